Source: an optimization exercise on an open RTL-to-GDS flow (aim: small area, a short achievable clock period and few clock cycles). Production flows keep margins and buffers that such runs may drop. At most, simulation tests tie the RTL to the original design; equivalence was not proved. The runs stand in the order in which they began. Some may have run side by side, so a run need not build on the results above it, and the first need not be the original design. The series may have gaps, and a smaller design here may also do less where the tests do not look. Only the layout flow was run in runs 1 and 4; the RTL was not checked for function there. Power and IR drop assume default switching activity.

[flow/design.v]
`timescale 1ns / 1ps
module Pipeline_CPU(
    input aclk,
    input reset,
    output [3 :0] if_ben,
    output [31:0] if_wdata,
    output [31:0] if_addr,
    input         if_addr_ok,
    input         if_data_ok,
    input  [31:0] if_rdata,
    output [3 :0] mem_ben,
    output [31:0] mem_wdata,
    output        mem_wr,
    output [31:0] mem_addr,
    input         mem_addr_ok,
    input         mem_data_ok,
    input  [31:0] mem_rdata
    );
    parameter KM = 4;    
    parameter KD = 2;    
    reg rst;
    always @(posedge aclk) rst <= reset;
    reg  [29:0] pc_f;             
    reg  [29:0] pc_f2;            
    reg         v_f2;             
    reg  [31:0] ir;               
    reg  [29:0] pc_d;
    reg         v_d;
    reg  [31:0] sb;               
    reg  [29:0] pc_sb;
    reg         v_sb;
    reg         v_e;              
    reg  [4 :0] e_dst;
    reg  [31:0] e_a, e_b, e_imm;
    reg         e_fa_em, e_fa_w2, e_fb_em, e_fb_w2;
    reg         e_useimm, e_sub;
    reg         e_sel_add, e_sel_slt, e_sel_sltu, e_sel_and, e_sel_or,
                e_sel_xor, e_sel_nor, e_sel_sh, e_sel_link, e_sel_hi, e_sel_lo;
    reg         e_shl, e_sha, e_shimm, e_shbig;
    reg         e_load, e_store, e_lsign;
    reg  [1 :0] e_size;
    reg         e_mthi, e_mtlo, e_md, e_mddiv, e_mdu;
    reg  [29:0] e_pc8;
    reg  [4 :0] m_dst;            
    reg  [31:0] m_res;
    reg         m_load, m_lsign, m_pend, m_wr;
    reg  [1 :0] m_size;
    reg  [3 :0] m_ben;
    reg  [31:0] m_wdata;
    reg  [4 :0] w_dst;            
    reg  [31:0] w_res;
    reg         w_load, w_lsign;
    reg  [1 :0] w_size, w_a;
    reg  [4 :0] w2_dst;           
    reg  [31:0] w2_val;
    reg         w2_load, w2_lsign;
    reg  [1 :0] w2_size, w2_a;
    reg  [31:0] rf [1:31];
    reg  [31:0] hi, lo;
    assign if_ben    = 4'b1111;
    assign if_wdata  = 32'b0;
    assign if_addr   = {3'b000, pc_f[26:0], 2'b00};
    assign mem_ben   = m_ben;
    assign mem_wr    = m_wr;
    assign mem_wdata = m_wdata;
    assign mem_addr  = {3'b000, m_res[28:0]};
    wire hold = m_pend & ~mem_addr_ok;       
    wire [7 :0] l_byte = (w2_a == 2'd0) ? w2_val[7:0]   :
                         (w2_a == 2'd1) ? w2_val[15:8]  :
                         (w2_a == 2'd2) ? w2_val[23:16] : w2_val[31:24];
    wire [15:0] l_half = w2_a[1] ? w2_val[31:16] : w2_val[15:0];
    wire [31:0] w2_wb  = (!w2_load || w2_size == 2'd2) ? w2_val :
                         (w2_size == 2'd1) ? {{16{w2_lsign & l_half[15]}}, l_half} :
                                             {{24{w2_lsign & l_byte[7]}},  l_byte};
    always @(posedge aclk)
        if (w2_dst != 5'd0)
            rf[w2_dst] <= w2_wb;
    wire [5:0] op = ir[31:26];
    wire [4:0] rs = ir[25:21];
    wire [4:0] rt = ir[20:16];
    wire [4:0] rd = ir[15:11];
    wire [5:0] fn = ir[5:0];
    wire op_r    = (op == 6'h00);
    wire op_ri   = (op == 6'h01);
    wire i_j     = (op == 6'h02);
    wire i_jal   = (op == 6'h03);
    wire i_beq   = (op == 6'h04);
    wire i_bne   = (op == 6'h05);
    wire i_blez  = (op == 6'h06);
    wire i_bgtz  = (op == 6'h07);
    wire i_alui  = (op[5:3] == 3'b001);
    wire i_load  = (op[5:3] == 3'b100);
    wire i_store = (op[5:3] == 3'b101);
    wire i_lui   = (op == 6'h0F);
    wire i_logi  = i_alui & op[2] & ~(op[1] & op[0]);    
    wire i_jr    = op_r & (fn == 6'h08);
    wire i_jalr  = op_r & (fn == 6'h09);
    wire i_mfhi  = op_r & (fn == 6'h10);
    wire i_mthi  = op_r & (fn == 6'h11);
    wire i_mflo  = op_r & (fn == 6'h12);
    wire i_mtlo  = op_r & (fn == 6'h13);
    wire i_md    = op_r & (fn[5:2] == 4'b0110);
    wire i_shift = op_r & (fn[5:3] == 3'b000);
    wire i_arith = op_r & (fn[5:2] == 4'b1000);          
    wire i_logr  = op_r & (fn[5:2] == 4'b1001);          
    wire i_sltr  = op_r & (fn[5:1] == 5'b10101);
    wire is_br   = i_beq | i_bne | i_blez | i_bgtz | op_ri;
    wire is_jmp  = i_j | i_jal | i_jr | i_jalr;
    wire is_cti  = is_br | is_jmp;
    wire i_link  = i_jal | i_jalr | (op_ri & rt[4]);
    wire [4:0] d_dst = op_r ? rd :
                       (i_alui | i_load) ? rt :
                       (i_jal | (op_ri & rt[4])) ? 5'd31 : 5'd0;
    wire use_rs  = ~(i_j | i_jal);
    wire use_rt  = op_r | i_beq | i_bne | i_store;
    wire d_rs    = is_br | i_jr | i_jalr;                
    wire d_rt    = i_beq | i_bne;                        
    wire [31:0] d_imm = i_lui  ? {ir[15:0], 16'b0} :
                        i_logi ? {16'b0, ir[15:0]} :
                                 {{16{ir[15]}}, ir[15:0]};
    wire rs_nz = (rs != 5'd0);
    wire rt_nz = (rt != 5'd0);
    wire hE_s  = rs_nz & (e_dst  == rs);
    wire hM_s  = rs_nz & (m_dst  == rs);
    wire hW_s  = rs_nz & (w_dst  == rs);
    wire hW2_s = rs_nz & (w2_dst == rs);
    wire hE_t  = rt_nz & (e_dst  == rt);
    wire hM_t  = rt_nz & (m_dst  == rt);
    wire hW_t  = rt_nz & (w_dst  == rt);
    wire hW2_t = rt_nz & (w2_dst == rt);
    wire [31:0] rf_s = rs_nz ? rf[rs] : 32'd0;
    wire [31:0] rf_t = rt_nz ? rf[rt] : 32'd0;
    wire [31:0] d_a = hM_s ? m_res : hW_s ? w_res : hW2_s ? w2_wb : rf_s;
    wire [31:0] d_b = hM_t ? m_res : hW_t ? w_res : hW2_t ? w2_wb : rf_t;
    wire sE_s = (hE_s & e_load) | (~hE_s & hM_s & m_load);
    wire sE_t = (hE_t & e_load) | (~hE_t & hM_t & m_load);
    wire sD_s = hE_s | (hM_s & m_load) | (~hM_s & hW_s & w_load);
    wire sD_t = hE_t | (hM_t & m_load) | (~hM_t & hW_t & w_load);
    wire md_wait;
    wire hilo_use = i_mfhi | i_mflo | i_mthi | i_mtlo | i_md;
    wire haz = (use_rs & (d_rs ? sD_s : sE_s)) |
               (use_rt & (d_rt ? sD_t : sE_t)) |
               (hilo_use & (md_wait | (v_e & e_md))) |
               (is_cti & ~v_sb & ~v_f2);
    wire d_adv  = v_d & ~haz & ~hold;
    wire d_free = ~v_d | d_adv;
    wire        a_eq  = (d_a == d_b);
    wire        a_z   = (d_a == 32'd0);
    wire        a_n   = d_a[31];
    wire        taken = is_jmp |
                        (i_beq  &  a_eq) |
                        (i_bne  & ~a_eq) |
                        (i_blez & (a_n | a_z)) |
                        (i_bgtz & ~a_n & ~a_z) |
                        (op_ri  & (rt[0] ^ a_n));
    wire [29:0] pc_d1   = pc_d + 30'd1;
    wire [29:0] br_tgt  = pc_d1 + {{14{ir[15]}}, ir[15:0]};
    wire [29:0] target  = (i_jr | i_jalr) ? d_a[31:2] :
                          (i_j  | i_jal)  ? {pc_d1[29:26], ir[25:0]} : br_tgt;
    wire redirect = d_adv & is_cti & taken;
    wire drop     = v_d & ~d_adv & v_sb & v_f2;      
    always @(posedge aclk)
    begin
        if (rst)
            pc_f <= 30'h2FF00000;                
        else if (redirect)
            pc_f <= target;
        else if (drop)
            pc_f <= pc_f2;
        else
            pc_f <= pc_f + 30'd1;
        pc_f2 <= pc_f;
        v_f2  <= ~rst & ~redirect & ~drop;
        if (d_free)
        begin
            if (v_sb)
            begin
                ir    <= sb;
                pc_d  <= pc_sb;
                sb    <= if_rdata;
                pc_sb <= pc_f2;
            end
            else
            begin
                ir    <= if_rdata;
                pc_d  <= pc_f2;
            end
        end
        else if (~v_sb)
        begin
            sb    <= if_rdata;
            pc_sb <= pc_f2;
        end
        if (rst)
        begin
            v_d  <= 1'b0;
            v_sb <= 1'b0;
        end
        else if (d_free)
        begin
            v_d  <= v_sb | v_f2;
            v_sb <= v_sb & v_f2 & ~redirect;
        end
        else if (~v_sb)
            v_sb <= v_f2;
    end
    wire [31:0] fa, fb;       
    always @(posedge aclk)
    begin
        if (hold)
        begin
            e_a     <= fa;
            e_b     <= fb;
            e_fa_em <= 1'b0;
            e_fa_w2 <= 1'b0;
            e_fb_em <= 1'b0;
            e_fb_w2 <= 1'b0;
        end
        else
        begin
            e_a     <= d_a;
            e_b     <= d_b;
            e_fa_em <= hE_s;
            e_fa_w2 <= ~hE_s & ~hM_s & hW_s & w_load;
            e_fb_em <= hE_t;
            e_fb_w2 <= ~hE_t & ~hM_t & hW_t & w_load;
            e_imm      <= d_imm;
            e_useimm   <= i_alui | i_load | i_store;
            e_sub      <= i_sltr | (op == 6'h0A) | (op == 6'h0B) | (i_arith & fn[1]);
            e_sel_add  <= i_arith | (op == 6'h08) | (op == 6'h09);
            e_sel_slt  <= (i_sltr & ~fn[0]) | (op == 6'h0A);
            e_sel_sltu <= (i_sltr &  fn[0]) | (op == 6'h0B);
            e_sel_and  <= (i_logr & fn[1:0] == 2'd0) | (op == 6'h0C);
            e_sel_or   <= (i_logr & fn[1:0] == 2'd1) | (op == 6'h0D) | i_lui;
            e_sel_xor  <= (i_logr & fn[1:0] == 2'd2) | (op == 6'h0E);
            e_sel_nor  <= (i_logr & fn[1:0] == 2'd3);
            e_sel_sh   <= i_shift;
            e_shl      <= ~fn[1];
            e_sha      <= fn[0];
            e_shimm    <= ~fn[2];
            e_shbig    <= fn[2] & ~fn[0];
            e_sel_link <= i_link;
            e_sel_hi   <= i_mfhi;
            e_sel_lo   <= i_mflo;
            e_size     <= (op[1:0] == 2'b11) ? 2'd2 : {1'b0, op[0]};
            e_lsign    <= ~op[2];
            e_mddiv    <= fn[1];
            e_mdu      <= fn[0];
            e_pc8      <= pc_d + 30'd2;
        end
        if (rst)
        begin
            v_e     <= 1'b0;
            e_dst   <= 5'd0;
            e_load  <= 1'b0;
            e_store <= 1'b0;
            e_mthi  <= 1'b0;
            e_mtlo  <= 1'b0;
            e_md    <= 1'b0;
        end
        else if (~hold)
        begin
            v_e     <= d_adv;
            e_dst   <= d_adv ? d_dst : 5'd0;
            e_load  <= d_adv & i_load;
            e_store <= d_adv & i_store;
            e_mthi  <= d_adv & i_mthi;
            e_mtlo  <= d_adv & i_mtlo;
            e_md    <= d_adv & i_md;
        end
    end
    assign fa = e_fa_em ? m_res : e_fa_w2 ? w2_wb : e_a;
    assign fb = e_fb_em ? m_res : e_fb_w2 ? w2_wb : e_b;
    wire [31:0] alu_b = e_useimm ? e_imm : fb;
    wire [32:0] sum   = {1'b0, fa} + {1'b0, alu_b ^ {32{e_sub}}} + {32'd0, e_sub};
    wire        slt   = (fa[31] ^ alu_b[31]) ? fa[31] : sum[31];
    wire        sltu  = ~sum[32];
    wire [4 :0] sh_amt = e_shimm ? e_imm[10:6] : fa[4:0];
    wire        sh_zero = e_shbig & (fa[31:5] != 27'd0);
    wire [31:0] sh_in;
    wire [31:0] sh_rev;
    genvar gi;
    generate for (gi = 0; gi < 32; gi = gi + 1) begin : rev
        assign sh_in[gi]  = e_shl ? fb[31-gi] : fb[gi];
    end endgenerate
    wire [32:0] sh_x   = {e_sha & fb[31], sh_in};
    wire [32:0] sh_r   = $signed(sh_x) >>> sh_amt;
    generate for (gi = 0; gi < 32; gi = gi + 1) begin : rev2
        assign sh_rev[gi] = e_shl ? sh_r[31-gi] : sh_r[gi];
    end endgenerate
    wire [31:0] e_res = ({32{e_sel_add}}  & sum[31:0]) |
                        ({32{e_sel_slt}}  & {31'd0, slt}) |
                        ({32{e_sel_sltu}} & {31'd0, sltu}) |
                        ({32{e_sel_and}}  & (fa & alu_b)) |
                        ({32{e_sel_or}}   & (fa | alu_b)) |
                        ({32{e_sel_xor}}  & (fa ^ alu_b)) |
                        ({32{e_sel_nor}}  & ~(fa | alu_b)) |
                        ({32{e_sel_sh & ~sh_zero}} & sh_rev) |
                        ({32{e_sel_link}} & {e_pc8, 2'b00}) |
                        ({32{e_sel_hi}}   & hi) |
                        ({32{e_sel_lo}}   & lo);
    wire        e_mem   = e_load | e_store;
    wire [3 :0] e_ben   = ~e_store ? 4'b1111 :
                          (e_size == 2'd2) ? 4'b1111 :
                          (e_size == 2'd1) ? (sum[1] ? 4'b1100 : 4'b0011) :
                          (4'b0001 << sum[1:0]);
    wire [31:0] e_wdata = (e_size == 2'd0) ? {4{fb[7:0]}} :
                          (e_size == 2'd1) ? {2{fb[15:0]}} : fb;
    always @(posedge aclk)
    begin
        if (rst)
        begin
            m_dst  <= 5'd0;
            m_load <= 1'b0;
            m_pend <= 1'b0;
            m_ben  <= 4'b0000;
        end
        else if (~hold)
        begin
            m_dst   <= e_dst;
            m_res   <= e_mem ? sum[31:0] : e_res;
            m_load  <= e_load;
            m_pend  <= e_mem;
            m_ben   <= e_mem ? e_ben : 4'b0000;
            m_wr    <= e_store;
            m_wdata <= e_wdata;
            m_size  <= e_size;
            m_lsign <= e_lsign;
        end
        if (rst | hold)
        begin
            w_dst  <= 5'd0;
            w_load <= 1'b0;
        end
        else
        begin
            w_dst  <= m_dst;
            w_load <= m_load;
        end
        w_res   <= m_res;
        w_size  <= m_size;
        w_lsign <= m_lsign;
        w_a     <= m_res[1:0];
        if (rst)
        begin
            w2_dst  <= 5'd0;
            w2_load <= 1'b0;
        end
        else
        begin
            w2_dst  <= w_dst;
            w2_load <= w_load;
        end
        w2_val   <= w_load ? mem_rdata : w_res;
        w2_size  <= w_size;
        w2_lsign <= w_lsign;
        w2_a     <= w_a;
    end
    wire e_fire = v_e & ~hold;
    reg         md_busy, md_fix, md_div, md_sgn, md_negq, md_negr;
    reg  [4 :0] md_cnt;
    reg  [31:0] md_m;
    localparam NM = 32 / KM;
    localparam ND = 32 / KD;
    wire md_fixnext = md_div & (md_negq | md_negr);
    wire md_endit   = md_div ? (md_cnt == ND - 1) : (md_cnt == NM - 1);
    wire md_last    = md_busy & (md_fix | (md_endit & ~md_fixnext));
    assign md_wait  = md_busy & ~md_last;
    reg  [31:0] it_h, it_l;
    reg  [32:0] it_t, it_add, it_s;
    integer k;
    always @*
    begin
        it_h = hi;
        it_l = lo;
        if (md_div)
        begin
            for (k = 0; k < KD; k = k + 1)
            begin
                it_t = {it_h, it_l[31]} - {1'b0, md_m};
                if (!it_t[32])
                    it_h = it_t[31:0];
                else
                    it_h = {it_h[30:0], it_l[31]};
                it_l = {it_l[30:0], ~it_t[32]};
            end
        end
        else
        begin
            for (k = 0; k < KM; k = k + 1)
            begin
                it_add = it_l[0] ? {md_sgn & md_m[31], md_m} : 33'd0;
                if (md_sgn && (md_cnt * KM + k == 31))
                    it_s = {md_sgn & it_h[31], it_h} - it_add;
                else
                    it_s = {md_sgn & it_h[31], it_h} + it_add;
                it_h = it_s[32:1];
                it_l = {it_s[0], it_l[31:1]};
            end
        end
    end
    wire        st_an = ~e_mdu & fa[31];
    wire        st_bn = ~e_mdu & fb[31];
    wire [31:0] neg_a = st_an ? -fa : fa;
    wire [31:0] neg_b = st_bn ? -fb : fb;
    always @(posedge aclk)
    begin
        if (rst)
        begin
            md_busy <= 1'b0;
            md_fix  <= 1'b0;
        end
        else if (e_fire & e_md)
        begin
            md_busy <= 1'b1;
            md_fix  <= 1'b0;
            md_cnt  <= 5'd0;
            md_div  <= e_mddiv;
            md_sgn  <= ~e_mdu;
            md_negq <= st_an ^ st_bn;
            md_negr <= st_an;
            md_m    <= e_mddiv ? neg_b : fa;
            hi      <= 32'd0;
            lo      <= e_mddiv ? neg_a : fb;
        end
        else if (md_busy)
        begin
            if (md_fix)
            begin
                hi      <= md_negr ? -hi : hi;
                lo      <= md_negq ? -lo : lo;
                md_busy <= 1'b0;
            end
            else
            begin
                hi     <= it_h;
                lo     <= it_l;
                md_cnt <= md_cnt + 5'd1;
                if (md_endit)
                begin
                    if (md_fixnext)
                        md_fix  <= 1'b1;
                    else
                        md_busy <= 1'b0;
                end
            end
        end
        else if (e_fire)
        begin
            if (e_mthi) hi <= fa;
            if (e_mtlo) lo <= fa;
        end
    end
endmodule
[flow/config.mk]
export PLATFORM = sky130hd
export DESIGN_NAME = Pipeline_CPU
export DESIGN_NICKNAME = Pipeline_CPU
export VERILOG_FILES = /design/flow/design.v
export SDC_FILE = /design/flow/constraint.sdc
export NUM_CORES = 4
export LEC_CHECK = 0
export CAP_MARGIN = 20
export CORE_MARGIN = 2
export CORE_UTILIZATION = 30
export PLACE_DENSITY = 0.55
export SLEW_MARGIN = 20
[flow/run.sh]
#!/bin/bash
# synth_recipe.tcl (not shown) runs the flow's synth.tcl, then flattens the netlist and writes it again
# the make line also repeats each setting of config.mk as NAME=value (left out here)
make -C /OpenROAD-flow-scripts/flow DESIGN_CONFIG=/design/flow/config.mk WORK_HOME=/design/flow/orfs CLKGATE_MAP_FILE= SYNTH_SCRIPT=/design/flow/synth_recipe.tcl finish
[flow/constraint.sdc]
create_clock -name core_clock -period 22.0 [get_ports {aclk}]
set_input_delay 4.4000 -clock core_clock [delete_from_list [all_inputs] [get_ports {aclk}]]
set_output_delay 4.4000 -clock core_clock [all_outputs]
set_load 0.01 [all_outputs]
==> impl_metrics.yaml, run 1 <==
cts:
  clock_tree_from_tritoncts: "yes"
  worstSkewPairLatency_ns: 0.94
  clock_buffer_count_from_cts: 184
  numClockSinks: 1622
  clock_tree_buf_depth: 4
  cts_max_level: 4
  cts_post_setup_buffers_inserted: 0
  cell_at_the_root_of_the_clock_tree: "sky130_fd_sc_hd__clkbuf_16"
  post_cts_resized: 0
  cts_hold_repair.buffers: 0
  clkSlewWorstSetupHoldPaths_ns: 0.07
route:
  route.detailed.drc: 0
  routed_via_density: 6.00
  drt_wl_total_um: 455000
  first_pass_iters: 7
  drt_iter0_markers: 10900
  drtAntennaViolNets: 0
  detail_route.wl_per_cell_um: 32.8
  vias: 83300
synthesis:
  syn_area_per_cell_um2: 11.2
  cell_count_after_synthesis: 9178
  async_reset_ff_frac: 0
  synth_area_mm2: 0.102
  edff_count_synth: 1372
  dominantRegCellSynth: "sky130_fd_sc_hd__edfxtp_1"
  post_synth_num_cell_types: 133
  synth.ff_latch_count: 1622
  synth_seq_area_share: 0.451
  yosysWarningCount: 1
worst_hold_path:
  worstHoldStart: "w_size[1]$_DFF_P_"
  timing.hold.worst.class: "reg -> reg"
sta:
  final.hold.worst_slack_ns: 0.326
  tightestPinTransition_ns: 1.21
  timing.final.max_slew_violations: 0
  timing.final.hold_violations: 0
  relSlewSlack: 0.172
  timing.final.setup_violations: 0
  period_minus_slack_ns: 10.44
  final_critical_path_share_of_the_clock_period: 0.475
  setup_repair_after_global_routing_missed_its_margin: "false"
  max_freq_ghz: 0.0958
  tns_ns: 0
  fin_skew_ns: 0.134
floorplan:
  chipHeight_um: 588
  core_region_area_mm2: 0.340
  pin_count: 207
  rows: 214
  floorplan.die.width_um: 588
  initial_utilization: 0.301
  die_area_mm2: 0.346
cells_and_area:
  final_net_count: 9582
  drive_gt1_frac: 0.146
  layout-area-overhead-vs-synth_pct: 12.3
  top_library_cells_by_usage_in_the_layout_fill_and_taps_aside: "1372 x sky130_fd_sc_hd__edfxtp_1, 670 x sky130_fd_sc_hd__nor2_1, 569 x sky130_fd_sc_hd__a21oi_1, 560 x sky130_fd_sc_hd__nand2_1, 457 x sky130_fd_sc_hd__o21ai_0"
  fillCellCount: 33800
  layout.cell_area.non_filler_mm2: 0.115
  layout_commonest_cell: "sky130_fd_sc_hd__edfxtp_1"
grt:
  grt_first_pass_wirelength_um: 627000
  grt_antenna_before_repair: 49
  grt_start_max_net_pins: 132
  groute.usage.overall: 0.253
  first_global_vias: 79400
  grt_overflow: 0
power:
  power_frac_comb: 0.393
  clock_power_share: 0.266
  power.density_mw_per_mm2: 101
  power.share.sequential: 0.341
  sw_share: 0.405
  power.static_leakage_nw: 40.5
  power_switching_w: 0.00468
  internal_power_w: 0.00689
  irDropWorstVdd_mv: 0.0735
worst_setup_path:
  setup.worst_path.end_class: "flip-flop"
  worst_path_dominant_cell_family: "compound AO/OA/AOI/OAI gates"
  crit_buf_inv: 2
  crit_path_frequent_cell: "sky130_fd_sc_hd__nor2_1"
  reg2reg_from: "lo[0]$_DFFE_PP_"
  cp-startpoint: "lo[0]$_DFFE_PP_"
  timing.critical_path.slowest_cell_delay_ns: 0.75
  critPathMaxFanout: 31
  start_kind: "flip-flop"
  timing.setup.critical_path_class: "reg -> reg"
  critPathSlowestCell: "sky130_fd_sc_hd__o31ai_1"
  critPathRequiredTime_ns: 22.59
  worst-endpoint-arrival_ns: 11.03
run_status:
  outcome: "finished clean"
run:
  max-cap-violations: 0
placed_design:
  placement.io_buffers: 159
  dp_hpwl_um: 325000
  routabilityCongestion: 0.973
  post_dp_cell_area_mm2: 0.109
[path summary, 6_finish.rpt]
path	endpoint	slack, ns	depth (start not counted)
setup reg to reg	hi[31]$_SDFFCE_PP0P_	11.56	39
setup / recovery	hi[31]$_SDFFCE_PP0P_	11.56	39
hold / removal	w2_size[1]$_DFF_P_	0.33	0
hold reg to reg	w2_size[1]$_DFF_P_	0.33	0
[layout make-up]
type | instances | area [um2] | area share
Clock buffer | 244 | 5100 | 0.0443
Timing Repair Buffer | 473 | 3990 | 0.0346
Multi-Input combinational cell | 6632 | 52200 | 0.454
Sequential cell | 1622 | 46200 | 0.402
Inverter | 266 | 1000 | 0.00872
Antenna cell | 22 | 55.1 | 0.000479
Tap cell | 4536 | 5680 | 0.0493
Clock inverter | 86 | 749 | 0.00651
[worst register-to-register path: cells and delay by family (launching register included)]
| kind | cells | cell delay, ns |
|---|---|---|
| AO/OA/AOI/OAI | 17 | 4.80 |
| AND/OR/NAND/NOR | 13 | 2.67 |
| adder cells (fa/ha/maj) | 4 | 1.31 |
| flip-flops | 1 | 0.49 |
| buffers and inverters | 2 | 0.46 |
| XOR/XNOR | 3 | 0.46 |
[synth_stat cells, drive strengths merged (64+ instances only)]
| cell | number | area (um2) |
|---|---|---|
| and3 | 66 | 418 |
| and2 | 84 | 526 |
| xnor2 | 367 | 3210 |
| mux2 | 177 | 2020 |
| a31oi | 139 | 906 |
| nor3 | 143 | 721 |
| o22ai | 112 | 701 |
| dfxtp | 250 | 5000 |
| ha | 325 | 4070 |
| o211ai | 112 | 876 |
| nor2b | 80 | 500 |
| clkbuf | 360 | 1430 |
| edfxtp | 1372 | 41200 |
| a21oi | 574 | 2880 |
| a21o | 112 | 841 |
| nand2b | 75 | 469 |
| nand2 | 565 | 2130 |
| o21ai | 482 | 2420 |
| nand4 | 75 | 469 |
| xor2 | 164 | 1440 |
| a22oi | 172 | 1330 |
| nand3 | 175 | 888 |
| mux4 | 387 | 8750 |
| inv | 260 | 976 |
| mux2i | 441 | 4410 |
| buf | 339 | 2180 |
| nor2 | 717 | 2720 |
| a211oi | 199 | 1500 |
| o21a | 64 | 480 |
[cell families (layout without fill, tap and decap cells)]
logic type,count (synthesis),in the layout,synth area share
buffers and inverters,966,1069,0.0452
multiplexers,1005,1005,0.148
AND/OR/NAND/NOR,2204,2204,0.103
other,2,66,0.0000733
adder cells (fa/ha/maj),333,333,0.0413
AO/OA/AOI/OAI,2514,2514,0.166
XOR/XNOR,532,532,0.0456
flip-flops,1622,1622,0.451
[state kept, by name, indices dropped and copies added, names as in the netlist, 4 cells and up, named ones only]
name and count:
sb 32, pc_d 30, w_dst 5, ir 32, md_cnt 5, hi 32
e_b 32, w2_val 32, m_wdata 32, pc_f 30, lo 32, m_res 32
w2_dst 5, w_res 31, e_imm 32, rf 992, pc_f2 30, e_pc8 30
md_m 32, m_ben 4, e_dst 5, e_a 32, pc_sb 30, m_dst 5
[metrics by stage]
step	total power, W	cells	util	setup WS [ns]
floorplan	0.00638	9220	-	12.96
global placement	0.00835	13500	0.321	11.58
detailed placement	0.00837	13500	0.321	11.57
CTS	0.0114	13900	0.338	11.53
global route	0.0119	13900	0.338	10.73
finish	0.0116	13900	0.339	11.56
[power groups by stage]
stage | logic, W | registers, W | clock network, W
2_1_floorplan | 0.00256 | 0.00382 | 0
3_3_place_gp | 0.00435 | 0.00400 | 0
3_5_place_dp | 0.00437 | 0.00400 | 0
4_1_cts | 0.00439 | 0.00394 | 0.00311
5_1_grt | 0.00469 | 0.00395 | 0.00323
6_report | 0.00454 | 0.00395 | 0.00308
[per-layer routing]
layer  vias up  wire length (um)  global-route usage
li1      35400                 -                   -
met3       998             42900              0.0541
met2      4664            203000               0.393
met4        38             28200               0.138
met1     42200            181000               0.328
met5         -               247                   0
==> run 2, diff against run 1 <==
--- a/flow/design.v
+++ b/flow/design.v
@@ -19,3 +19,2 @@
     parameter KM = 4;    
-    parameter KD = 2;    
     reg rst;
@@ -359,13 +358,14 @@
     wire e_fire = v_e & ~hold;
-    reg         md_busy, md_fix, md_div, md_sgn, md_negq, md_negr;
-    reg  [4 :0] md_cnt;
-    reg  [31:0] md_m;
     localparam NM = 32 / KM;
-    localparam ND = 32 / KD;
-    wire md_fixnext = md_div & (md_negq | md_negr);
-    wire md_endit   = md_div ? (md_cnt == ND - 1) : (md_cnt == NM - 1);
-    wire md_last    = md_busy & (md_fix | (md_endit & ~md_fixnext));
-    assign md_wait  = md_busy & ~md_last;
-    reg  [31:0] it_h, it_l;
-    reg  [32:0] it_t, it_add, it_s;
+    localparam W  = 32 + KM;
+    reg         md_mi, md_mf, md_dp, md_di, md_df;    
+    reg  [4 :0] md_cnt;
+    reg  [31:0] md_m;             
+    reg  [31:0] md_c;             
+    reg         md_cy;            
+    reg         md_n1;            
+    reg         md_n2;            
+    wire md_busy = md_mi | md_mf | md_dp | md_di | md_df;
+    reg  [W-1:0] cs_s, cs_c, cs_p, cs_t;
+    reg  [KM :0] cs_low;
     integer k;
@@ -373,34 +373,46 @@
     begin
-        it_h = hi;
-        it_l = lo;
-        if (md_div)
-        begin
-            for (k = 0; k < KD; k = k + 1)
-            begin
-                it_t = {it_h, it_l[31]} - {1'b0, md_m};
-                if (!it_t[32])
-                    it_h = it_t[31:0];
-                else
-                    it_h = {it_h[30:0], it_l[31]};
-                it_l = {it_l[30:0], ~it_t[32]};
-            end
-        end
-        else
-        begin
-            for (k = 0; k < KM; k = k + 1)
-            begin
-                it_add = it_l[0] ? {md_sgn & md_m[31], md_m} : 33'd0;
-                if (md_sgn && (md_cnt * KM + k == 31))
-                    it_s = {md_sgn & it_h[31], it_h} - it_add;
-                else
-                    it_s = {md_sgn & it_h[31], it_h} + it_add;
-                it_h = it_s[32:1];
-                it_l = {it_s[0], it_l[31:1]};
-            end
+        cs_s = {{KM{1'b0}}, hi};
+        cs_c = {{KM{1'b0}}, md_c};
+        for (k = 0; k < KM; k = k + 1)
+        begin
+            cs_p = lo[k] ? ({{KM{1'b0}}, md_m} << k) : {W{1'b0}};
+            cs_t = cs_s ^ cs_c ^ cs_p;
+            cs_c = ((cs_s & cs_c) | (cs_s & cs_p) | (cs_c & cs_p)) << 1;
+            cs_s = cs_t;
         end
+        cs_low = {1'b0, cs_s[KM-1:0]} + {1'b0, cs_c[KM-1:0]} + {{KM{1'b0}}, md_cy};
     end
+    wire        lo_z   = (lo == 32'd0);
+    wire        ad_xi  = (md_mf & md_n1) | (md_df & md_n1);
+    wire [31:0] ad_x   = hi ^ {32{ad_xi}};
+    wire [31:0] ad_y   = md_mf ? (md_c ^ {32{md_n1}}) :
+                         md_di ? ~md_m : 32'd0;
+    wire [1 :0] ad_ci  = md_mf ? (md_n1 ? ({1'b0, ~md_cy} + {1'b0, lo_z}) : {1'b0, md_cy}) :
+                         md_di ? 2'd1 : {1'b0, md_n1};
+    wire [32:0] ad_sum = {1'b0, ad_x} + {1'b0, ad_y} + {31'd0, ad_ci};
+    wire [31:0] lo_neg = ~lo + 32'd1;
+    function [5:0] clz32(input [31:0] x);
+        integer j;
+        begin
+            clz32 = 6'd32;
+            for (j = 0; j < 32; j = j + 1)
+                if (x[j]) clz32 = 6'd31 - j;
+        end
+    endfunction
+    wire [5 :0] za    = clz32(hi);
+    wire [5 :0] zb    = clz32(md_m);
+    wire        dv_z  = (md_m == 32'd0);
+    wire        dv_lt = (zb < za);
+    wire [4 :0] dv_d  = zb[4:0] - za[4:0];
+    wire        dp_end = dv_z | dv_lt;
+    wire        md_neg = md_n1 | md_n2;
+    wire        md_last = md_mf | md_df |
+                          (md_dp & dp_end & ~md_neg) |
+                          (md_di & (md_cnt == 5'd0) & ~md_neg);
+    assign md_wait = md_busy & ~md_last;
     wire        st_an = ~e_mdu & fa[31];
     wire        st_bn = ~e_mdu & fb[31];
-    wire [31:0] neg_a = st_an ? -fa : fa;
-    wire [31:0] neg_b = st_bn ? -fb : fb;
+    wire [31:0] abs_a = st_an ? (~fa + 32'd1) : fa;
+    wire [31:0] abs_b = st_bn ? (~fb + 32'd1) : fb;
+    wire        st_z  = (fa == 32'd0) | (fb == 32'd0);
     always @(posedge aclk)
@@ -409,4 +421,7 @@
         begin
-            md_busy <= 1'b0;
-            md_fix  <= 1'b0;
+            md_mi <= 1'b0;
+            md_mf <= 1'b0;
+            md_dp <= 1'b0;
+            md_di <= 1'b0;
+            md_df <= 1'b0;
         end
@@ -414,20 +429,55 @@
         begin
-            md_busy <= 1'b1;
-            md_fix  <= 1'b0;
-            md_cnt  <= 5'd0;
-            md_div  <= e_mddiv;
-            md_sgn  <= ~e_mdu;
-            md_negq <= st_an ^ st_bn;
-            md_negr <= st_an;
-            md_m    <= e_mddiv ? neg_b : fa;
-            hi      <= 32'd0;
-            lo      <= e_mddiv ? neg_a : fb;
+            md_cnt <= 5'd0;
+            md_c   <= 32'd0;
+            md_cy  <= 1'b0;
+            if (e_mddiv)
+            begin
+                md_dp <= 1'b1;
+                hi    <= abs_a;
+                lo    <= 32'd0;
+                md_m  <= abs_b;
+                md_n1 <= st_an;
+                md_n2 <= st_an ^ st_bn;
+            end
+            else if (st_z)
+            begin
+                hi    <= 32'd0;
+                lo    <= 32'd0;
+            end
+            else
+            begin
+                md_mi <= 1'b1;
+                hi    <= 32'd0;
+                lo    <= abs_b;
+                md_m  <= abs_a;
+                md_n1 <= st_an ^ st_bn;
+                md_n2 <= 1'b0;
+            end
+        end
+        else if (md_mi)
+        begin
+            hi     <= cs_s[W-1:KM];
+            md_c   <= cs_c[W-1:KM];
+            md_cy  <= cs_low[KM];
+            lo     <= {cs_low[KM-1:0], lo[31:KM]};
+            md_cnt <= md_cnt + 5'd1;
+            if (md_cnt == NM - 1)
+            begin
+                md_mi <= 1'b0;
+                md_mf <= 1'b1;
+            end
+        end
+        else if (md_mf)
+        begin
+            hi    <= ad_sum[31:0];
+            if (md_n1) lo <= lo_neg;
+            md_mf <= 1'b0;
         end
-        else if (md_busy)
+        else if (md_dp)
         begin
-            if (md_fix)
+            md_dp <= 1'b0;
+            if (dp_end)
             begin
-                hi      <= md_negr ? -hi : hi;
-                lo      <= md_negq ? -lo : lo;
-                md_busy <= 1'b0;
+                if (dv_z) lo <= 32'hFFFFFFFF;
+                md_df <= md_neg;
             end
@@ -435,14 +485,25 @@
             begin
-                hi     <= it_h;
-                lo     <= it_l;
-                md_cnt <= md_cnt + 5'd1;
-                if (md_endit)
-                begin
-                    if (md_fixnext)
-                        md_fix  <= 1'b1;
-                    else
-                        md_busy <= 1'b0;
-                end
+                md_m   <= md_m << dv_d;
+                md_cnt <= dv_d;
+                md_di  <= 1'b1;
             end
         end
+        else if (md_di)
+        begin
+            if (ad_sum[32]) hi <= ad_sum[31:0];
+            lo     <= {lo[30:0], ad_sum[32]};
+            md_m   <= md_m >> 1;
+            md_cnt <= md_cnt - 5'd1;
+            if (md_cnt == 5'd0)
+            begin
+                md_di <= 1'b0;
+                md_df <= md_neg;
+            end
+        end
+        else if (md_df)
+        begin
+            hi    <= ad_sum[31:0];
+            if (md_n2) lo <= lo_neg;
+            md_df <= 1'b0;
+        end
         else if (e_fire)
==> run 2 against run 1 <==
  * Register-to-register slack improved by 0.94 ns
  * Sequential power fell by 2%
  * Critical path depth fell by 11
  * Clock skew fell by 0.014 ns
  * Hold slack improved by 0.0050 ns
  * Clock power rose by 6%
  * Count of clock-buffer cells in the layout fell by 13
  * Final area fell by 1.5%
  * Worst setup slack improved by 0.94 ns
  * First-iteration DRC count fell by 2.7%
  * Sequential share of layout area rose by 1.5 points
  * Critical path type unchanged
  * Critical endpoint is now hi[6]$_DFFE_PP_
  * Largest cell class unchanged
  * Highest routed layer unchanged
==> impl_metrics.yaml, run 2 <==
run:
  max-cap-violations: 0
sta:
  tns_ns: 0
  final.hold.worst_slack_ns: 0.331
  timing.final.hold_violations: 0
  setup_repair_after_global_routing_missed_its_margin: "false"
  relSlewSlack: 0.0674
  timing.final.setup_violations: 0
  final_critical_path_share_of_the_clock_period: 0.432
  timing.final.max_slew_violations: 0
  period_minus_slack_ns: 9.51
  max_freq_ghz: 0.105
  fin_skew_ns: 0.120
  tightestPinTransition_ns: 1.40
power:
  power.density_mw_per_mm2: 96.1
  power.static_leakage_nw: 39.7
  totalPowerFinal_w: 0.0109
  irDropWorstVdd_mv: 0.0753
synthesis:
  post_synth_num_cell_types: 110
  syn_area_per_cell_um2: 11.6
  cell_types_with_the_highest_counts_after_synthesis: "1403 x sky130_fd_sc_hd__edfxtp_1, 792 x sky130_fd_sc_hd__nand2_1, 568 x sky130_fd_sc_hd__nor2_1"
  async_reset_ff_frac: 0
  synth_seq_area_share: 0.471
  synth.ff_latch_count: 1656
  yosys.area.top_type: "sky130_fd_sc_hd__edfxtp_1"
  post-synth-top-area-fraction: 0.420
  synth_area_mm2: 0.100
  yosysWarningCount: 1
  synth_most_common_cell: "sky130_fd_sc_hd__edfxtp_1"
  dominantRegCellSynth: "sky130_fd_sc_hd__edfxtp_1"
  cell_count_after_synthesis: 8659
  edff_count_synth: 1403
  ys_top_cells_by_area: "sky130_fd_sc_hd__edfxtp_1 42%, sky130_fd_sc_hd__mux4_2 11%, sky130_fd_sc_hd__dfxtp_1 5.1%, sky130_fd_sc_hd__mux2i_1 3.0%, sky130_fd_sc_hd__nand2_1 3.0%"
cts:
  cts_hold_repair.buffers: 0
  numClockSinks: 1656
  post_cts_resized: 0
  clock_tree_buf_depth: 4
  cts_max_level: 4
  cell_at_the_root_of_the_clock_tree: "sky130_fd_sc_hd__clkbuf_16"
  clock_tree_from_tritoncts: "yes"
  cts_post_setup_buffers_inserted: 0
  clock_buffer_count_from_cts: 190
  worstSkewPairLatency_ns: 0.94
  clkSlewWorstSetupHoldPaths_ns: 0.06
route:
  routed_via_density: 6.00
  drtAntennaViolNets: 0
  detail_route.wl_per_cell_um: 33.1
  first_pass_iters: 8
  vias: 79100
  route.detailed.drc: 0
  drt_iter0_markers: 10600
  drt_wl_total_um: 437000
worst_setup_path:
  worst-endpoint-arrival_ns: 9.99
  critPathMaxFanout: 32
  crit_buf_inv: 3
  setup.worst_path.end_class: "flip-flop"
  worst_path_dominant_cell_family: "compound AO/OA/AOI/OAI gates"
  critPathRequiredTime_ns: 22.49
  start_kind: "flip-flop"
  timing.critical_path.slowest_cell_delay_ns: 0.73
  critPathSlowestCell: "sky130_fd_sc_hd__nor4_1"
  timing.setup.critical_path_class: "reg -> reg"
floorplan:
  initial_utilization: 0.301
  core_region_area_mm2: 0.333
  pin_count: 207
  chipHeight_um: 582
  rows: 212
  floorplan.die.width_um: 582
  die_area_mm2: 0.339
cells_and_area:
  layout_commonest_cell: "sky130_fd_sc_hd__edfxtp_1"
  largest_reg_flops: 992
  final_net_count: 9036
  drive_gt1_frac: 0.157
  top_library_cells_by_usage_in_the_layout_fill_and_taps_aside: "1403 x sky130_fd_sc_hd__edfxtp_1, 792 x sky130_fd_sc_hd__nand2_1, 521 x sky130_fd_sc_hd__nor2_1, 485 x sky130_fd_sc_hd__mux4_2, 420 x sky130_fd_sc_hd__a21oi_1"
  layout-area-overhead-vs-synth_pct: 13.0
  max_flop_register: "rf"
run_status:
  outcome: "finished clean"
grt:
  grt_overflow: 0
  grt_start_max_net_pins: 92
  grt_antenna_before_repair: 46
  groute.usage.overall: 0.249
  grt_first_pass_wirelength_um: 603000
  first_global_vias: 76200
placed_design:
  dp_hpwl_um: 305000
  routabilityCongestion: 0.997
  placement.io_buffers: 159
worst_hold_path:
  timing.hold.worst.class: "reg -> reg"
[run 2: routing by layer]
layer  GRT usage  vias up  routed length [um]
met5           0        -                 236
met4       0.168       36               34500
li1            -    32900                   -
met3      0.0597     1112               43300
met2       0.384     4750              194000
met1       0.309    40300              165000
[run 2: final timing paths]
kind | to | startpoint | cells after the start | slack [ns]
min | w2_size[0]$_DFF_P_ | w_size[0]$_DFF_P_ | 0 | 0.33
max | hi[6]$_DFFE_PP_ | lo[0]$_DFFE_PP_ | 28 | 12.49
max reg2reg | hi[6]$_DFFE_PP_ | lo[0]$_DFFE_PP_ | 28 | 12.49
min reg2reg | w2_size[0]$_DFF_P_ | w_size[0]$_DFF_P_ | 0 | 0.33
[run 2: power by group]
| part | internal, W | switching [W] |
|---|---|---|
| Combinational | 0.00125 | 0.00250 |
| Clock | 0.00186 | 0.00140 |
| Sequential | 0.00369 | 0.000205 |
[run 2: logic make-up (layout without fill, tap and decap cells)]
family | count (synthesis) | count (layout) | synth area share
AND/OR/NAND/NOR | 2237 | 2237 | 0.104
AO/OA/AOI/OAI | 2063 | 2063 | 0.140
flip-flops | 1656 | 1656 | 0.471
buffers and inverters | 1068 | 1151 | 0.0478
multiplexers | 882 | 882 | 0.150
XOR/XNOR | 415 | 415 | 0.0362
adder cells (fa/ha/maj) | 336 | 336 | 0.0517
other | 2 | 62 | 0.0000749
[run 2: area by class of cell]
cell class              count  area [um2]
clock inverters           115        1150
clock buffers             231        5070
fillers                 33000      220000
diodes                     18        45.0
repair buffers            477        4110
inverters                 328        1240
well taps                4387        5490
multi-input cells        5977       49000
flip-flops and latches   1656       47200
[run 2: worst reg2reg max path, delay by kind of cell, from the launching register on]
kind | cells | cell delay (ns)
AOI/OAI and AO/OA | 12 | 3.07
and+or+nand+nor | 7 | 2.62
adders and majority gates | 4 | 1.45
buffers and inverters | 3 | 1.24
DFF | 1 | 0.37
xor gates and xnor gates | 1 | 0.25
muxes | 1 | 0.13
[run 2: through the flow]
stage          utilization  worst slack, ns  std cells  area, um2
2_1_floorplan            -            13.18       8701     100000
3_3_place_gp         0.321            12.09      12800     107000
3_5_place_dp         0.321            12.04      12800     107000
4_1_cts              0.340            12.62      13200     113000
5_1_grt              0.340            12.28      13200     113000
6_report             0.340            12.49      13200     113000
Testbench counts for the RTL of run 2, summed over its fixed seeds: cycles 46,752.
==> run 3, diff against run 2 <==
==> flow/flow/run.sh (new file) <==
#!/bin/bash
set -euo pipefail
MARGIN=$(cat flow/margin.txt)
bash standard.sh SETUP_SLACK_MARGIN=$MARGIN finish > flow_make.log 2>&1
==> flow/flow/margin.txt (new file) <==
15
==> flow/standard.sh (new file) <==
#!/bin/bash
# synth_recipe.tcl (not shown) runs the flow's synth.tcl, then flattens the netlist and writes it again
# the make line also repeats each setting of config.mk as NAME=value (left out here)
make -C /OpenROAD-flow-scripts/flow DESIGN_CONFIG=/design/flow/config.mk WORK_HOME=/design/flow/orfs CLKGATE_MAP_FILE= SYNTH_SCRIPT=/design/flow/synth_recipe.tcl "${@:-finish}"
removed: flow/run.sh
==> run 3 against run 2 <==
  * Count of clock-buffer cells in the layout increased by 25
  * Global-route usage rose by 0.22 points
  * Fmax is 37% higher
  * Hold slack better by 0.00089 ns
  * Largest power group unchanged
  * Critical path type is now reg -> out
  * Highest routed layer unchanged
  * Still clean on timing, DRC and antenna
  * Critical path depth down 27
  * Total power is 0.46% higher
  * Largest cell class unchanged
  * Sequential share of layout area shrank 0.40 points
==> impl_metrics.yaml, run 3 <==
cts:
  numClockSinks: 1656
  cell_at_the_root_of_the_clock_tree: "sky130_fd_sc_hd__clkbuf_16"
  worstSkewPairLatency_ns: 0.94
  clkSlewWorstSetupHoldPaths_ns: 0.06
  clock_tree_from_tritoncts: "yes"
  clock_buffer_count_from_cts: 194
  clock_tree_buf_depth: 4
  cts_max_level: 4
floorplan:
  die_area_mm2: 0.339
  rows: 212
  core_region_area_mm2: 0.333
  pin_count: 207
  floorplan.die.width_um: 582
  initial_utilization: 0.301
  chipHeight_um: 582
route:
  detail_route.wl_per_cell_um: 33.3
  route.detailed.drc: 0
  drtAntennaViolNets: 0
  first_pass_iters: 7
  drt_iter0_markers: 10500
  vias: 79100
  drt_wl_total_um: 441000
  routed_via_density: 5.97
worst_setup_path:
  timing.setup.critical_path_class: "reg -> out"
  worst_r2r_path_depth: 14
  crit_buf_inv: 1
  crit_path_cell_trace: "clkdlybuf4s50_1"
  critPathMaxFanout: 7
  critPathRequiredTime_ns: 17.60
  setup.worst_path.end_class: "primary output"
  timing.critical_path.depth: 1
  critPathSlowestCell: "sky130_fd_sc_hd__clkdlybuf4s50_1"
  worst-endpoint-arrival_ns: 2.56
  start_kind: "flip-flop"
  timing.critical_path.slowest_cell_delay_ns: 0.96
  worst_path_dominant_cell_family: "buffers and inverters"
synthesis:
  synth_seq_area_share: 0.471
  async_reset_ff_frac: 0
  synth_area_mm2: 0.100
  dominantRegCellSynth: "sky130_fd_sc_hd__edfxtp_1"
  synth.ff_latch_count: 1656
  post_synth_num_cell_types: 110
  yosys.area.top_type: "sky130_fd_sc_hd__edfxtp_1"
  edff_count_synth: 1403
  post-synth-top-area-fraction: 0.420
  yosysWarningCount: 1
  ys_top_cells_by_area: "sky130_fd_sc_hd__edfxtp_1 42%, sky130_fd_sc_hd__mux4_2 11%, sky130_fd_sc_hd__dfxtp_1 5.1%, sky130_fd_sc_hd__mux2i_1 3.0%, sky130_fd_sc_hd__nand2_1 3.0%"
  cell_count_after_synthesis: 8659
  syn_area_per_cell_um2: 11.6
  cell_types_with_the_highest_counts_after_synthesis: "1403 x sky130_fd_sc_hd__edfxtp_1, 792 x sky130_fd_sc_hd__nand2_1, 568 x sky130_fd_sc_hd__nor2_1"
  synth_most_common_cell: "sky130_fd_sc_hd__edfxtp_1"
grt:
  met2_capacity_usage_during_global_routing: 0.392
  grt_first_pass_wirelength_um: 606000
  grt_antenna_before_repair: 40
  first_global_vias: 75600
  grt.busiest_layer: "met2"
  groute.layer.met1.usage: 0.314
  grt_overflow: 0
  grt_start_max_net_pins: 97
  groute.usage.overall: 0.251
  globalRouteMet3Util: 0.0550
sta:
  max_freq_ghz: 0.144
  final_critical_path_setup_slack_ns: 15.04
  final.hold.worst_slack_ns: 0.332
  fin_skew_ns: 0.115
  timing.final.hold_violations: 0
  setup_repair_after_global_routing_missed_its_margin: "true"
  final_critical_path_share_of_the_clock_period: 0.316
  tns_ns: 0
  timing.final.setup_violations: 0
  tightestPinTransition_ns: 1.39
  relSlewSlack: 0.0704
  timing.final.max_slew_violations: 0
  period_minus_slack_ns: 6.96
placed_design:
  dp_hpwl_um: 309000
  placement.io_buffers: 159
  routabilityCongestion: 0.998
  dp.cells: 12800
  place_worst_setup_slack_ns: 12.94
cells_and_area:
  drive_gt1_frac: 0.167
  largest_reg_flops: 992
  post_layout_nonfiller_instances: 13200
  top_library_cells_by_usage_in_the_layout_fill_and_taps_aside: "1403 x sky130_fd_sc_hd__edfxtp_1, 792 x sky130_fd_sc_hd__nand2_1, 519 x sky130_fd_sc_hd__nor2_1, 485 x sky130_fd_sc_hd__mux4_2, 414 x sky130_fd_sc_hd__a21oi_1"
  final_core_utilization: 0.343
  layout-area-overhead-vs-synth_pct: 14.1
  layout_commonest_cell: "sky130_fd_sc_hd__edfxtp_1"
  max_flop_register: "rf"
  final_net_count: 9096
  fillCellCount: 32800
power:
  irDropWorstVdd_mv: 0.0650
  power.density_mw_per_mm2: 95.6
  power.static_leakage_nw: 40.1
run:
  max-cap-violations: 0
run_status:
  outcome: "finished clean"
worst_hold_path:
  timing.hold.worst.class: "reg -> reg"
  hold-path-cell-count: 0
run 3: worst paths after layout:
kind | startpoint | endpoint | slack, ns
worst max-delay path | m_res[18]$_DFFE_PP_ | mem_addr[18] | 15.04
worst min-delay path | w_size[0]$_DFF_P_ | w2_size[0]$_DFF_P_ | 0.33
worst max register to register | w2_a[1]$_DFF_P_ | m_res[25]$_DFFE_PP_ | 15.09
worst min register to register | w_size[0]$_DFF_P_ | w2_size[0]$_DFF_P_ | 0.33
run 3: cells by family (layout without fill, tap and decap cells):
logic type / Yosys count / in the layout / share of synthesized area
AND/OR/NAND/NOR: 2237 / 2239 / 0.104
AO/OA/AOI/OAI: 2063 / 2064 / 0.140
flip-flops: 1656 / 1656 / 0.471
buffers and inverters: 1068 / 1207 / 0.0478
multiplexers: 882 / 882 / 0.150
XOR/XNOR: 415 / 415 / 0.0362
adder cells (fa/ha/maj): 336 / 336 / 0.0517
other: 2 / 62 / 0.0000749
run 3: layout make-up:
| type | instances | area [um2] | share of cell area |
|---|---|---|---|
| multi-input combinational | 5980 | 49400 | 0.431 |
| sequential | 1656 | 47200 | 0.413 |
| tap | 4387 | 5490 | 0.0480 |
| clock buffer | 256 | 5410 | 0.0473 |
| timing repair buffer | 530 | 4740 | 0.0415 |
| inverter | 328 | 1250 | 0.0109 |
| clock inverter | 93 | 893 | 0.00781 |
| antenna | 18 | 45.0 | 0.000394 |
run 3: through the flow:
step | area [um2] | total power (W)
6_report | 114000 | 0.0109
4_1_cts | 114000 | 0.0108
2_1_floorplan | 100000 | 0.00597
3_3_place_gp | 107000 | 0.00753
5_1_grt | 114000 | 0.0112
3_5_place_dp | 107000 | 0.00755
run 3: metal layers:
| metal | share of wire | wire (um) |
|---|---|---|
| met1 | 0.37 | 165000 |
| met2 | 0.45 | 199000 |
| met3 | 0.098 | 43100 |
| met4 | 0.076 | 33700 |
| met5 | 0.00031 | 138 |
run 3: power by group:
group	switching (W)	total [W]	internal (W)
Combinational	0.00251	0.00377	0.00126
Clock	0.00140	0.00328	0.00188
Sequential	0.000206	0.00390	0.00369
Total	0.00411	0.0109	0.00684
run 3: repair_timing:
item                       4_1_cts  5_1_grt
gates cloned                     7        1
buffers inserted                23       23
gates resized for setup         79       44
setup endpoints to repair      408      216
pin swaps                       17       24
hold buffers                     0        0
==> run 4, diff against run 3 <==
--- a/flow/design.v
+++ b/flow/design.v
@@ -48,2 +48,9 @@
     reg  [31:0] m_wdata;
+    reg         v_m1;             
+    reg  [4 :0] m1_dst;
+    reg  [31:0] m1_res;
+    reg         m1_load, m1_lsign, m1_pend, m1_wr;
+    reg  [1 :0] m1_size;
+    reg  [3 :0] m1_ben;
+    reg  [31:0] m1_wdata;
     reg  [4 :0] w_dst;            
@@ -65,3 +72,3 @@
     assign mem_addr  = {3'b000, m_res[28:0]};
-    wire hold = m_pend & ~mem_addr_ok;       
+    wire hold = m_pend & ~mem_addr_ok;
     wire [7 :0] l_byte = (w2_a == 2'd0) ? w2_val[7:0]   :
@@ -143,3 +150,3 @@
                (is_cti & ~v_sb & ~v_f2);
-    wire d_adv  = v_d & ~haz & ~hold;
+    wire d_adv  = v_d & ~haz & ~v_m1;
     wire d_free = ~v_d | d_adv;
@@ -208,3 +215,3 @@
     begin
-        if (hold)
+        if (v_m1)
         begin
@@ -259,3 +266,3 @@
         end
-        else if (~hold)
+        else if (~v_m1)
         begin
@@ -270,4 +277,5 @@
     end
-    assign fa = e_fa_em ? m_res : e_fa_w2 ? w2_wb : e_a;
-    assign fb = e_fb_em ? m_res : e_fb_w2 ? w2_wb : e_b;
+    wire [31:0] m_fwd = v_m1 ? m1_res : m_res;    
+    assign fa = e_fa_em ? m_fwd : e_fa_w2 ? w2_wb : e_a;
+    assign fb = e_fb_em ? m_fwd : e_fb_w2 ? w2_wb : e_b;
     wire [31:0] alu_b = e_useimm ? e_imm : fb;
@@ -307,4 +315,22 @@
                           (e_size == 2'd1) ? {2{fb[15:0]}} : fb;
+    wire [31:0] e_mres = e_mem ? sum[31:0] : e_res;
+    wire [3 :0] e_mben = e_mem ? e_ben : 4'b0000;
     always @(posedge aclk)
     begin
+        if (~v_m1)
+        begin
+            m1_dst   <= e_dst;
+            m1_res   <= e_mres;
+            m1_load  <= e_load;
+            m1_pend  <= e_mem;
+            m1_ben   <= e_mben;
+            m1_wr    <= e_store;
+            m1_wdata <= e_wdata;
+            m1_size  <= e_size;
+            m1_lsign <= e_lsign;
+        end
+        if (rst)
+            v_m1 <= 1'b0;
+        else
+            v_m1 <= hold & (v_m1 | v_e);
         if (rst)
@@ -318,11 +344,26 @@
         begin
-            m_dst   <= e_dst;
-            m_res   <= e_mem ? sum[31:0] : e_res;
-            m_load  <= e_load;
-            m_pend  <= e_mem;
-            m_ben   <= e_mem ? e_ben : 4'b0000;
-            m_wr    <= e_store;
-            m_wdata <= e_wdata;
-            m_size  <= e_size;
-            m_lsign <= e_lsign;
+            if (v_m1)
+            begin
+                m_dst   <= m1_dst;
+                m_res   <= m1_res;
+                m_load  <= m1_load;
+                m_pend  <= m1_pend;
+                m_ben   <= m1_ben;
+                m_wr    <= m1_wr;
+                m_wdata <= m1_wdata;
+                m_size  <= m1_size;
+                m_lsign <= m1_lsign;
+            end
+            else
+            begin
+                m_dst   <= e_dst;
+                m_res   <= e_mres;
+                m_load  <= e_load;
+                m_pend  <= e_mem;
+                m_ben   <= e_mben;
+                m_wr    <= e_store;
+                m_wdata <= e_wdata;
+                m_size  <= e_size;
+                m_lsign <= e_lsign;
+            end
         end
@@ -357,3 +398,3 @@
     end
-    wire e_fire = v_e & ~hold;
+    wire e_fire = v_e & ~v_m1;
     localparam NM = 32 / KM;
@@ -384,11 +425,11 @@
     end
-    wire        lo_z   = (lo == 32'd0);
+    reg         md_lz;            
     wire        ad_xi  = (md_mf & md_n1) | (md_df & md_n1);
     wire [31:0] ad_x   = hi ^ {32{ad_xi}};
-    wire [31:0] ad_y   = md_mf ? (md_c ^ {32{md_n1}}) :
-                         md_di ? ~md_m : 32'd0;
-    wire [1 :0] ad_ci  = md_mf ? (md_n1 ? ({1'b0, ~md_cy} + {1'b0, lo_z}) : {1'b0, md_cy}) :
-                         md_di ? 2'd1 : {1'b0, md_n1};
+    wire [31:0] ad_y   = md_mf ? (md_c ^ {32{md_n1}}) : 32'd0;
+    wire [1 :0] ad_ci  = md_mf ? (md_n1 ? ({1'b0, ~md_cy} + {1'b0, md_lz}) : {1'b0, md_cy}) :
+                                 {1'b0, md_n1};
     wire [32:0] ad_sum = {1'b0, ad_x} + {1'b0, ad_y} + {31'd0, ad_ci};
     wire [31:0] lo_neg = ~lo + 32'd1;
+    wire [32:0] dv_t   = {1'b0, hi} + {1'b0, ~md_m} + 33'd1;     
     function [5:0] clz32(input [31:0] x);
@@ -432,2 +473,3 @@
             md_cy  <= 1'b0;
+            md_lz  <= 1'b1;
             if (e_mddiv)
@@ -461,2 +503,3 @@
             md_cy  <= cs_low[KM];
+            md_lz  <= md_lz & (cs_low[KM-1:0] == {KM{1'b0}});
             lo     <= {cs_low[KM-1:0], lo[31:KM]};
@@ -492,4 +535,4 @@
         begin
-            if (ad_sum[32]) hi <= ad_sum[31:0];
-            lo     <= {lo[30:0], ad_sum[32]};
+            if (dv_t[32]) hi <= dv_t[31:0];
+            lo     <= {lo[30:0], dv_t[32]};
             md_m   <= md_m >> 1;
==> flow/flow/margin.txt (replaced) <==
17
==> run 4 against run 3 <==
  * Synthesized area is 3.8% higher
  * Clock power hardly changed
  * Critical path depth is 18 higher
  * Still clean
  * Clock skew is 0.027 ns higher
  * Largest cell class unchanged
  * Via count is 9.6% higher
  * Total power is 14% higher
  * Synthesized cell count is 3.6% higher
  * Sequential power is 5% higher
==> impl_metrics.yaml, run 4 <==
cells_and_area:
  drive_gt1_frac: 0.268
  final-seq-area_mm2: 0.0490
  max_flop_register: "rf"
  top_library_cells_by_usage_in_the_layout_fill_and_taps_aside: "1404 x sky130_fd_sc_hd__edfxtp_1, 604 x sky130_fd_sc_hd__nand2_1, 566 x sky130_fd_sc_hd__nor2_1, 538 x sky130_fd_sc_hd__buf_4, 432 x sky130_fd_sc_hd__mux4_2"
  layout-area-overhead-vs-synth_pct: 22.8
  multi_input_comb_area_mm2: 0.0544
  final_net_count: 9925
  fillCellCount: 33300
  layout_commonest_cell: "sky130_fd_sc_hd__edfxtp_1"
  largest_reg_flops: 992
  post_layout_nonfiller_instances: 14200
sta:
  timing.final.setup_violations: 0
  setup_repair_after_global_routing_missed_its_margin: "true"
  period_minus_slack_ns: 6.13
  relSlewSlack: 0.119
  max_freq_ghz: 0.163
  final_critical_path_share_of_the_clock_period: 0.279
  tightestPinTransition_ns: 1.32
  tns_ns: 0
  timing.final.max_slew_violations: 0
  fin_skew_ns: 0.142
  timing.final.hold_violations: 0
worst_hold_path:
  whs_endpoint: "w2_size[1]$_DFF_P_"
  timing.hold.worst.class: "reg -> reg"
  worstHoldStart: "w_size[1]$_DFF_P_"
  hold-path-cell-count: 0
cts:
  cts_max_level: 4
  clock_tree_buf_depth: 4
  worstSkewPairLatency_ns: 0.94
  clkSlewWorstSetupHoldPaths_ns: 0.06
  clock_buffer_count_from_cts: 197
  numClockSinks: 1737
  clock_tree_from_tritoncts: "yes"
  cell_at_the_root_of_the_clock_tree: "sky130_fd_sc_hd__clkbuf_16"
  cts_hold_repair.buffers: 0
floorplan:
  chipHeight_um: 593
  core_region_area_mm2: 0.346
  pin_count: 207
  rows: 216
  initial_utilization: 0.301
  floorplan.die.width_um: 593
  die_area_mm2: 0.352
synthesis:
  yosysWarningCount: 1
  synth_seq_area_share: 0.469
  synth_area_mm2: 0.104
  post_synth_num_cell_types: 122
  synth.ff_latch_count: 1737
  ys_top_cells_by_area: "sky130_fd_sc_hd__edfxtp_1 41%, sky130_fd_sc_hd__mux4_2 9.3%, sky130_fd_sc_hd__dfxtp_1 6.4%, sky130_fd_sc_hd__mux2i_1 3.9%, sky130_fd_sc_hd__ha_1 2.8%"
  cell_types_with_the_highest_counts_after_synthesis: "1404 x sky130_fd_sc_hd__edfxtp_1, 644 x sky130_fd_sc_hd__nor2_1, 636 x sky130_fd_sc_hd__nand2_1"
  cell_count_after_synthesis: 8974
  edff_count_synth: 1404
  synth_most_common_cell: "sky130_fd_sc_hd__edfxtp_1"
  syn_area_per_cell_um2: 11.6
  dominantRegCellSynth: "sky130_fd_sc_hd__edfxtp_1"
  post-synth-top-area-fraction: 0.405
  async_reset_ff_frac: 0
  yosys.area.top_type: "sky130_fd_sc_hd__edfxtp_1"
worst_setup_path:
  critPathSlowestCell: "sky130_fd_sc_hd__a31oi_1"
  worst-endpoint-arrival_ns: 6.80
  critPathRequiredTime_ns: 22.67
  crit_path_frequent_cell: "sky130_fd_sc_hd__buf_4"
  crit_buf_inv: 5
  crit_path_cell_trace: "buf_4 > buf_6 > nand2_2 > nor2_2 > buf_4 > a22oi_1 > o21ai_0 > o21ai_0 > a31oi_1 > xor2_1 > nand4_1 > nor2_1 > nand4_1 > buf_4 > and4_4 > or3_4 > buf_12 > o211ai_1 > a21oi_1"
  worst_r2r_endpoint: "pc_f[3]$_SDFF_PP0_"
  worst_r2r_path_depth: 19
  critPathMaxFanout: 33
  worst_path_dominant_cell_family: "compound AO/OA/AOI/OAI gates"
  timing.setup.critical_path_class: "reg -> reg"
  timing.critical_path.slowest_cell_delay_ns: 0.98
  start_kind: "flip-flop"
  r2r_setup_slack_ns: 15.87
  setup.worst_path.end_class: "flip-flop"
run:
  max-cap-violations: 0
power:
  power.density_mw_per_mm2: 98.0
  irDropWorstVdd_mv: 0.0734
  power.static_leakage_nw: 46.3
grt:
  grt_overflow: 0
  grt_start_max_net_pins: 89
  grt_antenna_before_repair: 61
  first_global_vias: 82700
  groute.usage.overall: 0.273
  grt_first_pass_wirelength_um: 675000
route:
  drtAntennaViolNets: 0
  vias: 86700
  first_pass_iters: 9
  drt_wl_total_um: 497000
  route.detailed.drc: 0
  routed_via_density: 6.08
  drt_iter0_markers: 11600
  detail_route.wl_per_cell_um: 34.9
placed_design:
  dp_hpwl_um: 328000
  dp.cells: 13400
  placement.io_buffers: 159
  routabilityCongestion: 0.990
run_status:
  outcome: "finished clean"
[run 4: changes by cell type after synthesis, moves of 53 or more]
| cell | previous run | this run |
|---|---|---|
| sky130_fd_sc_hd__mux2i_1 | 304 | 407 |
| sky130_fd_sc_hd__nor2_1 | 568 | 644 |
| sky130_fd_sc_hd__and2_1 | 169 | 106 |
| sky130_fd_sc_hd__nand2_1 | 792 | 636 |
| sky130_fd_sc_hd__dfxtp_1 | 253 | 333 |
| sky130_fd_sc_hd__mux4_2 | 485 | 432 |
| sky130_fd_sc_hd__o21ai_0 | 367 | 426 |
| sky130_fd_sc_hd__mux2_2 | 91 | 214 |
[run 4: how the worst max path moves through the flow]
stage                                    end              start  cells past startpoint  slack [ns]
after floorplan            m_lsign$_DFFE_PP_        mem_addr_ok                      3       16.71
after global placement    pc_f[3]$_SDFF_PP0_          flip-flop                     18       13.78
after detailed placement  pc_f[3]$_SDFF_PP0_          flip-flop                     18       13.77
final                     pc_f[3]$_SDFF_PP0_          flip-flop                     19       15.87
after CTS                             mem_wr     m_wr$_DFFE_PP_                      1       15.90
after global routing      pc_f[7]$_SDFF_PP0_  md_m[3]$_DFFE_PP_                     34       15.78
[run 4: kinds of logic (layout without fill, tap and decap cells)]
family / Yosys count / count (layout) / share of synthesized area
buffers and inverters: 1102 / 1728 / 0.0493
and+or+nand+nor: 2068 / 2074 / 0.0918
DFF: 1737 / 1737 / 0.469
other: 2 / 63 / 0.0000721
AOI/OAI and AO/OA: 2194 / 2194 / 0.142
muxes: 1054 / 1054 / 0.156
xor gates and xnor gates: 450 / 450 / 0.0379
adders and majority gates: 367 / 367 / 0.0536
[run 4: power by group]
part / total (W) / switching, W / leakage (nW) / internal, W
clock: 0.00331 / 0.00145 / 3.05 / 0.00185
sequential: 0.00409 / 0.000229 / 15.8 / 0.00386
combinational: 0.00513 / 0.00324 / 27.4 / 0.00189
total: 0.0125 / 0.00492 / 46.3 / 0.00761
[run 4: final cells by class]
class / count / share of cell area
Sequential cell: 1737 / 0.383
Clock buffer: 252 / 0.0415
Tap cell: 4578 / 0.0448
Antenna cell: 19 / 0.000372
Multi-Input combinational cell: 6183 / 0.425
Inverter: 371 / 0.0119
Timing Repair Buffer: 992 / 0.0845
Timing Repair inverter: 6 / 0.000499
Clock inverter: 107 / 0.00764
[run 4: worst register-to-register path, delay by kind of cell, from the launching register on]
kind | cells | cell delay [ns]
AOI/OAI and AO/OA | 6 | 1.78
and+or+nand+nor | 7 | 1.74
buffers and inverters | 5 | 1.54
DFF | 1 | 0.67
xor gates and xnor gates | 1 | 0.21
[run 4: stage by stage]
stage                     utilization  hold slack (ns)  total power (W)  area, um2  setup slack, ns
after floorplan                     -            0.310          0.00642     104000            16.71
after global placement          0.321            0.316          0.00824     111000            13.78
after detailed placement        0.321            0.316          0.00827     111000            13.77
after CTS                       0.361            0.331           0.0121     125000            15.90
after global routing            0.370            0.333           0.0128     128000            15.78
final                           0.370            0.329           0.0125     128000            15.87
[run 4: metal layers]
metal	vias to the layer above	share of wire	global-route usage	wire length [um]
met5	-	0.00063	0.000541	315
met4	42	0.092	0.204	45800
met3	1623	0.11	0.0708	54400
met2	6011	0.43	0.414	215000
met1	43700	0.36	0.336	181000
li1	35200	-	-	-
[run 4: what timing repair did]
item	CTS	global route
buffers inserted	328	111
gates cloned	60	9
resized for setup	1317	396
endpoints found under the setup margin	647	581
pin swaps	191	158
==> run 5, diff against run 4 <==
--- a/flow/design.v
+++ b/flow/design.v
@@ -41,3 +41,2 @@
     reg         e_mthi, e_mtlo, e_md, e_mddiv, e_mdu;
-    reg  [29:0] e_pc8;
     reg  [4 :0] m_dst;            
@@ -226,6 +225,6 @@
         begin
-            e_a     <= d_a;
+            e_a     <= i_link ? {pc_d + 30'd2, 2'b00} : d_a;    
             e_b     <= d_b;
-            e_fa_em <= hE_s;
-            e_fa_w2 <= ~hE_s & ~hM_s & hW_s & w_load;
+            e_fa_em <= hE_s & ~i_link;
+            e_fa_w2 <= ~hE_s & ~hM_s & hW_s & w_load & ~i_link;
             e_fb_em <= hE_t;
@@ -254,3 +253,2 @@
             e_mdu      <= fn[0];
-            e_pc8      <= pc_d + 30'd2;
         end
@@ -305,3 +303,3 @@
                         ({32{e_sel_sh & ~sh_zero}} & sh_rev) |
-                        ({32{e_sel_link}} & {e_pc8, 2'b00}) |
+                        ({32{e_sel_link}} & fa) |
                         ({32{e_sel_hi}}   & hi) |
@@ -457,3 +455,4 @@
     wire [31:0] abs_b = st_bn ? (~fb + 32'd1) : fb;
-    wire        st_z  = (fa == 32'd0) | (fb == 32'd0);
+    wire        fa_z  = (fa == 32'd0);
+    wire        fb_z  = (fb == 32'd0);
     always @(posedge aclk)
@@ -474,3 +473,13 @@
             md_lz  <= 1'b1;
-            if (e_mddiv)
+            if (e_mddiv & fb_z)
+            begin
+                hi    <= fa;                 
+                lo    <= (~e_mdu & fa[31]) ? 32'd1 : 32'hFFFFFFFF;
+            end
+            else if (e_mddiv & fa_z)
+            begin
+                hi    <= 32'd0;
+                lo    <= 32'd0;
+            end
+            else if (e_mddiv)
             begin
@@ -483,3 +492,3 @@
             end
-            else if (st_z)
+            else if (fa_z | fb_z)
             begin
==> flow/flow/margin.txt (replaced) <==
16
==> run 5 against run 4 <==
  * Non-clock buffer count is 345 lower
  * Highest routed layer unchanged
  * Critical endpoint is now m_res[23]$_DFFE_PP_
  * Synthesized area rose by 1.4%
  * Still clean on timing, DRC and antenna
  * Register-to-register slack lost 0.17 ns
  * Sequential power fell by 3%
  * First-iteration DRC count grew 1.5%
  * Largest power group unchanged
  * Core utilization down 2.1 points
  * Clock power is 4% higher
  * Count of clock-buffer cells in the layout is 7 lower
==> impl_metrics.yaml, run 5 <==
route:
  vias: 86800
  drt_wl_total_um: 492000
  drt_iter0_markers: 11800
  route.detailed.drc: 0
  first_pass_iters: 6
  drtAntennaViolNets: 0
  routed_via_density: 6.13
  detail_route.wl_per_cell_um: 34.7
floorplan:
  rows: 217
  pin_count: 207
  core_region_area_mm2: 0.350
  die_area_mm2: 0.357
  initial_utilization: 0.302
  floorplan.die.width_um: 597
  chipHeight_um: 597
worst_setup_path:
  timing.critical_path.slowest_cell_delay_ns: 1.08
  critPathSlowestCell: "sky130_fd_sc_hd__a2111oi_1"
  r2r_setup_slack_ns: 15.70
  worst-endpoint-arrival_ns: 6.98
  worstSetupEndpoint: "m_res[23]$_DFFE_PP_"
  timing.critical_path.depth: 13
  timing.setup.critical_path_class: "reg -> reg"
  crit_path_cell_trace: "buf_12 > mux4_2 > and3_4 > a2111oi_1 > o31a_1 > buf_4 > nand4_1 > and4bb_2 > a31o_2 > nand2_1 > o21ai_0 > a32oi_1 > a41oi_1"
  worst_path_dominant_cell_family: "compound AO/OA/AOI/OAI gates"
  setup.worst_path.end_class: "flip-flop"
  cp-startpoint: "w2_a[1]$_DFF_P_"
  start_kind: "flip-flop"
  critPathMaxFanout: 17
  worst_r2r_path_depth: 13
  worst_r2r_endpoint: "m_res[23]$_DFFE_PP_"
  reg2reg_from: "w2_a[1]$_DFF_P_"
  crit_buf_inv: 2
  critPathRequiredTime_ns: 22.68
sta:
  fin_skew_ns: 0.105
  final_critical_path_share_of_the_clock_period: 0.286
  tns_ns: 0
  relSlewSlack: 0.186
  timing.final.max_slew_violations: 0
  max_freq_ghz: 0.159
  timing.final.setup_violations: 0
  tightestPinTransition_ns: 1.21
  timing.final.hold_violations: 0
  final.hold.worst_slack_ns: 0.329
  period_minus_slack_ns: 6.30
  setup_repair_after_global_routing_missed_its_margin: "true"
synthesis:
  async_reset_ff_frac: 0
  post-synth-top-area-fraction: 0.391
  cell_types_with_the_highest_counts_after_synthesis: "1374 x sky130_fd_sc_hd__edfxtp_1, 702 x sky130_fd_sc_hd__nor2_1, 628 x sky130_fd_sc_hd__nand2_1"
  dominantRegCellSynth: "sky130_fd_sc_hd__edfxtp_1"
  synth_most_common_cell: "sky130_fd_sc_hd__edfxtp_1"
  yosysWarningCount: 1
  synth_area_mm2: 0.106
  syn_area_per_cell_um2: 11.4
  cell_count_after_synthesis: 9272
  post_synth_num_cell_types: 112
  ys_top_cells_by_area: "sky130_fd_sc_hd__edfxtp_1 39%, sky130_fd_sc_hd__mux4_2 10%, sky130_fd_sc_hd__dfxtp_1 6.3%, sky130_fd_sc_hd__mux2i_1 3.4%, sky130_fd_sc_hd__ha_1 2.8%"
  synth_seq_area_share: 0.454
  yosys.area.top_type: "sky130_fd_sc_hd__edfxtp_1"
  synth.ff_latch_count: 1707
  edff_count_synth: 1374
cts:
  cts_max_level: 4
  clkSlewWorstSetupHoldPaths_ns: 0.06
  cell_at_the_root_of_the_clock_tree: "sky130_fd_sc_hd__clkbuf_16"
  clock_buffer_count_from_cts: 199
  numClockSinks: 1707
  clock_tree_buf_depth: 4
  clock_tree_from_tritoncts: "yes"
  worstSkewPairLatency_ns: 0.96
grt:
  grt_overflow: 0
  grt_antenna_before_repair: 39
  first_global_vias: 83700
  groute.usage.overall: 0.266
  grt_start_max_net_pins: 108
  grt_first_pass_wirelength_um: 672000
cells_and_area:
  max_flop_register: "rf"
  final_core_utilization: 0.349
  post_layout_nonfiller_instances: 14200
  largest_reg_flops: 992
  final_net_count: 9826
  layout_commonest_cell: "sky130_fd_sc_hd__edfxtp_1"
  layout-area-overhead-vs-synth_pct: 15.5
  drive_gt1_frac: 0.200
  top_library_cells_by_usage_in_the_layout_fill_and_taps_aside: "1374 x sky130_fd_sc_hd__edfxtp_1, 653 x sky130_fd_sc_hd__nor2_1, 618 x sky130_fd_sc_hd__nand2_1, 470 x sky130_fd_sc_hd__mux4_2, 462 x sky130_fd_sc_hd__a21oi_1"
placed_design:
  dp_hpwl_um: 333000
  routabilityCongestion: 1.01
  placement.io_buffers: 159
  dp.cells: 13600
power:
  power.static_leakage_nw: 43.2
  irDropWorstVdd_mv: 0.0747
  totalPowerFinal_w: 0.0120
  power.density_mw_per_mm2: 98.1
run_status:
  outcome: "finished clean"
worst_hold_path:
  timing.hold.worst.class: "reg -> reg"
run:
  max-cap-violations: 0
run 5: changes by cell type in the layout (fill, tap and decap cells not counted), moves of 61 or more:
cell,delta
sky130_fd_sc_hd__buf_6,-147
sky130_fd_sc_hd__buf_4,-119
sky130_fd_sc_hd__nor2_1,+87
sky130_fd_sc_hd__o21ai_0,+71
sky130_fd_sc_hd__mux2_2,+63
sky130_fd_sc_hd__a21oi_1,+61
run 5: worst register-to-register path: cells and delay by family, from the launching register on:
kind / cells / cell delay, ns
AOI/OAI and AO/OA: 6 / 3.09
muxes: 1 / 0.59
and+or+nand+nor: 4 / 1.62
buffers and inverters: 2 / 0.40
DFF: 1 / 0.40
run 5: kinds of logic (layout without fill, tap and decap cells):
group,Yosys count,in the layout,share of synthesized area
AOI/OAI and AO/OA,2314,2314,0.149
xor gates and xnor gates,436,436,0.0362
adders and majority gates,367,367,0.0529
buffers and inverters,1144,1378,0.0479
DFF,1707,1707,0.454
muxes,1058,1058,0.159
other,2,62,0.0000711
and+or+nand+nor,2244,2250,0.101
run 5: timing repair:
item,in CTS,in global routing
pin swaps,11,19
cloned,16,8
endpoints found under the setup margin,590,305
buffers inserted,92,44
hold buffers,0,0
resized for setup,578,78
run 5: area by class of cell:
type                       instances  area (um2)
fill                           34500      228000
multi-input combinational       6469       54100
sequential                      1707       48000
timing repair buffer             647        6060
tap                             4599        5750
clock buffer                     245        5310
inverter                         360        1390
clock inverter                   121        1210
antenna                           18        45.0
timing repair inverter             5        25.0
run 5: worst min-delay path by stage:
| stage | startpoint | to | slack, ns | cells past startpoint |
|---|---|---|---|---|
| floorplan | w_lsign$_DFF_P_ | w2_lsign$_DFF_P_ | 0.31 | 0 |
| global placement | w_lsign$_DFF_P_ | w2_lsign$_DFF_P_ | 0.32 | 0 |
| detailed placement | w_size[1]$_DFF_P_ | w2_size[1]$_DFF_P_ | 0.32 | 0 |
| CTS | w_size[0]$_DFF_P_ | w2_size[0]$_DFF_P_ | 0.33 | 0 |
| global route | w_size[1]$_DFF_P_ | w2_size[1]$_DFF_P_ | 0.34 | 0 |
| finish | w_size[1]$_DFF_P_ | w2_size[1]$_DFF_P_ | 0.33 | 0 |
run 5: layer usage:
layer  GRT usage  vias up  routed length [um]
met1       0.321    44000              178000
met3      0.0573     1362               48500
met2       0.418     5715              223000
met4       0.194       26               42800
met5           0        -                 175
li1            -    35700                   -
run 5: report_power, final:
group,switching [W],internal (W),leakage [nW]
Combinational,0.00305,0.00150,24.5
Clock,0.00150,0.00194,3.18
Sequential,0.000194,0.00378,15.5
Total,0.00474,0.00722,43.2
run 5: metrics by stage:
step                      instance area, um2  setup WS, ns
after floorplan                       106000         16.08
after global placement                113000         13.29
after detailed placement              113000         13.26
after CTS                             121000         15.86
after global routing                  122000         15.88
final                                 122000         15.70
Testbench counts for the RTL of run 5, summed over its fixed seeds: cycles 46,742.
==> run 6, diff against run 5 <==
--- a/flow/design.v
+++ b/flow/design.v
@@ -25,2 +25,3 @@
     reg  [31:0] ir;               
+    reg         ir_p;             
     reg  [29:0] pc_d;
@@ -28,2 +29,3 @@
     reg  [31:0] sb;               
+    reg         sb_p;
     reg  [29:0] pc_sb;
@@ -60,4 +62,2 @@
     reg  [31:0] w2_val;
-    reg         w2_load, w2_lsign;
-    reg  [1 :0] w2_size, w2_a;
     reg  [31:0] rf [1:31];
@@ -72,9 +72,10 @@
     wire hold = m_pend & ~mem_addr_ok;
-    wire [7 :0] l_byte = (w2_a == 2'd0) ? w2_val[7:0]   :
-                         (w2_a == 2'd1) ? w2_val[15:8]  :
-                         (w2_a == 2'd2) ? w2_val[23:16] : w2_val[31:24];
-    wire [15:0] l_half = w2_a[1] ? w2_val[31:16] : w2_val[15:0];
-    wire [31:0] w2_wb  = (!w2_load || w2_size == 2'd2) ? w2_val :
-                         (w2_size == 2'd1) ? {{16{w2_lsign & l_half[15]}}, l_half} :
-                                             {{24{w2_lsign & l_byte[7]}},  l_byte};
+    wire [7 :0] l_byte = (w_a == 2'd0) ? mem_rdata[7:0]   :
+                         (w_a == 2'd1) ? mem_rdata[15:8]  :
+                         (w_a == 2'd2) ? mem_rdata[23:16] : mem_rdata[31:24];
+    wire [15:0] l_half = w_a[1] ? mem_rdata[31:16] : mem_rdata[15:0];
+    wire [31:0] l_data = (w_size == 2'd2) ? mem_rdata :
+                         (w_size == 2'd1) ? {{16{w_lsign & l_half[15]}}, l_half} :
+                                            {{24{w_lsign & l_byte[7]}},  l_byte};
+    wire [31:0] w2_wb  = w2_val;
     always @(posedge aclk)
@@ -148,3 +149,3 @@
                (hilo_use & (md_wait | (v_e & e_md))) |
-               (is_cti & ~v_sb & ~v_f2);
+               (is_cti & ~ir_p & ~v_sb & ~v_f2);
     wire d_adv  = v_d & ~haz & ~v_m1;
@@ -164,4 +165,6 @@
                           (i_j  | i_jal)  ? {pc_d1[29:26], ir[25:0]} : br_tgt;
-    wire redirect = d_adv & is_cti & taken;
+    wire redirect = d_adv & is_cti & taken & ~ir_p;
     wire drop     = v_d & ~d_adv & v_sb & v_f2;      
+    wire        f_j    = v_f2 & (if_rdata[31:27] == 5'b00001);
+    wire        f_pred = f_j & ~redirect & ~drop;
     always @(posedge aclk)
@@ -174,2 +177,4 @@
             pc_f <= pc_f2;
+        else if (f_pred)
+            pc_f <= {pc_f[29:26], if_rdata[25:0]};
         else
@@ -183,4 +188,6 @@
                 ir    <= sb;
+                ir_p  <= sb_p;
                 pc_d  <= pc_sb;
                 sb    <= if_rdata;
+                sb_p  <= f_pred;
                 pc_sb <= pc_f2;
@@ -190,2 +197,3 @@
                 ir    <= if_rdata;
+                ir_p  <= f_pred;
                 pc_d  <= pc_f2;
@@ -196,4 +204,7 @@
             sb    <= if_rdata;
+            sb_p  <= f_pred;
             pc_sb <= pc_f2;
         end
+        else if (drop)
+            sb_p  <= 1'b0;       
         if (rst)
@@ -216,4 +227,4 @@
         begin
-            e_a     <= fa;
-            e_b     <= fb;
+            e_a     <= e_fa_em ? m1_res : fa;
+            e_b     <= e_fb_em ? m1_res : fb;
             e_fa_em <= 1'b0;
@@ -234,3 +245,3 @@
             e_sub      <= i_sltr | (op == 6'h0A) | (op == 6'h0B) | (i_arith & fn[1]);
-            e_sel_add  <= i_arith | (op == 6'h08) | (op == 6'h09);
+            e_sel_add  <= i_arith | (op == 6'h08) | (op == 6'h09) | i_load | i_store;
             e_sel_slt  <= (i_sltr & ~fn[0]) | (op == 6'h0A);
@@ -275,5 +286,4 @@
     end
-    wire [31:0] m_fwd = v_m1 ? m1_res : m_res;    
-    assign fa = e_fa_em ? m_fwd : e_fa_w2 ? w2_wb : e_a;
-    assign fb = e_fb_em ? m_fwd : e_fb_w2 ? w2_wb : e_b;
+    assign fa = e_fa_em ? m_res : e_fa_w2 ? w2_wb : e_a;
+    assign fb = e_fb_em ? m_res : e_fb_w2 ? w2_wb : e_b;
     wire [31:0] alu_b = e_useimm ? e_imm : fb;
@@ -313,3 +323,3 @@
                           (e_size == 2'd1) ? {2{fb[15:0]}} : fb;
-    wire [31:0] e_mres = e_mem ? sum[31:0] : e_res;
+    wire [31:0] e_mres = e_res;          
     wire [3 :0] e_mben = e_mem ? e_ben : 4'b0000;
@@ -382,15 +392,6 @@
         if (rst)
-        begin
-            w2_dst  <= 5'd0;
-            w2_load <= 1'b0;
-        end
+            w2_dst <= 5'd0;
         else
-        begin
-            w2_dst  <= w_dst;
-            w2_load <= w_load;
-        end
-        w2_val   <= w_load ? mem_rdata : w_res;
-        w2_size  <= w_size;
-        w2_lsign <= w_lsign;
-        w2_a     <= w_a;
+            w2_dst <= w_dst;
+        w2_val <= w_load ? l_data : w_res;
     end
@@ -448,3 +449,2 @@
     wire        md_last = md_mf | md_df |
-                          (md_dp & dp_end & ~md_neg) |
                           (md_di & (md_cnt == 5'd0) & ~md_neg);
--- a/flow/config.mk
+++ b/flow/config.mk
@@ -9,4 +9,4 @@
 export CORE_MARGIN = 2
-export CORE_UTILIZATION = 30
-export PLACE_DENSITY = 0.55
+export CORE_UTILIZATION = 45
+export PLACE_DENSITY = 0.65
 export SLEW_MARGIN = 20
==> run 6 against run 5 <==
  * Still clean
  * Core utilization rose by 16 points
  * Sequential share of layout area grew 1.6 points
  * First-iteration DRC count rose by 15%
  * Register-to-register slack improved by 0.21 ns
  * Critical endpoint is now mem_addr[10]
  * Largest cell class unchanged
==> impl_metrics.yaml, run 6 <==
run_status:
  outcome: "finished clean"
sta:
  final_critical_path_share_of_the_clock_period: 0.277
  max_freq_ghz: 0.164
  final_critical_path_setup_slack_ns: 15.90
  relSlewSlack: 0.169
  timing.final.max_slew_violations: 0
  tightestPinTransition_ns: 1.21
  fin_skew_ns: 0.118
  setup_repair_after_global_routing_missed_its_margin: "true"
  period_minus_slack_ns: 6.10
  timing.final.hold_violations: 0
  timing.final.setup_violations: 0
  tns_ns: 0
synthesis:
  synth_area_mm2: 0.104
  dominantRegCellSynth: "sky130_fd_sc_hd__edfxtp_1"
  ys_top_cells_by_area: "sky130_fd_sc_hd__edfxtp_1 40%, sky130_fd_sc_hd__mux4_2 11%, sky130_fd_sc_hd__dfxtp_1 6.3%, sky130_fd_sc_hd__a21oi_1 3.0%, sky130_fd_sc_hd__nand2_1 2.9%"
  edff_count_synth: 1376
  cell_types_with_the_highest_counts_after_synthesis: "1376 x sky130_fd_sc_hd__edfxtp_1, 798 x sky130_fd_sc_hd__nand2_1, 736 x sky130_fd_sc_hd__nor2_1"
  yosys.area.top_type: "sky130_fd_sc_hd__edfxtp_1"
  post_synth_num_cell_types: 101
  synth.ff_latch_count: 1703
  synth_seq_area_share: 0.461
  syn_area_per_cell_um2: 11.2
  synth_most_common_cell: "sky130_fd_sc_hd__edfxtp_1"
  post-synth-top-area-fraction: 0.398
  yosysWarningCount: 1
  async_reset_ff_frac: 0
  cell_count_after_synthesis: 9261
floorplan:
  pin_count: 207
  floorplan.die.width_um: 484
  initial_utilization: 0.452
  chipHeight_um: 484
  die_area_mm2: 0.234
  core_region_area_mm2: 0.230
  rows: 176
grt:
  grt_start_max_net_pins: 144
  groute.usage.overall: 0.371
  groute.layer.met1.usage: 0.468
  grt.busiest_layer: "met2"
  grt_first_pass_wirelength_um: 622000
  met2_capacity_usage_during_global_routing: 0.553
  globalRouteMet3Util: 0.0986
  grt_overflow: 0
  grt_antenna_before_repair: 36
  first_global_vias: 81000
route:
  first_pass_iters: 11
  drt_iter0_markers: 13600
  vias: 85500
  routed_via_density: 6.83
  detail_route.wl_per_cell_um: 35.8
  drt_wl_total_um: 448000
  drtAntennaViolNets: 0
  route.detailed.drc: 0
cells_and_area:
  layout-area-overhead-vs-synth_pct: 12.6
  largest_reg_flops: 992
  final_net_count: 9754
  layout.cell_area.non_filler_mm2: 0.117
  post_layout_nonfiller_instances: 12500
  drive_gt1_frac: 0.168
  layout_commonest_cell: "sky130_fd_sc_hd__edfxtp_1"
  max_flop_register: "rf"
  top_library_cells_by_usage_in_the_layout_fill_and_taps_aside: "1376 x sky130_fd_sc_hd__edfxtp_1, 795 x sky130_fd_sc_hd__nand2_1, 697 x sky130_fd_sc_hd__nor2_1, 618 x sky130_fd_sc_hd__a21oi_1, 493 x sky130_fd_sc_hd__mux4_2"
power:
  irDropWorstVdd_mv: 0.0947
  power.static_leakage_nw: 42.2
  totalPowerFinal_w: 0.0114
  power.density_mw_per_mm2: 97.2
placed_design:
  placement.io_buffers: 159
  post_dp_cell_area_mm2: 0.109
  dp.cells: 12100
  dp_hpwl_um: 314000
  routabilityCongestion: 1.08
  place_worst_setup_slack_ns: 13.76
cts:
  cts_hold_repair.buffers: 0
  numClockSinks: 1703
  worstSkewPairLatency_ns: 0.93
  clkSlewWorstSetupHoldPaths_ns: 0.06
  clock_buffer_count_from_cts: 184
  cell_at_the_root_of_the_clock_tree: "sky130_fd_sc_hd__clkbuf_16"
  clock_tree_buf_depth: 3
  cts_max_level: 4
  clock_tree_from_tritoncts: "yes"
worst_hold_path:
  timing.hold.worst.class: "reg -> reg"
worst_setup_path:
  crit_path_cell_trace: "buf_2"
  critPathSlowestCell: "sky130_fd_sc_hd__edfxtp_1"
  timing.critical_path.slowest_cell_delay_ns: 0.55
  timing.setup.critical_path_class: "reg -> out"
  setup.worst_path.end_class: "primary output"
  crit_buf_inv: 1
  critPathMaxFanout: 2
  start_kind: "flip-flop"
  worst-endpoint-arrival_ns: 1.70
  critPathRequiredTime_ns: 17.60
  worst_path_dominant_cell_family: "flip-flops"
run:
  max-cap-violations: 0
-- run 6: path summary, 6_finish.rpt --
check,start,endpoint,slack (ns),cells past startpoint
max reg2reg,flip-flop,pc_f[18]$_SDFF_PP0_,15.91,14
max,m_res[10]$_DFFE_PP_,mem_addr[10],15.90,1
min,pc_f[27]$_SDFFE_PP1P_,pc_f2[27]$_DFF_P_,0.34,0
min reg2reg,pc_f[27]$_SDFFE_PP1P_,pc_f2[27]$_DFF_P_,0.34,0
-- run 6: cells by family (layout without fill, tap and decap cells) --
kind of cell / after synthesis / after routing / synth area share
other: 2 / 58 / 0.0000724
adder cells (fa/ha/maj): 367 / 367 / 0.0538
flip-flops: 1703 / 1703 / 0.461
XOR/XNOR: 433 / 433 / 0.0365
multiplexers: 875 / 875 / 0.145
AND/OR/NAND/NOR: 2444 / 2445 / 0.109
buffers and inverters: 1146 / 1321 / 0.0491
AO/OA/AOI/OAI: 2291 / 2291 / 0.145
-- run 6: stage by stage --
| stage | hold WS [ns] | utilization |
|---|---|---|
| 6_report | 0.336 | 0.509 |
| 5_1_grt | 0.345 | 0.509 |
| 4_1_cts | 0.328 | 0.506 |
| 3_5_place_dp | 0.367 | 0.474 |
| 3_3_place_gp | 0.370 | 0.474 |
| 2_1_floorplan | 0.323 | - |
-- run 6: final cells by class --
type,instances,area (um2)
fillers,19900,113000
multi-input cells,6455,52000
flip-flops and latches,1703,48000
repair buffers,585,5330
clock buffers,232,4880
well taps,3026,3790
inverters,388,1470
clock inverters,116,1400
diodes,14,35.0
-- run 6: metal layers --
layer	share of wire	vias to the layer above
li1	-	35100
met1	0.36	42400
met2	0.43	6440
met3	0.12	1542
met4	0.088	38
met5	0.00054	-
-- run 6: timing repair --
| item | CTS | global route |
|---|---|---|
| setup buffers | 52 | 30 |
| resized for setup | 399 | 77 |
| setup endpoints to repair | 428 | 268 |
| hold endpoints to repair | 0 | 0 |
| gates cloned | 5 | 2 |
| pin swaps | 10 | 11 |
-- run 6: power breakdown --
part	leakage, nW	internal (W)	switching [W]
clock network	3.03	0.00181	0.00144
registers	15.4	0.00388	0.000236
logic	23.7	0.00130	0.00269
Testbench counts for the RTL of run 6, summed over its fixed seeds: cycles 46,265.
==> run 7, diff against run 6 <==
--- a/flow/config.mk
+++ b/flow/config.mk
@@ -9,4 +9,4 @@
 export CORE_MARGIN = 2
-export CORE_UTILIZATION = 45
-export PLACE_DENSITY = 0.65
+export CORE_UTILIZATION = 30
+export PLACE_DENSITY = 0.55
 export SLEW_MARGIN = 20
==> run 7 against run 6 <==
  * Highest routed layer unchanged
  * Clock skew down 0.0055 ns
  * First-iteration DRC count down 23%
  * Global-route usage down 12 points
  * Synthesized area unchanged
  * Fmax up 0.95%
  * Sequential share of layout area down 0.78 points
  * Worst setup slack better by 0.058 ns
  * Wire length up 3.1%
==> impl_metrics.yaml, run 7 <==
run_status:
  outcome: "finished clean"
synthesis:
  dominantRegCellSynth: "sky130_fd_sc_hd__edfxtp_1"
  post-synth-top-area-fraction: 0.398
  cell_count_after_synthesis: 9261
  synth_seq_area_share: 0.461
  yosysWarningCount: 1
  edff_count_synth: 1376
  syn_area_per_cell_um2: 11.2
  synth_area_mm2: 0.104
  yosys.area.top_type: "sky130_fd_sc_hd__edfxtp_1"
  synth.ff_latch_count: 1703
  synth_most_common_cell: "sky130_fd_sc_hd__edfxtp_1"
  cell_types_with_the_highest_counts_after_synthesis: "1376 x sky130_fd_sc_hd__edfxtp_1, 798 x sky130_fd_sc_hd__nand2_1, 736 x sky130_fd_sc_hd__nor2_1"
  post_synth_num_cell_types: 101
  ys_top_cells_by_area: "sky130_fd_sc_hd__edfxtp_1 40%, sky130_fd_sc_hd__mux4_2 11%, sky130_fd_sc_hd__dfxtp_1 6.3%, sky130_fd_sc_hd__a21oi_1 3.0%, sky130_fd_sc_hd__nand2_1 2.9%"
  async_reset_ff_frac: 0
cts:
  worstSkewPairLatency_ns: 0.95
  cts_max_level: 4
  cell_at_the_root_of_the_clock_tree: "sky130_fd_sc_hd__clkbuf_16"
  clock_buffer_count_from_cts: 196
  cts_hold_repair.buffers: 0
  clkSlewWorstSetupHoldPaths_ns: 0.07
  clock_tree_buf_depth: 4
  clock_tree_from_tritoncts: "yes"
  numClockSinks: 1703
worst_setup_path:
  worst-endpoint-arrival_ns: 1.64
  worst_path_dominant_cell_family: "flip-flops"
  timing.setup.critical_path_class: "reg -> out"
  start_kind: "flip-flop"
  setup.worst_path.end_class: "primary output"
  critPathMaxFanout: 4
  critPathSlowestCell: "sky130_fd_sc_hd__edfxtp_1"
  timing.critical_path.slowest_cell_delay_ns: 0.43
  crit_path_cell_trace: "buf_12 > buf_6"
  critPathRequiredTime_ns: 17.60
  crit_buf_inv: 2
cells_and_area:
  post_layout_nonfiller_instances: 14100
  layout_commonest_cell: "sky130_fd_sc_hd__edfxtp_1"
  max_flop_register: "rf"
  largest_reg_flops: 992
  layout-area-overhead-vs-synth_pct: 14.8
  final_net_count: 9774
  drive_gt1_frac: 0.175
  top_library_cells_by_usage_in_the_layout_fill_and_taps_aside: "1376 x sky130_fd_sc_hd__edfxtp_1, 795 x sky130_fd_sc_hd__nand2_1, 695 x sky130_fd_sc_hd__nor2_1, 618 x sky130_fd_sc_hd__a21oi_1, 493 x sky130_fd_sc_hd__mux4_2"
power:
  power.static_leakage_nw: 42.5
  irDropWorstVdd_mv: 0.0791
  power.density_mw_per_mm2: 95.9
worst_hold_path:
  timing.hold.worst.class: "reg -> reg"
sta:
  timing.final.setup_violations: 0
  setup_repair_after_global_routing_missed_its_margin: "true"
  tightestPinTransition_ns: 1.32
  timing.final.max_slew_violations: 0
  relSlewSlack: 0.117
  period_minus_slack_ns: 6.04
  fin_skew_ns: 0.112
  timing.final.hold_violations: 0
  final_critical_path_share_of_the_clock_period: 0.275
  tns_ns: 0
  max_freq_ghz: 0.166
route:
  first_pass_iters: 8
  vias: 83500
  routed_via_density: 5.94
  drtAntennaViolNets: 0
  detail_route.wl_per_cell_um: 32.8
  drt_wl_total_um: 461000
  route.detailed.drc: 0
  drt_iter0_markers: 10400
floorplan:
  chipHeight_um: 592
  die_area_mm2: 0.351
  core_region_area_mm2: 0.344
  pin_count: 207
  initial_utilization: 0.302
  floorplan.die.width_um: 592
  rows: 215
placed_design:
  dp_hpwl_um: 319000
  routabilityCongestion: 1.00
  placement.io_buffers: 159
  dp.cells: 13600
grt:
  first_global_vias: 81200
  grt_antenna_before_repair: 19
  groute.usage.overall: 0.255
  grt_first_pass_wirelength_um: 637000
  grt_start_max_net_pins: 164
  grt_overflow: 0
run:
  max-cap-violations: 0
==> run 7: changes by cell type in the layout (fill, tap and decap cells not counted), sizes merged <==
| cell | before | now |
|---|---|---|
| clkinv | 90 | 78 |
| inv | 386 | 394 |
| bufinv | 18 | 11 |
| clkbuf | 238 | 261 |
| buf | 449 | 457 |
| diode | 14 | 10 |
| clkdlybuf4s15 | 37 | 15 |
| dlygate4sd2 | 23 | 42 |
==> run 7: metal layers <==
layer	global-route usage	routed length, um	up-vias	share of wire
met5	0	50	-	0.00011
met4	0.179	39300	10	0.085
met3	0.0489	40300	1230	0.087
met2	0.411	213000	4954	0.46
met1	0.307	169000	42200	0.37
li1	-	-	35100	-
==> run 7: metrics by stage <==
step / total power [W] / cell area [um2] / hold WS, ns / setup slack [ns] / util
6_report: 0.0114 / 119000 / 0.342 / 15.96 / 0.347
3_3_place_gp: 0.00785 / 111000 / 0.343 / 13.43 / 0.322
2_1_floorplan: 0.00619 / 104000 / 0.323 / 16.10 / -
5_1_grt: 0.0117 / 119000 / 0.366 / 15.95 / 0.347
3_5_place_dp: 0.00789 / 111000 / 0.328 / 13.34 / 0.322
4_1_cts: 0.0113 / 118000 / 0.345 / 15.90 / 0.344
==> run 7: area by class of cell <==
| cell class | count | area [um2] |
|---|---|---|
| clock inverter | 105 | 962 |
| multi-input combinational | 6455 | 52100 |
| antenna | 10 | 25.0 |
| sequential | 1703 | 48000 |
| timing repair buffer | 593 | 5550 |
| fill | 33900 | 224000 |
| clock buffer | 252 | 5320 |
| inverter | 388 | 1480 |
| tap | 4557 | 5700 |
==> run 7: logic make-up after synthesis <==
family | after synthesis | share of synthesized area
mux | 875 | 0.145
buf+inv | 1146 | 0.0491
simple gates | 2444 | 0.109
fa+ha+maj | 367 | 0.0538
flops | 1703 | 0.461
other cells | 2 | 0.0000724
compound gates | 2291 | 0.145
xor+xnor | 433 | 0.0365
==> run 7: what timing repair did <==
action / in CTS / in global routing
cloned: 5 / 8
resized for setup: 434 / 80
hold endpoints to repair: 0 / 0
setup endpoints to repair: 432 / 227
pin swaps: 10 / 15
setup buffers: 62 / 26
==> run 7: worst register-to-register path, delay by kind of cell (launching register included) <==
kind                   cells  cell delay (ns)
AO/OA/AOI/OAI              6             2.11
buffers and inverters      4             1.17
XOR/XNOR                   1             0.19
flip-flops                 1             0.31
AND/OR/NAND/NOR            6             2.03
==> run 7: final timing paths <==
path	startpoint	end	slack [ns]	cells after the start
setup / recovery	m_res[26]$_DFFE_PP_	mem_addr[26]	15.96	2
setup reg to reg	flip-flop	pc_f[18]$_SDFF_PP0_	16.06	17
hold reg to reg	m_lsign$_DFFE_PP_	w_lsign$_DFF_P_	0.34	0
hold / removal	m_lsign$_DFFE_PP_	w_lsign$_DFF_P_	0.34	0
==> run 7: power by group <==
part / internal [W] / total, W / switching [W] / leakage [nW]
sequential: 0.00388 / 0.00408 / 0.000197 / 15.4
combinational: 0.00131 / 0.00404 / 0.00273 / 23.9
clock: 0.00185 / 0.00330 / 0.00146 / 3.09
total: 0.00704 / 0.0114 / 0.00439 / 42.5

re-timing with driven ports:
Ports are ideal in the flow. The routed layouts listed here were re-timed in OpenROAD. Step 1 sets driving cells, clkbuf_16 on the clock port and buf_2 on the other inputs (assumed; they add their load-dependent delay and slew). Step 2 moves the port delays by t, midway between the first and last clock arrival at a register: inputs arrive t later, outputs are due t later. That takes back most of the time a late clock gives input paths. Three values: ideal, step 1, step 2; two values: the first two.
| run | t, ns | slack for setup (ns) | hold WS [ns] | latest minus earliest clock arrival (ns) |
|---|---|---|---|---|
| run 1 | 0.963 | 11.558 / 11.558 / 11.558 | 0.326 / 0.326 / 0.326 | 0.136 / 0.136 |
| run 2 | 0.974 | 12.493 / 12.493 / 12.003 | 0.331 / 0.331 / 0.331 | 0.120 / 0.121 |
| run 3 | 0.978 | 15.040 / 14.940 / 14.310 | 0.332 / 0.332 / 0.332 | 0.116 / 0.116 |
| run 4 | 0.975 | 15.868 / 15.823 / 15.868 | 0.329 / 0.329 / 0.329 | 0.143 / 0.143 |
| run 5 | 1.016 | 15.700 / 15.700 / 15.063 | 0.329 / 0.329 / 0.329 | 0.106 / 0.106 |
| run 6 | 0.963 | 15.903 / 15.812 / 15.098 | 0.336 / 0.336 / 0.336 | 0.119 / 0.118 |
| run 7 | 0.994 | 15.960 / 15.859 / 15.102 | 0.342 / 0.342 / 0.342 | 0.113 / 0.113 |
After both steps every run listed still meets setup and hold. For run 7, which loses most, drivers alone change the setup slack by -0.101 ns; drivers and shift together by -0.858 ns.
